Background: an optimization exercise with open tools, aiming at small area, a short achievable clock period and few clock cycles. Do not read the settings as production practice.
RTL that was checked went through simulation tests only; none was proved equivalent to the original.
Runs are listed by start time; runs that overlapped did not see each other's results, and the first one shown may already differ from the original design.
The series may have gaps, and a smaller design here may also do less where the tests do not look.
No functional check of the RTL was part of run 1.
Power figures rest on the tool's default switching activity, not on a simulated workload.

===== flow/run.sh =====
#!/bin/bash
# synth_recipe.tcl (not shown) runs the flow's synth.tcl, then flattens the netlist and writes it again
# the make line also repeats each setting of config.mk as NAME=value (left out here)
make -C /OpenROAD-flow-scripts/flow DESIGN_CONFIG=/design/flow/config.mk WORK_HOME=/design/flow/orfs CLKGATE_MAP_FILE= SYNTH_SCRIPT=/design/flow/synth_recipe.tcl finish

===== flow/config.mk =====
export PLATFORM = sky130hd
export DESIGN_NAME = cpu
export DESIGN_NICKNAME = cpu
export VERILOG_FILES = /design/flow/design.v
export SDC_FILE = /design/flow/constraint.sdc
export NUM_CORES = 4
export LEC_CHECK = 0
export CAP_MARGIN = 20
export CORE_MARGIN = 2
export CORE_UTILIZATION = 40
export PLACE_DENSITY = 0.6
export SLEW_MARGIN = 20

===== flow/constraint.sdc =====
create_clock -name core_clock -period 11.0 [get_ports {clk}]
set_input_delay 2.2000 -clock core_clock [delete_from_list [all_inputs] [get_ports {clk}]]
set_output_delay 2.2000 -clock core_clock [all_outputs]
set_load 0.01 [all_outputs]

===== flow/design.v =====
module alu(
    input [6:0] funct7,
    input [2:0] funct3,
    input [11:0] imm,
    input [31:0] rv1,
    input [31:0] rv2,
    input [6:0] opcode,
    input [4:0] shamt,
    output reg [31:0] valout
);
    wire [31:0] imm_ext = {{20{imm[11]}}, imm};  
    always @(*) begin
        valout = 32'd0;
        case (opcode)
            7'b0010011:  
                begin
                    case (funct3)
                        3'b000: valout = imm_ext + rv1;  
                        3'b010: valout = ($signed(rv1) < $signed(imm_ext)) ? 32'd1 : 32'd0;  
                        3'b011: valout = (rv1 < imm_ext) ? 32'd1 : 32'd0;  
                        3'b100: valout = rv1 ^ imm_ext;  
                        3'b110: valout = rv1 | imm_ext;  
                        3'b111: valout = rv1 & imm_ext;  
                        3'b001: valout = rv1 << shamt;  
                        3'b101:
                            begin
                                case (funct7)
                                    7'b0000000: valout = rv1 >> shamt;  
                                    7'b0100000: valout = $signed(rv1) >>> shamt;  
                                    default: valout = 32'd0;
                                endcase 
                            end
                    endcase
                end
            7'b0110011:  
                begin
                    case (funct3)
                        3'b000:
                            case (funct7)
                                7'b0000000: valout = rv1 + rv2;  
                                7'b0100000: valout = rv1 - rv2;  
                                default: valout = 32'd0;
                            endcase
                        3'b001: valout = rv1 << rv2[4:0];  
                        3'b010: valout = ($signed(rv1) < $signed(rv2)) ? 32'd1 : 32'd0;  
                        3'b011: valout = rv1 < rv2 ? 32'd1 : 32'd0;  
                        3'b100: valout = rv1 ^ rv2;  
                        3'b101:
                            case (funct7)
                                7'b0000000: valout = rv1 >> rv2[4:0];  
                                7'b0100000: valout = $signed(rv1) >>> rv2[4:0];  
                                default: valout = 32'd0;
                            endcase
                        3'b110: valout = rv1 | rv2;  
                        3'b111: valout = rv1 & rv2;  
                    endcase
                end
            default: valout = 32'd0;
        endcase
    end
endmodule
module register_file(
    input clk,
    input reset,
    input [4:0] reg1_address,
    input [4:0] reg2_address,
    input write_enable,
    input [4:0] write_address,
    input [31:0] write_data,
    output [31:0] reg1_data,
    output [31:0] reg2_data
);
    reg[31:0] registers[31:0];
    assign reg1_data = registers[reg1_address];
    assign reg2_data = registers[reg2_address];
    integer i;
    always @(posedge clk ) begin
        if (reset) begin
            for (i = 0; i < 32 ; i++) begin
                registers[i] <= 32'd0;
            end
        end
        else begin
            if(write_enable && write_address != 5'd0) begin
                registers[write_address] <= write_data;
            end
        end
    end
endmodule
module cpu (
    input clk, 
    input reset,
    output reg [31:0] iaddr,
    input [31:0] idata,
    output reg [31:0] daddr,
    input [31:0] drdata,
    output reg [31:0] dwdata,
    output reg [3:0] dwe
);
    reg [31:0] iaddr_new;
    reg [31:0] reg_write;
    reg jump;    
    reg rf_we;
    wire[6:0] opcode;
    wire[4:0] rd;
    wire[2:0] funct3;
    wire[4:0] rs1;
    wire[4:0] rs2;
    wire[6:0] funct7;
    wire[11:0] imm;
    wire[11:0] offset_load;
    wire[11:0] offset_store;
    assign opcode = idata[6:0];
    assign rd = idata[11:7];
    assign funct3 = idata[14:12];
    assign rs1 = idata[19:15];
    assign rs2 = idata[24:20];
    assign funct7 = idata[31:25];
    assign imm = idata[31:20];
    assign offset_load = idata[31:20];
    assign offset_store = {idata[31:25], idata[11:7]};
    wire [31:0] rv1;
    wire [31:0] rv2;
    wire [31:0] alu_out;
    register_file RF(.clk(clk), .reset(reset), .reg1_address(rs1), .reg2_address(rs2), .write_enable(rf_we), .write_address(rd), .write_data(reg_write), .reg1_data(rv1), .reg2_data(rv2));
    alu A(.funct7(funct7), .funct3(funct3), .imm(imm), .rv1(rv1), .rv2(rv2), .opcode(opcode), .shamt(rs2), .valout(alu_out));
    always @(*) begin
        dwe = 4'b0000;
        jump = 1'b0;
        rf_we = 1'b1;
        reg_write = 32'd0;
        iaddr_new = 32'd0;
        daddr = 32'd0;
        dwdata = 32'd0;
        case (opcode)
            7'b1100011:  
                begin
                    rf_we = 0;
                    case(funct3)
                        3'b000 : begin  
                            if(rv1 == rv2) begin
                                jump = 1'b1;
                                iaddr_new = iaddr + {{20{idata[31]}}, idata[7], idata[30:25], idata[11:8], 1'b0 };    
                            end
                        end
                        3'b001 : begin  
                            if(rv1 != rv2) begin
                                jump = 1'b1;
                                iaddr_new = iaddr + {{20{idata[31]}}, idata[7], idata[30:25], idata[11:8], 1'b0 };    
                            end
                        end
                        3'b100 : begin  
                            if($signed(rv1) < $signed(rv2)) begin
                                jump = 1'b1;
                                iaddr_new = iaddr + {{20{idata[31]}}, idata[7], idata[30:25], idata[11:8], 1'b0 };    
                            end
                        end
                        3'b101 : begin  
                            if($signed(rv1) >= $signed(rv2)) begin
                                jump = 1'b1;
                                iaddr_new = iaddr + {{20{idata[31]}}, idata[7], idata[30:25], idata[11:8], 1'b0 };    
                            end
                        end
                        3'b110 : begin  
                            if(rv1 < rv2) begin
                                jump = 1'b1;
                                iaddr_new = iaddr + {{20{idata[31]}}, idata[7], idata[30:25], idata[11:8], 1'b0 };    
                            end
                        end
                        3'b111 : begin  
                            if(rv1 >= rv2) begin
                                jump = 1'b1;
                                iaddr_new = iaddr + {{20{idata[31]}}, idata[7], idata[30:25], idata[11:8], 1'b0 };    
                            end
                        end
                    endcase
                end            
            7'b1101111:  
                begin
                    reg_write = iaddr + 3'b100;
                    jump = 1'b1;
                    iaddr_new = iaddr + {{12{idata[31]}}, idata[19:12], idata[20], idata[30:21], 1'b0};
                end
            7'b1100111:  
                begin
                    reg_write = iaddr + 3'b100;
                    jump = 1'b1;
                    iaddr_new = (rv1 + { {20{imm[11]}},imm}) & (~32'b1);
                end
            7'b0110111: reg_write = {idata[31:12], {12'd0}};  
            7'b0010111: reg_write = {idata[31:12], {12'd0}} + iaddr;  
            7'b0010011: reg_write = alu_out;
            7'b0110011: reg_write = alu_out;
            7'b0000011:  
                begin
                    daddr = {{20{offset_load[11]}}, offset_load} + rv1;
                    case (funct3)
                        3'b000:  
                            begin
                                if     (daddr%4 == 0) reg_write = {{24{drdata[ 7]}}, drdata[ 7: 0]};
                                else if(daddr%4 == 1) reg_write = {{24{drdata[15]}}, drdata[15: 8]};
                                else if(daddr%4 == 2) reg_write = {{24{drdata[23]}}, drdata[23:16]};
                                else if(daddr%4 == 3) reg_write = {{24{drdata[31]}}, drdata[31:24]};
                            end
                        3'b001:  
                            begin
                                if     (daddr%4 == 0) reg_write = {{16{drdata[15]}}, drdata[15: 0]};
                                else if(daddr%4 == 2) reg_write = {{16{drdata[31]}}, drdata[31:16]};
                            end
                        3'b010:  
                            begin
                                reg_write = drdata;
                            end
                        3'b100:  
                            begin
                                if     (daddr%4 == 0) reg_write = {{24{1'b0}}, drdata[ 7: 0]};
                                else if(daddr%4 == 1) reg_write = {{24{1'b0}}, drdata[15: 8]};
                                else if(daddr%4 == 2) reg_write = {{24{1'b0}}, drdata[23:16]};
                                else if(daddr%4 == 3) reg_write = {{24{1'b0}}, drdata[31:24]};
                            end
                        3'b101:  
                            begin
                                if     (daddr%4 == 0) reg_write = {{16{1'b0}}, drdata[15: 0]};
                                else if(daddr%4 == 2) reg_write = {{16{1'b0}}, drdata[31:16]};
                            end
                    endcase
                end
            7'b0100011:  
                begin
                    rf_we = 0;
                    daddr = {{20{offset_store[11]}}, offset_store} + rv1;
                    case (funct3)
                        3'b000:  
                            begin
                                if     (daddr%4 == 0) begin
                                    dwe = 4'b0001;
                                    dwdata = {{24{1'b0}}, rv2[7:0]};
                                end
                                else if(daddr%4 == 1) begin
                                    dwe = 4'b0010;
                                    dwdata = {{16{1'b0}}, rv2[7:0], {8{1'b0}}};
                                end
                                else if(daddr%4 == 2) begin
                                    dwe = 4'b0100;
                                    dwdata = {{ 8{1'b0}}, rv2[7:0], {16{1'b0}}};
                                end
                                else if(daddr%4 == 3) begin
                                    dwe = 4'b1000;
                                    dwdata = {rv2[7:0], {24{1'b0}}};
                                end
                            end
                        3'b001:  
                            begin
                                if     (daddr%4 == 0) begin
                                    dwe = 4'b0011;
                                    dwdata = {{16{1'b0}}, rv2[15:0]};
                                end
                                else if(daddr%4 == 2) begin
                                    dwe = 4'b1100;
                                    dwdata = {rv2[15:0], {16{1'b0}}};
                                end
                            end
                        3'b010:  
                            begin
                                dwe = 4'b1111;
                                dwdata = rv2;
                            end
                    endcase
                end
        endcase
    end
    always @(posedge clk) begin
        if (reset) begin
            iaddr <= 0;
        end else begin 
            if(jump == 0) iaddr <= iaddr + 4;
            else begin  
                iaddr <= iaddr_new;
            end 
        end
    end
endmodule

==> results of run 1 <==
[Yosys cell counts (19+ instances only)]
master,instances,area [sq um]
sky130_fd_sc_hd__a22o_1,20,175
sky130_fd_sc_hd__o21bai_1,37,278
sky130_fd_sc_hd__buf_6,37,417
sky130_fd_sc_hd__buf_2,155,776
sky130_fd_sc_hd__nor3_1,92,460
sky130_fd_sc_hd__nand4_1,47,294
sky130_fd_sc_hd__ha_1,259,3240
sky130_fd_sc_hd__o21a_1,35,263
sky130_fd_sc_hd__mux2i_1,634,6350
sky130_fd_sc_hd__nor2_1,1282,4810
sky130_fd_sc_hd__a211oi_1,61,458
sky130_fd_sc_hd__nand2b_1,38,238
sky130_fd_sc_hd__xor2_1,46,403
sky130_fd_sc_hd__a21o_1,56,420
sky130_fd_sc_hd__edfxtp_1,1024,30700
sky130_fd_sc_hd__mux2_2,33,372
sky130_fd_sc_hd__buf_4,32,240
sky130_fd_sc_hd__nor2b_1,64,400
sky130_fd_sc_hd__buf_1,63,236
sky130_fd_sc_hd__o31ai_1,32,240
sky130_fd_sc_hd__o21ai_0,321,1610
sky130_fd_sc_hd__o211ai_1,67,503
sky130_fd_sc_hd__and3_1,37,231
sky130_fd_sc_hd__mux4_2,397,8940
sky130_fd_sc_hd__dfxtp_1,31,621
sky130_fd_sc_hd__and2_1,23,144
sky130_fd_sc_hd__nand3_1,144,721
sky130_fd_sc_hd__o221ai_1,51,447
sky130_fd_sc_hd__or3_1,23,144
sky130_fd_sc_hd__nor2_2,30,188
sky130_fd_sc_hd__a22oi_1,182,1370
sky130_fd_sc_hd__a221o_1,19,190
sky130_fd_sc_hd__a221oi_1,70,613
sky130_fd_sc_hd__inv_1,133,499
sky130_fd_sc_hd__nor4_1,42,263
sky130_fd_sc_hd__nand2_1,479,1800
sky130_fd_sc_hd__clkbuf_1,441,1660
sky130_fd_sc_hd__a31oi_1,48,300
sky130_fd_sc_hd__xnor2_1,107,937
sky130_fd_sc_hd__o22ai_1,186,1160
sky130_fd_sc_hd__a21oi_1,534,2670
[layer usage]
metal	up-vias	global-route usage (%)	share of wire, %
li1	29900	-	-
met1	38000	54.2	36
met2	6392	64.0	42
met3	1644	13.0	13
met4	32	33.2	9.5
met5	-	0	0.045
[critical path, cell delays in order]
cell and delay (ps):
sky130_fd_sc_hd__buf_8 340, sky130_fd_sc_hd__buf_4 470, sky130_fd_sc_hd__buf_4 340, sky130_fd_sc_hd__mux2i_1 270
sky130_fd_sc_hd__o22ai_1 100, sky130_fd_sc_hd__nor4_1 380, sky130_fd_sc_hd__and3_1 900, sky130_fd_sc_hd__clkinv_1 270
sky130_fd_sc_hd__ha_1 320, sky130_fd_sc_hd__a21oi_1 300, sky130_fd_sc_hd__o21ai_0 270, sky130_fd_sc_hd__a21o_1 230
sky130_fd_sc_hd__a221oi_1 420, sky130_fd_sc_hd__o21ai_0 170, sky130_fd_sc_hd__a21o_1 230, sky130_fd_sc_hd__nor2_1 110
sky130_fd_sc_hd__a21oi_1 50, sky130_fd_sc_hd__a21oi_1 190, sky130_fd_sc_hd__clkdlybuf4s50_1 560
[cells by family (layout without fill, tap and decap cells)]
family,Yosys count,in the layout
other cells,1,60
fa+ha+maj,266,266
simple gates,2390,2390
compound gates,1974,1974
xor+xnor,153,153
mux,1082,1082
buf+inv,884,994
flops,1055,1055
[power breakdown]
part / total [W] / switching, W / internal (W)
clock: 0.00378 / 0.00169 / 0.00209
sequential: 0.00464 / 0.0000909 / 0.00455
combinational: 0.00422 / 0.00297 / 0.00126
[final timing paths]
kind	slack, ps	depth (start not counted)	startpoint	end
hold / removal	720	1	iaddr[2]	iaddr[2]
setup reg to reg	3480	20	RF.registers[22][1]	RF.registers[25][9]
hold reg to reg	720	1	iaddr[2]	iaddr[2]
setup / recovery	480	19	idata[16]	daddr[28]
[flip-flops by register name, summed over array words and instances, names as in the netlist]
signal and count:
iaddr 31, RF.registers 1024
[layout make-up]
| type | count | area (sq um) | area share (%) |
|---|---|---|---|
| Tap cell | 2640 | 3300 | 3.69 |
| Antenna cell | 27 | 67.6 | 0.0755 |
| Sequential cell | 1055 | 31400 | 35.1 |
| Clock inverter | 54 | 623 | 0.697 |
| Timing Repair Buffer | 642 | 5500 | 6.14 |
| Inverter | 152 | 576 | 0.643 |
| Multi-Input combinational cell | 5898 | 45100 | 50.4 |
| Clock buffer | 146 | 2930 | 3.28 |
[stage by stage]
stage | cell area, sq um | instances | total power, W
3_5_place_dp | 85800 | 10400 | 0.00871
5_1_grt | 89400 | 10600 | 0.0128
6_report | 89400 | 10600 | 0.0126
2_1_floorplan | 79800 | 7837 | 0.00682
3_3_place_gp | 85700 | 10400 | 0.00872
4_1_cts | 89300 | 10600 | 0.0124
==> run summary, run 1 <==
- The final max-slew violation count is 0.
- The number of antenna violations at the first check in global routing is 37.
- The average cell area after synthesis is just over 10 sq um.
- Synthesis produced a netlist whose cell count is around 7800.
- The tool flagged a number of max-cap violations equal to 0.
- The analysis attributes to cell leakage a power of roughly 32 nW.
- The element type at the critical path end is an output pin.
- The post-synthesis cell type count is approximately 110.
- In this run, the number of DRC markers left after iteration 0 of detailed routing was around 12000.
- Input and output buffers added on the ports amount to 164.
- The fraction of synthesized area in multiplexers is 20.2%.
- The number of setup buffers added after CTS is 0.
- The commonest non-fill, non-tap cell in the layout is sky130_fd_sc_hd__nor2_1.
- STA puts the critical path data arrival time at ~8300 ps.
- The number of hold violations in the final report came to 0.
- The power density over the cells is 141 nW/um^2.
- The number of warning messages in the yosys log is 3.
- The final setup TNS is 0 ps.
- Of all nets on the critical path, the largest fanout is 41.
- Subtracting the final worst setup slack from the clock period gives about 11000 ps.
- After clock tree synthesis, the clock-pin slew on the worst setup and hold paths is roughly 60 ps.
- The total setup violations reported at the end of the flow is 0.
- For this configuration, the core starts out at a cell density of 40.3%.
- The largest net degree at the start of global routing is around 110.
- The netlist area before placement is 79700 sq um.
- The share of the synthesized area in compound gates (AO/OA/AOI/OAI) is ~16%.
- Setup repair after global routing left no endpoint under its margin.
- In this run the remaining antenna-violating nets after routing total 0.
- The count of nets after finishing is between 8000 and 9000.
- IR analysis of the VDD net gives a maximum drop of 182 uV.
- The category of the most critical setup path is in2out.
- The post-layout worst setup margin is 478 ps.
- For the worst-skew pair, the clock arrives at the later sink with an insertion delay of approximately 800 ps.
- The floorplan has ~160 rows.
- Buffers inserted during clock tree synthesis total 112.
- The number of hold buffers added after CTS was 0.
- The H-tree depth reported by CTS is 3.
- The final worst-path cycle share is between 90 and 100%.
- The sequential-to-total area share from yosys stat is between 30% and 40%.
- The post-cts sizing count is 0.
- The floorplan step defined a die boundary enclosing around 200000 sq um.
- The flow ran to the end and the layout has no timing, DRC or antenna violations.
- In the layout the commonest cells are sky130_fd_sc_hd__nor2_1 (1275), sky130_fd_sc_hd__edfxtp_1 (1024), sky130_fd_sc_hd__mux2i_1 (628).
- The detailed-routing iteration count for the pre-antenna-repair pass is 8.
- The number of global-route vias before repair is about 71000.
- The floorplan die width is between 400 and 500 um.
- The combinational family with the most area after synthesis is multiplexers.
- The maximum clock frequency is around 95 MHz.
- After synthesis, the share of flip-flops with an asynchronous set or reset is 0%.
- The filler cells instantiated in the layout total between 15000 and 20000.
- The tree is rooted in a sky130_fd_sc_hd__clkbuf_16.
- The startpoint type of the worst setup path is an input port.
- Detailed placement ended at an HPWL of 320 mm.
- Of the total synthesized cell area, the portion taken by full adders, half adders and majority gates is roughly 4.2%.
- The routability-driven placement congestion ratio is around 1.1.
- The final hold slack is approximately 720 ps.
- Using the TritonRoute via totals, the vias-per-cell ratio works out to ~7.
- Data on the critical path is required at its endpoint by 8800 ps.
- The relative slew slack is a little over an eighth.
- At the end of the flow the core is filled with cells to a little under half.
- Pin placement for this block handled ~170 I/O pins.
- The clock tree from TritonCTS is yes.
- In the routed design, unresolved DRC markers number 0.
- Counting flops with a built-in enable in the synthesized netlist gives 1024.
- The total core area is between 150000 and 200000 sq um.
- Counting flops and latches in the post-synthesis netlist gives 1055.
- The height of the die is approximately 450 um.
- The clock passes through at most 3 buffers.
- The post-synthesis share of cell area spent on xor and xnor gates is 1.68%.
- The total wirelength of the detailed-routed design is around 460 mm.
- For this design, the sink count on the clock tree is roughly 1100.
- Summed over all layers, the global routing overflow is 0.
- The via count is approximately 76000.
- The area growth from synthesis to layout is 12.2%.
- The post-route clock skew is around 100 ps.
- At the pin with the least slew margin, the transition time is approximately 1300 ps.
- Cells with a size suffix above 1 make up 16.3% of the layout.
- The post-synthesis share of cell area spent on and, or, nand and nor gates is 13.1%.
- The most used flip-flop cell after synthesis is sky130_fd_sc_hd__edfxtp_1.
- Global routing used between 40% and 50% of the available tracks across all layers.
- The setup slack at placement is approximately 830 ps.
- The wire length of the first global-routing pass is between 600 and 700 mm.
- The routed length per instance is between 40 and 50 um.
- The type of the worst min-delay path is reg2reg.
==> run 2, diff against run 1 <==
==> flow/design.v (replaced) <==
module alu(
    input [31:0] a,
    input [31:0] b,
    input        sub,       
    input        sra,       
    input        sel_add,
    input        sel_slt,
    input        sel_sltu,
    input        sel_xor,
    input        sel_or,
    input        sel_and,
    input        sel_sll,
    input        sel_srl,
    output [31:0] sum,
    output        eq,
    output        lt,
    output        ltu,
    output [31:0] result
);
    wire [32:0] s = {1'b0, a} + {1'b0, sub ? ~b : b} + {32'd0, sub};
    assign sum = s[31:0];
    assign eq  = (a == b);
    assign ltu = ~s[32];
    assign lt  = (a[31] ^ b[31]) ? a[31] : ltu;
    wire [31:0] shl = a << b[4:0];
    wire [31:0] shr = $signed({sra & a[31], a}) >>> b[4:0];
    assign result = ({32{sel_add}}  & sum)
                  | ({32{sel_slt}}  & {31'd0, lt})
                  | ({32{sel_sltu}} & {31'd0, ltu})
                  | ({32{sel_xor}}  & (a ^ b))
                  | ({32{sel_or}}   & (a | b))
                  | ({32{sel_and}}  & (a & b))
                  | ({32{sel_sll}}  & shl)
                  | ({32{sel_srl}}  & shr);
endmodule
module register_file(
    input clk,
    input reset,
    input [4:0] reg1_address,
    input [4:0] reg2_address,
    input write_enable,
    input [4:0] write_address,
    input [31:0] write_data,
    output [31:0] reg1_data,
    output [31:0] reg2_data
);
    reg [31:0] registers [1:31];
    reg [31:1] valid;
    wire [31:0] valid0 = {valid, 1'b0};
    wire [31:0] r1 = registers[reg1_address];
    wire [31:0] r2 = registers[reg2_address];
    wire byp1 = write_enable && (write_address == reg1_address);
    wire byp2 = write_enable && (write_address == reg2_address);
    assign reg1_data = byp1 ? write_data : (valid0[reg1_address] ? r1 : 32'd0);
    assign reg2_data = byp2 ? write_data : (valid0[reg2_address] ? r2 : 32'd0);
    always @(posedge clk) begin
        if (reset)
            valid <= 31'd0;
        else if (write_enable)
            valid[write_address] <= 1'b1;
    end
    integer i;
    always @(posedge clk) begin
        for (i = 1; i < 32; i = i + 1)
            if (write_enable && write_address == i[4:0])
                registers[i] <= write_data;
    end
endmodule
module cpu (
    input clk,
    input reset,
    output reg [31:0] iaddr,
    input [31:0] idata,
    output reg [31:0] daddr,
    input [31:0] drdata,
    output reg [31:0] dwdata,
    output reg [3:0] dwe
);
    reg [31:0] ex_a, ex_b, ex_c;
    reg        ex_valid;
    reg        ex_we;          
    reg [4:0]  ex_rd;
    reg        ex_load, ex_store, ex_branch, ex_jalr, ex_link;
    reg [2:0]  ex_f3;
    reg        ex_sub, ex_sra;
    reg        ex_sel_add, ex_sel_slt, ex_sel_sltu, ex_sel_xor, ex_sel_or,
               ex_sel_and, ex_sel_sll, ex_sel_srl;
    reg        ex_fa, ex_fb, ex_fc;
    reg        mem_we;
    reg [4:0]  mem_rd;
    reg        mem_load;
    reg [2:0]  mem_f3;
    wire [1:0] ma = daddr[1:0];
    wire [7:0] ld_byte = ma[1] ? (ma[0] ? drdata[31:24] : drdata[23:16])
                               : (ma[0] ? drdata[15:8]  : drdata[7:0]);
    wire [15:0] ld_half = ma[1] ? drdata[31:16] : drdata[15:0];
    wire ld_sign = ~mem_f3[2] & (mem_f3[0] ? ld_half[15] : ld_byte[7]);
    wire [31:0] ld_val = mem_f3[1] ? drdata :
                         mem_f3[0] ? {{16{ld_sign}}, ld_half} :
                                     {{24{ld_sign}}, ld_byte};
    wire [31:0] wb_val = mem_load ? ld_val : daddr;
    wire [31:0] ir = idata;
    wire [6:0] opcode = ir[6:0];
    wire [4:0] rd     = ir[11:7];
    wire [2:0] funct3 = ir[14:12];
    wire [4:0] rs1    = ir[19:15];
    wire [4:0] rs2    = ir[24:20];
    wire       f7b5   = ir[30];
    wire op_lui    = (opcode == 7'b0110111);
    wire op_auipc  = (opcode == 7'b0010111);
    wire op_jal    = (opcode == 7'b1101111);
    wire op_jalr   = (opcode == 7'b1100111);
    wire op_branch = (opcode == 7'b1100011);
    wire op_load   = (opcode == 7'b0000011);
    wire op_store  = (opcode == 7'b0100011);
    wire op_imm    = (opcode == 7'b0010011);
    wire op_reg    = (opcode == 7'b0110011);
    wire [31:0] imm_i = {{20{ir[31]}}, ir[31:20]};
    wire [31:0] imm_s = {{20{ir[31]}}, ir[31:25], ir[11:7]};
    wire [31:0] imm_b = {{19{ir[31]}}, ir[31], ir[7], ir[30:25], ir[11:8], 1'b0};
    wire [31:0] imm_u = {ir[31:12], 12'd0};
    wire [31:0] imm_j = {{11{ir[31]}}, ir[31], ir[19:12], ir[20], ir[30:21], 1'b0};
    wire [31:0] rv1, rv2;
    register_file RF(.clk(clk), .reset(reset),
                     .reg1_address(rs1), .reg2_address(rs2),
                     .write_enable(mem_we), .write_address(mem_rd), .write_data(wb_val),
                     .reg1_data(rv1), .reg2_data(rv2));
    wire [31:0] fd_target = iaddr + (ir[3] ? imm_j : imm_b);
    wire [31:0] pc_plus4 = iaddr + 32'd4;
    wire uses_rs1 = ~(op_lui | op_auipc | op_jal);
    wire uses_rs2 = op_reg | op_store | op_branch;
    wire writes_rd = (op_lui | op_auipc | op_jal | op_jalr | op_load | op_imm | op_reg)
                     & (rd != 5'd0);
    wire load_use = ex_we & ex_load &
                    ((uses_rs1 & (rs1 == ex_rd)) | (uses_rs2 & (rs2 == ex_rd)));
    wire a_is_rs = ~(op_lui | op_auipc);
    wire b_is_rs = op_reg | op_branch;
    wire [31:0] fa = ex_fa ? daddr : ex_a;
    wire [31:0] fb = ex_fb ? daddr : ex_b;
    wire [31:0] fc = ex_fc ? daddr : ex_c;
    wire [31:0] sum, alu_res;
    wire eq, lt, ltu;
    alu A(.a(fa), .b(fb), .sub(ex_sub), .sra(ex_sra),
          .sel_add(ex_sel_add), .sel_slt(ex_sel_slt), .sel_sltu(ex_sel_sltu),
          .sel_xor(ex_sel_xor), .sel_or(ex_sel_or), .sel_and(ex_sel_and),
          .sel_sll(ex_sel_sll), .sel_srl(ex_sel_srl),
          .sum(sum), .eq(eq), .lt(lt), .ltu(ltu), .result(alu_res));
    wire cond = (ex_f3[2] ? (ex_f3[1] ? ltu : lt) : eq) ^ ex_f3[0];
    wire ex_redirect = ex_valid & (ex_jalr | (ex_branch & cond));
    wire [31:0] ex_target = ex_jalr ? {sum[31:1], 1'b0} : ex_c;
    wire [31:0] ex_res = ex_link ? ex_c : alu_res;
    wire [3:0] st_mask = ex_f3[1] ? 4'b1111 :
                         ex_f3[0] ? (sum[1] ? 4'b1100 : 4'b0011) :
                         (4'b0001 << sum[1:0]);
    wire [31:0] st_data = ex_f3[1] ? fc :
                          ex_f3[0] ? {2{fc[15:0]}} : {4{fc[7:0]}};
    always @(posedge clk) begin
        if (reset)
            iaddr <= 32'd0;
        else if (ex_redirect)
            iaddr <= ex_target;
        else if (load_use)
            iaddr <= iaddr;
        else if (op_jal)
            iaddr <= fd_target;
        else
            iaddr <= pc_plus4;
    end
    wire issue = ~reset & ~ex_redirect & ~load_use;
    always @(posedge clk) begin
        ex_valid <= issue;
        ex_we    <= issue & writes_rd;
        ex_rd    <= rd;
        ex_load  <= op_load;
        ex_store <= op_store;
        ex_branch <= op_branch;
        ex_jalr  <= op_jalr;
        ex_link  <= op_jal | op_jalr;
        ex_f3    <= funct3;
        ex_sub   <= op_branch | (op_reg & f7b5 & (funct3 == 3'b000)) |
                    ((op_reg | op_imm) & (funct3 == 3'b010 || funct3 == 3'b011));
        ex_sra   <= f7b5;
        ex_sel_add  <= op_lui | op_auipc | op_load | op_store |
                       ((op_reg | op_imm) & (funct3 == 3'b000));
        ex_sel_slt  <= (op_reg | op_imm) & (funct3 == 3'b010);
        ex_sel_sltu <= (op_reg | op_imm) & (funct3 == 3'b011);
        ex_sel_xor  <= (op_reg | op_imm) & (funct3 == 3'b100);
        ex_sel_or   <= (op_reg | op_imm) & (funct3 == 3'b110);
        ex_sel_and  <= (op_reg | op_imm) & (funct3 == 3'b111);
        ex_sel_sll  <= (op_reg | op_imm) & (funct3 == 3'b001);
        ex_sel_srl  <= (op_reg | op_imm) & (funct3 == 3'b101);
        ex_a <= op_auipc ? iaddr : op_lui ? 32'd0 : rv1;
        ex_b <= b_is_rs ? rv2 : op_store ? imm_s : (op_lui | op_auipc) ? imm_u : imm_i;
        ex_c <= op_store ? rv2 : op_branch ? fd_target : pc_plus4;
        ex_fa <= a_is_rs & ex_we & (ex_rd == rs1);
        ex_fb <= b_is_rs & ex_we & (ex_rd == rs2);
        ex_fc <= op_store & ex_we & (ex_rd == rs2);
    end
    always @(posedge clk) begin
        daddr    <= ex_res;
        dwdata   <= st_data;
        dwe      <= (~reset & ex_valid & ex_store) ? st_mask : 4'b0000;
        mem_we   <= ~reset & ex_we;
        mem_rd   <= ex_rd;
        mem_load <= ex_load;
        mem_f3   <= ex_f3;
    end
endmodule
==> run 2 against run 1 <==
  * Clock power increased by 25%
  * Non-clock buffer count down 262
  * Register-to-register slack better by 1700 ps
  * Maximum frequency grew 50%
  * Still clean on timing, DRC and antenna
  * Clock skew shrank 26 ps
==> run summary, run 2 <==
- The flow ran to the end and the layout has no timing, DRC or antenna violations.
- The post-synthesis register bit count is 1257 (+19%).
- The largest net degree at the start of global routing is 68 (-39%).
- The minimum period implied by the final worst setup slack is 7000 ps (-3530 ps).
- The final worst-path cycle share is 63.6% (-32 points).
- Leaving out fill and tap cells, the most frequent cell in the layout is sky130_fd_sc_hd__edfxtp_1.
- The total global routing track utilization came to 40.2% (-3.5 points).
- The H-tree depth reported by CTS is 4 (+1).
- The fraction of final layout cells sized beyond drive strength 1 was 11.2% (-5.1 points).
- The sequential-to-total area share from yosys stat came to 54.9% (+16 points).
- Counting instances in the post-synthesis netlist gives the leading cell types as sky130_fd_sc_hd__edfxtp_1 (992), sky130_fd_sc_hd__a22oi_1 (617), sky130_fd_sc_hd__nor2_1 (459), sky130_fd_sc_hd__a21oi_1 (433), sky130_fd_sc_hd__nand2_1 (290).
- The startpoint type of the worst setup path is an input port.
- The type of the worst min-delay path is reg2reg.
- The cell accounting for the most synthesized area is sky130_fd_sc_hd__edfxtp_1.
- The data arrival time of the critical path is 7670 ps (-650 ps).
- The final max-slew violation count came to 0 (unchanged).
- The post-route clock skew is 73.6 ps (-26.4 ps).
- The initial core utilization is 40.3% (-0.042 points).
- The setup slack at placement came to 3990 ps (+3170 ps).
- The count of antenna-violating nets left after detailed routing is 0 (unchanged).
- The number of buffers inserted to repair setup after CTS is 0 (unchanged).
- The number of antenna violations at the first check in global routing is 28 (-24%).
- The number of max-cap violations was 0 (unchanged).
- In the layout the commonest cells are sky130_fd_sc_hd__edfxtp_1 (992), sky130_fd_sc_hd__a22oi_1 (617), sky130_fd_sc_hd__a21oi_1 (404).
- The top-level port count is 166 (unchanged).
- The clock root buffer master is sky130_fd_sc_hd__clkbuf_16.
- The via count was 59900 (-21%).
- The required time of the critical path is 11670 ps (+2870 ps).
- The CTS clock-pin slew for the worst setup and hold paths is 60 ps (about the same).
- The highest ir drop seen on vdd was 166 uV (-8.8%).
- The total setup violations reported at the end of the flow is 0 (unchanged).
- The maximum clock frequency is 143 MHz (+50%).
- The total chip power is 0.0108 W (-14%).
- The count of nets after finishing is 5970 (-27%).
- The cell class contributing the biggest share of worst-path delay is simple AND/OR/NAND/NOR gates.
- The maximum buffer depth of the clock tree is 3 (unchanged).
- The post-synthesis cell type count is 100 (-7.4%).
- The pin slew with the least headroom to its limit is 1400 ps (+107 ps).
- The number of flip-flops under the largest register name is 992 (-3.1%).
- The total stage count of the critical path is 11 (-8).
- The post-cts sizing count is 0 (unchanged).
- Walking the worst path, the cells encountered are clkdlybuf4s50_1 -> nand3b_1 -> nor2_4 -> buf_4 -> a22oi_1 -> and3_1 -> nand4_1 -> nor3_1 -> nor4_1 -> a21oi_1 -> o21ai_0.
- The share of Yosys cell area claimed by the top area cell type is 46.6% (+8.0 points).
- The cell count after synthesis is 5687 (-27%).
- The placed instance area is 68800 sq um (-20%).
- The via density per instance came to 7.53 (+5.3%).
- The peak per-stage delay on the critical path came to 1140 ps (+240 ps).
- The relative slew slack is 5.89% (-7.4 points).
- The insertion delay of the later-clocked pin in the worst-skew pair is 840 ps (+40 ps).
- From synthesis to final layout, the design area changed by 14.8%.
- The fraction of synthesis flops using an asynchronous set or reset pin was 0% (unchanged).
- Setup repair after global routing left no endpoint under its margin.
- The final core utilization is 46.3% (+1.0 points).
- The routability-driven placement congestion ratio was 1.05 (-4.8%).
- The number of clock sinks is 1257 (+19%).
- The critical path is of the in2reg type.
- The final instance area is 73400 sq um (-18%).
- The total core area is 159000 sq um (-20%).
- TritonCTS built the clock tree.
- The number of global-route vias before repair is 54800 (-23%).
- The starting DRC count in detailed routing is 13600 (+13%).
- The number of buffer and inverter stages on the critical path is 2 (-3).
- The number of buffers created by CTS came to 134 (+20%).
- The estimated wirelength of the detail-placed design is 214 mm (-33%).
- The post-layout worst setup margin was 4000 ps (+3530 ps).
- The total wirelength of the detailed-routed design is 340 mm (-26%).
- The wire length of the first global-routing pass came to 456 mm (-26%).
- The register with the most flip-flops in the final layout is RF.registers.
- The final setup TNS was 0 ps (unchanged).
- The routed length per instance is 42.7 um (-0.83%).
- By instance count, the leading cell after synthesis is sky130_fd_sc_hd__edfxtp_1.
- The netlist area before placement is 63900 sq um (-20%).
- The total DRC errors in the routed layout is 0 (unchanged).
- The peak fanout along the critical path is 19 (-54%).
- The count of flip-flops with a built-in enable after synthesis is 992 (-3.1%).
- The static leakage was 23.4 nW (-27%).
- In the synthesized netlist the dominant register cell turns out to be sky130_fd_sc_hd__edfxtp_1.
- The number of warning messages in the yosys log was 35 (+32).
- The die area is 163000 sq um (-20%).
- The worst reg2reg path depth came to 14 (-30%).
- The number of hold violations in the final report is 0 (unchanged).
- The largest individual stage delay along the critical path comes from the cell sky130_fd_sc_hd__clkdlybuf4s50_1.
- The overall overflow remaining after global route was 0 (unchanged).
- The element type at the critical path end is a flop.
- The average cell area after synthesis came to 11.2 sq um (+10%).
- The height of the die is 404 um (-10%).
- The floorplan die width is 404 um (-10%).
- The number of input and output port buffers inserted is 165 (+0.61%).
- The site row count is 146 (-10%).
- The instance count along the most critical hold path is 0 (-1).
- The number of hold buffers added after cts is 0 (unchanged).
- In the post-synthesis netlist, the biggest area contributors are sky130_fd_sc_hd__edfxtp_1 (47%), sky130_fd_sc_hd__dfxtp_1 (8.3%), sky130_fd_sc_hd__a22oi_1 (7.2%), sky130_fd_sc_hd__a21oi_1 (3.4%), sky130_fd_sc_hd__mux2i_1 (2.9%).
- The detailed-routing iteration count for the pre-antenna-repair pass was 17 (+9).
- The power density over the cells is 147 nW/um^2 (+4.3%).
[run 2: path summary, 6_finish.rpt]
| check | end | from | slack, ps |
|---|---|---|---|
| min reg2reg | mem_rd[3] | ex_rd[3] | 410 |
| max | ex_c[17] | idata[22] | 4000 |
| max reg2reg | iaddr[17] | ex_fb | 5210 |
| min | mem_rd[3] | ex_rd[3] | 410 |
[run 2: layout make-up]
cell class | instances | area (sq um)
fill | 14300 | 85200
sequential | 1257 | 35100
multi-input combinational | 3864 | 27400
clock buffer | 176 | 3640
timing repair buffer | 380 | 3270
tap | 2072 | 2590
clock inverter | 71 | 915
inverter | 126 | 473
antenna | 14 | 35.0
[run 2: logic make-up after synthesis]
group	count (synthesis)	share of synthesized area, %
DFF	1257	54.9
and+or+nand+nor	1405	10.8
AOI/OAI and AO/OA	1929	21.3
adders and majority gates	141	2.78
xor gates and xnor gates	138	1.89
muxes	251	4.60
buffers and inverters	566	3.69
[run 2: metrics by stage]
step	std cells	hold WS, ps
2_1_floorplan	5687	329
3_3_place_gp	7699	388
3_5_place_dp	7699	390
4_1_cts	7946	408
5_1_grt	7947	417
6_report	7960	409
[run 2: where the power goes]
part,leakage [nW],switching (W),internal (W)
Clock,2.19,0.00210,0.00263
Sequential,10.0,0.0000538,0.00512
Combinational,11.1,0.000625,0.000297
[run 2: routing by layer]
layer	wire length, um	up-vias	global-route usage (%)
met2	132000	6604	54.7
met5	406	-	0.922
li1	-	22700	-
met1	119000	28700	51.0
met4	31300	31	27.3
met3	57800	1856	17.7
Testbench counts for the RTL of run 2, summed over its fixed seeds: cycles 69,023.
==> run 3, diff against run 2 <==
--- a/flow/design.v
+++ b/flow/design.v
@@ -1 +1,48 @@
+module prefix_add #(parameter W = 32) (
+    input  [W-1:0] a,
+    input  [W-1:0] b,
+    input          cin,
+    output [W-1:0] s,
+    output         cout
+);
+    localparam L = (W + 1 <= 2) ? 1 : (W + 1 <= 4) ? 2 : (W + 1 <= 8) ? 3 :
+                   (W + 1 <= 16) ? 4 : (W + 1 <= 32) ? 5 : 6;
+    wire [W:0] g [0:L];
+    wire [W:0] p [0:L];
+    wire [W-1:0] hp = a ^ b;
+    assign g[0] = {a & b, cin};
+    assign p[0] = {hp, 1'b0};
+    genvar k, i;
+    generate
+        for (k = 0; k < L; k = k + 1) begin : lvl
+            for (i = 0; i <= W; i = i + 1) begin : bitk
+                if (i >= (1 << k)) begin : comb
+                    assign g[k+1][i] = g[k][i] | (p[k][i] & g[k][i - (1 << k)]);
+                    assign p[k+1][i] = p[k][i] & p[k][i - (1 << k)];
+                end else begin : pass
+                    assign g[k+1][i] = g[k][i];
+                    assign p[k+1][i] = p[k][i];
+                end
+            end
+        end
+    endgenerate
+    assign s = hp ^ g[L][W-1:0];
+    assign cout = g[L][W];
+endmodule
+module pc_rel #(parameter N = 13) (
+    input  [31:0] pc,
+    input  [N-1:0] imm,
+    output [31:0] t
+);
+    wire [N-1:0] lo;
+    wire c;
+    prefix_add #(.W(N)) add_lo(.a(pc[N-1:0]), .b(imm), .cin(1'b0), .s(lo), .cout(c));
+    wire [31-N:0] hi = pc[31:N];
+    wire [31-N:0] hi_inc, hi_dec;
+    wire ci, cd;
+    prefix_add #(.W(32-N)) inc(.a(hi), .b({(32-N){1'b0}}), .cin(1'b1), .s(hi_inc), .cout(ci));
+    prefix_add #(.W(32-N)) dec(.a(hi), .b({(32-N){1'b1}}), .cin(1'b0), .s(hi_dec), .cout(cd));
+    wire sg = imm[N-1];
+    assign t = {(c & ~sg) ? hi_inc : (~c & sg) ? hi_dec : hi, lo};
+endmodule
 module alu(
@@ -19,6 +66,6 @@
 );
-    wire [32:0] s = {1'b0, a} + {1'b0, sub ? ~b : b} + {32'd0, sub};
-    assign sum = s[31:0];
+    wire co;
+    prefix_add #(.W(32)) add(.a(a), .b(sub ? ~b : b), .cin(sub), .s(sum), .cout(co));
     assign eq  = (a == b);
-    assign ltu = ~s[32];
+    assign ltu = ~co;
     assign lt  = (a[31] ^ b[31]) ? a[31] : ltu;
@@ -43,4 +90,4 @@
     input [31:0] write_data,
-    output [31:0] reg1_data,
-    output [31:0] reg2_data
+    output reg [31:0] reg1_data,
+    output reg [31:0] reg2_data
 );
@@ -48,16 +95,19 @@
     reg [31:1] valid;
-    wire [31:0] valid0 = {valid, 1'b0};
-    wire [31:0] r1 = registers[reg1_address];
-    wire [31:0] r2 = registers[reg2_address];
-    wire byp1 = write_enable && (write_address == reg1_address);
-    wire byp2 = write_enable && (write_address == reg2_address);
-    assign reg1_data = byp1 ? write_data : (valid0[reg1_address] ? r1 : 32'd0);
-    assign reg2_data = byp2 ? write_data : (valid0[reg2_address] ? r2 : 32'd0);
-    always @(posedge clk) begin
-        if (reset)
-            valid <= 31'd0;
-        else if (write_enable)
-            valid[write_address] <= 1'b1;
-    end
     integer i;
+    always @(*) begin
+        reg1_data = 32'd0;
+        reg2_data = 32'd0;
+        for (i = 1; i < 32; i = i + 1) begin
+            reg1_data = reg1_data | ({32{valid[i] && reg1_address == i[4:0]}} & registers[i]);
+            reg2_data = reg2_data | ({32{valid[i] && reg2_address == i[4:0]}} & registers[i]);
+        end
+    end
+    always @(posedge clk) begin
+        for (i = 1; i < 32; i = i + 1) begin
+            if (reset)
+                valid[i] <= 1'b0;
+            else if (write_enable && write_address == i[4:0])
+                valid[i] <= 1'b1;
+        end
+    end
     always @(posedge clk) begin
@@ -71,3 +121,3 @@
     input reset,
-    output reg [31:0] iaddr,
+    output [31:0] iaddr,
     input [31:0] idata,
@@ -78,7 +128,9 @@
 );
+    reg [31:2] pc;
     reg [31:0] ex_a, ex_b, ex_c;
-    reg        ex_valid;
-    reg        ex_we;          
+    reg        ex_issued;      
+    reg        ex_killed;      
+    reg        ex_wr;          
     reg [4:0]  ex_rd;
-    reg        ex_load, ex_store, ex_branch, ex_jalr, ex_link;
+    reg        ex_load, ex_store, ex_branch, ex_jal, ex_jalr, ex_link;
     reg [2:0]  ex_f3;
@@ -90,13 +142,19 @@
     reg [4:0]  mem_rd;
-    reg        mem_load;
-    reg [2:0]  mem_f3;
-    wire [1:0] ma = daddr[1:0];
-    wire [7:0] ld_byte = ma[1] ? (ma[0] ? drdata[31:24] : drdata[23:16])
-                               : (ma[0] ? drdata[15:8]  : drdata[7:0]);
-    wire [15:0] ld_half = ma[1] ? drdata[31:16] : drdata[15:0];
-    wire ld_sign = ~mem_f3[2] & (mem_f3[0] ? ld_half[15] : ld_byte[7]);
-    wire [31:0] ld_val = mem_f3[1] ? drdata :
-                         mem_f3[0] ? {{16{ld_sign}}, ld_half} :
-                                     {{24{ld_sign}}, ld_byte};
-    wire [31:0] wb_val = mem_load ? ld_val : daddr;
+    wire ex_valid = ex_issued & ~ex_killed;
+    wire ex_we    = ex_wr & ~ex_killed;
+    reg m_n;                          
+    reg m_b0, m_b1, m_b2, m_b3;       
+    reg m_h1, m_h3, m_hs;             
+    reg m_w, m_ws;                    
+    reg m_s0, m_s1, m_s2, m_s3;       
+    wire ld_sign = (m_s0 & drdata[7]) | (m_s1 & drdata[15]) |
+                   (m_s2 & drdata[23]) | (m_s3 & drdata[31]);
+    wire [31:0] wb_val;
+    assign wb_val[7:0] = ({8{m_b0}} & drdata[7:0]) | ({8{m_b1}} & drdata[15:8]) |
+                         ({8{m_b2}} & drdata[23:16]) | ({8{m_b3}} & drdata[31:24]) |
+                         ({8{m_n}} & daddr[7:0]);
+    assign wb_val[15:8] = ({8{m_h1}} & drdata[15:8]) | ({8{m_h3}} & drdata[31:24]) |
+                          ({8{m_hs & ld_sign}}) | ({8{m_n}} & daddr[15:8]);
+    assign wb_val[31:16] = ({16{m_w}} & drdata[31:16]) | ({16{m_ws & ld_sign}}) |
+                           ({16{m_n}} & daddr[31:16]);
     wire [31:0] ir = idata;
@@ -122,3 +180,3 @@
     wire [31:0] imm_j = {{11{ir[31]}}, ir[31], ir[19:12], ir[20], ir[30:21], 1'b0};
-    wire [31:0] rv1, rv2;
+    wire [31:0] rf1, rf2;
     register_file RF(.clk(clk), .reset(reset),
@@ -126,5 +184,11 @@
                      .write_enable(mem_we), .write_address(mem_rd), .write_data(wb_val),
-                     .reg1_data(rv1), .reg2_data(rv2));
-    wire [31:0] fd_target = iaddr + (ir[3] ? imm_j : imm_b);
-    wire [31:0] pc_plus4 = iaddr + 32'd4;
+                     .reg1_data(rf1), .reg2_data(rf2));
+    wire byp1 = mem_we & (mem_rd == rs1);
+    wire byp2 = mem_we & (mem_rd == rs2);
+    wire [31:0] fd_target;
+    pc_rel #(.N(21)) t_pc(.pc(iaddr), .imm(ir[3] ? imm_j[20:0] : imm_b[20:0]), .t(fd_target));
+    wire [29:0] pc4_hi;
+    wire pc4_c;
+    prefix_add #(.W(30)) inc4(.a(pc), .b(30'd0), .cin(1'b1), .s(pc4_hi), .cout(pc4_c));
+    wire [31:0] pc_plus4 = {pc4_hi, 2'b00};
     wire uses_rs1 = ~(op_lui | op_auipc | op_jal);
@@ -135,4 +199,20 @@
                     ((uses_rs1 & (rs1 == ex_rd)) | (uses_rs2 & (rs2 == ex_rd)));
-    wire a_is_rs = ~(op_lui | op_auipc);
+    wire a_is_rs = ~(op_lui | op_auipc | op_jal);
     wire b_is_rs = op_reg | op_branch;
+    wire c_is_br = op_branch | op_jal;
+    wire a_rf  = a_is_rs & ~byp1;
+    wire a_byp = a_is_rs & byp1;
+    wire a_pc  = op_auipc | op_jal;
+    wire b_rf  = b_is_rs & ~byp2;
+    wire b_byp = b_is_rs & byp2;
+    wire c_rf  = op_store & ~byp2;
+    wire c_byp = op_store & byp2;
+    wire c_br  = c_is_br;
+    wire c_pc4 = ~op_store & ~c_is_br;
+    wire [31:0] b_imm = op_store ? imm_s : (op_lui | op_auipc) ? imm_u :
+                        op_jal ? 32'd4 : imm_i;
+    wire [31:0] fd_a = ({32{a_rf}} & rf1) | ({32{a_byp}} & wb_val) | ({32{a_pc}} & iaddr);
+    wire [31:0] fd_b = ({32{b_rf}} & rf2) | ({32{b_byp}} & wb_val) | ({32{~b_is_rs}} & b_imm);
+    wire [31:0] fd_c = ({32{c_rf}} & rf2) | ({32{c_byp}} & wb_val) |
+                       ({32{c_br}} & fd_target) | ({32{c_pc4}} & pc_plus4);
     wire [31:0] fa = ex_fa ? daddr : ex_a;
@@ -148,5 +228,13 @@
     wire cond = (ex_f3[2] ? (ex_f3[1] ? ltu : lt) : eq) ^ ex_f3[0];
-    wire ex_redirect = ex_valid & (ex_jalr | (ex_branch & cond));
+    wire ex_redirect = ex_valid & (ex_jal | ex_jalr | (ex_branch & cond));
     wire [31:0] ex_target = ex_jalr ? {sum[31:1], 1'b0} : ex_c;
     wire [31:0] ex_res = ex_link ? ex_c : alu_res;
+    wire ld   = ex_load;
+    wire ld_b = (ex_f3[1:0] == 2'b00);
+    wire ld_h = (ex_f3[1:0] == 2'b01);
+    wire ld_w = ex_f3[1];
+    wire la0 = (sum[1:0] == 2'd0);
+    wire la1 = (sum[1:0] == 2'd1);
+    wire la2 = (sum[1:0] == 2'd2);
+    wire la3 = (sum[1:0] == 2'd3);
     wire [3:0] st_mask = ex_f3[1] ? 4'b1111 :
@@ -156,18 +244,18 @@
                           ex_f3[0] ? {2{fc[15:0]}} : {4{fc[7:0]}};
+    assign iaddr = {pc, 2'b00};
     always @(posedge clk) begin
         if (reset)
-            iaddr <= 32'd0;
+            pc <= 30'd0;
         else if (ex_redirect)
-            iaddr <= ex_target;
+            pc <= ex_target[31:2];
         else if (load_use)
-            iaddr <= iaddr;
-        else if (op_jal)
-            iaddr <= fd_target;
+            pc <= pc;
         else
-            iaddr <= pc_plus4;
-    end
-    wire issue = ~reset & ~ex_redirect & ~load_use;
-    always @(posedge clk) begin
-        ex_valid <= issue;
-        ex_we    <= issue & writes_rd;
+            pc <= pc_plus4[31:2];
+    end
+    wire issue = ~reset & ~load_use;
+    always @(posedge clk) begin
+        ex_issued <= issue;
+        ex_killed <= ex_redirect;
+        ex_wr    <= issue & writes_rd;
         ex_rd    <= rd;
@@ -176,4 +264,5 @@
         ex_branch <= op_branch;
+        ex_jal   <= op_jal;
         ex_jalr  <= op_jalr;
-        ex_link  <= op_jal | op_jalr;
+        ex_link  <= op_jalr;
         ex_f3    <= funct3;
@@ -182,3 +271,3 @@
         ex_sra   <= f7b5;
-        ex_sel_add  <= op_lui | op_auipc | op_load | op_store |
+        ex_sel_add  <= op_lui | op_auipc | op_jal | op_load | op_store |
                        ((op_reg | op_imm) & (funct3 == 3'b000));
@@ -191,5 +280,5 @@
         ex_sel_srl  <= (op_reg | op_imm) & (funct3 == 3'b101);
-        ex_a <= op_auipc ? iaddr : op_lui ? 32'd0 : rv1;
-        ex_b <= b_is_rs ? rv2 : op_store ? imm_s : (op_lui | op_auipc) ? imm_u : imm_i;
-        ex_c <= op_store ? rv2 : op_branch ? fd_target : pc_plus4;
+        ex_a <= fd_a;
+        ex_b <= fd_b;
+        ex_c <= fd_c;
         ex_fa <= a_is_rs & ex_we & (ex_rd == rs1);
@@ -204,5 +293,17 @@
         mem_rd   <= ex_rd;
-        mem_load <= ex_load;
-        mem_f3   <= ex_f3;
-    end
-endmodule
+        m_n  <= ~ld;
+        m_b0 <= ld & (ld_w | (ld_h & la0) | (ld_b & la0));
+        m_b1 <= ld & ld_b & la1;
+        m_b2 <= ld & (ld_h | ld_b) & la2;
+        m_b3 <= ld & ld_b & la3;
+        m_h1 <= ld & (ld_w | (ld_h & la0));
+        m_h3 <= ld & ld_h & la2;
+        m_hs <= ld & ld_b & ~ex_f3[2];
+        m_w  <= ld & ld_w;
+        m_ws <= ld & (ld_b | ld_h) & ~ex_f3[2];
+        m_s0 <= ld_b & la0;
+        m_s1 <= (ld_b & la1) | (ld_h & la0);
+        m_s2 <= ld_b & la2;
+        m_s3 <= (ld_b & la3) | (ld_h & la2);
+    end
+endmodule
==> flow/flow/run.sh (new file) <==
#!/bin/bash
# The standard layout (standard.sh), with two extra ORFS settings from
# flow/extra.mk: repair_timing aims for extra setup slack (SETUP_SLACK_MARGIN),
# and ports are buffered with a regular buffer instead of a delay cell.
# The clock period, SDC and every other setting are the standard flow's.
set -euo pipefail
cat flow/extra.mk >> config.mk
bash standard.sh finish > standard_flow.log 2>&1
==> flow/flow/extra.mk (new file) <==
export SETUP_SLACK_MARGIN = 7
export BUFFER_PORTS_ARGS = -buffer_cell sky130_fd_sc_hd__buf_4
==> flow/standard.sh (new file) <==
#!/bin/bash
# synth_recipe.tcl (not shown) runs the flow's synth.tcl, then flattens the netlist and writes it again
# the make line also repeats each setting of config.mk as NAME=value (left out here)
make -C /OpenROAD-flow-scripts/flow DESIGN_CONFIG=/design/flow/config.mk WORK_HOME=/design/flow/orfs CLKGATE_MAP_FILE= SYNTH_SCRIPT=/design/flow/synth_recipe.tcl "${@:-finish}"
--- a/flow/config.mk
+++ b/flow/config.mk
@@ -12 +12,3 @@
 export SLEW_MARGIN = 20
+export SETUP_SLACK_MARGIN = 7
+export BUFFER_PORTS_ARGS = -buffer_cell sky130_fd_sc_hd__buf_4
removed: flow/run.sh
==> run 3 against run 2 <==
  * Combinational power shrank 38%
  * Design area grew 2.7%
  * Area after synthesis shrank 3.5%
  * Power shrank 3.1%
  * Die area shrank 3.5%
  * Worst hold slack lost 3.9 ps
  * Largest cell class unchanged
  * Via count shrank 3.5%
  * Sequential power is essentially flat
  * Register-to-register slack gained 1800 ps
  * Flip-flop and latch count grew 9
  * Sequential share of layout area shrank 1.0 points
==> run summary, run 3 <==
- The flow ran to the end and the layout has no timing, DRC or antenna violations.
- The number of clock sinks is 1266 (+0.72%).
- The met3 wire length is 56.1 mm (-3.1%).
- The number of antenna violations at the first check in global routing came to 18 (-36%).
- The number of flip-flops under the largest register name is 992 (unchanged).
- The number of global-route vias before repair is 53000 (-3.3%).
- The static leakage is 25.2 nW (+8.1%).
- The uppermost layer routed is met5.
- In the layout the commonest cells are sky130_fd_sc_hd__edfxtp_1 (992), sky130_fd_sc_hd__buf_4 (423), sky130_fd_sc_hd__a22oi_1 (394).
- The highest-delay cell along the critical path is sky130_fd_sc_hd__a2111o_1.
- The met1 routed wirelength after detailed routing was 107 mm (-9.8%).
- The synthesized design spends more area on one cell type than any other, namely sky130_fd_sc_hd__edfxtp_1.
- The floorplan die width is 397 um (-1.8%).
- The final setup TNS is 0 ps (unchanged).
- The maximum clock frequency is 233 MHz (+63%).
- The H-tree depth reported by CTS came to 4 (unchanged).
- The peak per-stage delay on the critical path is 440 ps (-700 ps).
- The average cell area after synthesis is 11.8 sq um (+4.7%).
- The final-layout fill cell count is 13400 (-6.4%).
- The total setup violations reported at the end of the flow is 0 (unchanged).
- The post-layout worst setup margin came to 6700 ps (+2700 ps).
- The fraction of synthesis flops using an asynchronous set or reset pin is 0% (unchanged).
- The sequential-to-total area share from yosys stat is 57.2% (+2.3 points).
- The minimum period implied by the final worst setup slack is 4300 ps (-2700 ps).
- The insertion delay of the later-clocked pin in the worst-skew pair is 870 ps (+30 ps).
- The share of Yosys cell area claimed by the top area cell type is 48.3% (+1.7 points).
- The total DRC errors in the routed layout came to 0 (unchanged).
- The count of flip-flops with a built-in enable after synthesis was 992 (unchanged).
- The final worst-path cycle share is 39.1% (-25 points).
- The clock root buffer master is sky130_fd_sc_hd__clkbuf_16.
- The commonest cells after synthesis are sky130_fd_sc_hd__edfxtp_1 (992), sky130_fd_sc_hd__a22oi_1 (406), sky130_fd_sc_hd__clkbuf_1 (366), sky130_fd_sc_hd__nor2_1 (347), sky130_fd_sc_hd__a221oi_1 (289).
- The required time of the critical path was 11690 ps (+20 ps).
- The power density over the cells is 139 nW/um^2 (-5.6%).
- The peak fanout along the critical path is 5 (-14).
- The post-route clock skew is 73.9 ps (+0.269 ps).
- The total met2 wirelength after detailed routing was 134 mm (+1.7%).
- The setup slack at placement is 4910 ps (+916 ps).
- The number of max-cap violations is 0 (unchanged).
- The largest register by flop count is RF.registers.
- Compared with the post-synthesis result, the final layout area differs by 22.3%.
- The largest net degree at the start of global routing is 66 (-2.9%).
- The top-level port count is 166 (unchanged).
- Setup repair after global routing could not meet its margin everywhere.
- The worst setup path is captured at a flop.
- The highest ir drop seen on vdd is 203 uV (+22%).
- The post-synthesis register bit count came to 1266 (+0.72%).
- The number of hold violations in the final report is 0 (unchanged).
- The startpoint of the most critical register-to-register path is ex_fb.
- The commonest non-fill, non-tap cell in the layout is sky130_fd_sc_hd__edfxtp_1.
- The most critical setup path has its startpoint at idata[3].
- The data arrival time of the critical path is 4990 ps (-2680 ps).
- The number of hold buffers added after cts is 0 (unchanged).
- The overall overflow remaining after global route came to 0 (unchanged).
- The worst hold path begins at ex_rd[0].
- The routed length per instance came to 43.7 um (+2.4%).
- The number of input and output port buffers inserted came to 163 (-1.2%).
- The startpoint type of the worst setup path is an input port.
- The cell count after synthesis is 5239 (-7.9%).
- The cell that appears most often on the critical path is sky130_fd_sc_hd__a21o_1.
- The total global routing track utilization was 40.8% (+0.52 points).
- After synthesis, the cell types taking the most area are sky130_fd_sc_hd__edfxtp_1 (48%), sky130_fd_sc_hd__dfxtp_1 (8.9%), sky130_fd_sc_hd__a22oi_1 (4.9%), sky130_fd_sc_hd__a221oi_1 (4.1%), sky130_fd_sc_hd__a22o_1 (3.9%).
- The site row count is 144 (-1.4%).
- The most used flip-flop cell after synthesis is sky130_fd_sc_hd__edfxtp_1.
- The total core area is 154000 sq um (-3.2%).
- The estimated wirelength of the detail-placed design is 199 mm (-6.9%).
- The height of the die is 397 um (-1.8%).
- The signal on the critical path passes through buf_16 -> mux2_4 -> ha_4 -> a21o_1 -> a21o_1 -> a2111o_1 -> nor4bb_4 -> o211ai_1 -> buf_4 -> nand3_4 -> o32ai_4 -> o221ai_2 -> a22o_1.
- The netlist area before placement came to 61600 sq um (-3.5%).
- The number of warning messages in the yosys log is 7 (-80%).
- The routability-driven placement congestion ratio was 1.04 (-1.3%).
- The detailed-routing iteration count for the pre-antenna-repair pass came to 14 (-3).
- The count of nets after finishing is 5682 (-4.8%).
- The initial core utilization was 40.2% (-0.14 points).
- The relative slew slack is 16.0% (+10 points).
- The CTS clock-pin slew for the worst setup and hold paths was 60 ps (about the same).
- The total wirelength of the detailed-routed design is 335 mm (-1.5%).
- The worst setup path is of the in2reg kind.
- The path class of the tightest hold or removal check is reg2reg.
- The final max-slew violation count is 0 (unchanged).
- The post-synthesis cell type count is 82 (-18%).
- The maximum buffer depth of the clock tree is 3 (unchanged).
- The number of buffers created by CTS is 137 (+2.2%).
- The most repeated cell in the gate-level netlist after synthesis is sky130_fd_sc_hd__edfxtp_1.
- The via density per instance was 7.55 (+0.23%).
- The total area of multi-input combinational cells is 27100 sq um (-0.83%).
- The pin slew with the least headroom to its limit is 1260 ps (-142 ps).
- The combined flip-flop and latch cell area is 35300 sq um (+0.59%).
- The count of antenna-violating nets left after detailed routing was 0 (unchanged).
- The via count is 57800 (-3.5%).
- The wire length of the first global-routing pass is 442 mm (-3.2%).
- The fraction of final layout cells sized beyond drive strength 1 is 22.3% (+11 points).
- The die area was 157000 sq um (-3.5%).
- The starting DRC count in detailed routing came to 12500 (-8.1%).
- The reg-to-reg setup timing slack was 6990 ps (+1780 ps).
- The clock tree from TritonCTS is yes.
==> run 3: worst paths after layout <==
kind                to  cells past startpoint
max           ex_c[24]                     13
min          mem_rd[0]                      0
max reg2reg     pc[28]                     16
min reg2reg  mem_rd[0]                      0
==> run 3: kinds of logic (layout without fill, tap and decap cells) <==
| group | Yosys count | in the layout | share of synthesized area, % |
|---|---|---|---|
| AOI/OAI and AO/OA | 1731 | 1731 | 21.5 |
| DFF | 1266 | 1266 | 57.2 |
| and+or+nand+nor | 1190 | 1195 | 9.39 |
| buffers and inverters | 552 | 910 | 3.40 |
| muxes | 236 | 237 | 3.96 |
| xor gates and xnor gates | 143 | 143 | 2.03 |
| adders and majority gates | 120 | 120 | 2.45 |
| other | 1 | 17 | 0.00608 |
==> run 3: metal layers <==
metal  GRT usage [%]  vias to the layer above
met2            56.9                     6399
li1                -                    21600
met5            2.59                        -
met4            33.8                       16
met3            18.3                     2123
met1            47.5                    27700
==> run 3: report_power, final <==
part           internal (W)  total [W]  switching, W
clock network       0.00259    0.00472       0.00213
registers           0.00515    0.00520     0.0000527
logic              0.000206   0.000570      0.000364
==> run 3: critical path, delay by kind of cell <==
family / cells / cell delay [ps]
buffers and inverters: 2 / 300
multiplexers: 1 / 330
AND/OR/NAND/NOR: 2 / 280
AO/OA/AOI/OAI: 7 / 1660
adder cells (fa/ha/maj): 1 / 210
==> run 3: per-stage QoR <==
| step | hold WS, ps | cells | cell area, sq um | utilization, % | power [W] |
|---|---|---|---|---|---|
| floorplan | 375 | 5240 | 62700 | - | 0.00554 |
| global placement | 387 | 7188 | 66000 | 43.0 | 0.00577 |
| finish | 405 | 7663 | 75400 | 49.1 | 0.0105 |
| global route | 415 | 7649 | 75300 | 49.1 | 0.0107 |
| detailed placement | 387 | 7188 | 66000 | 43.0 | 0.00577 |
| CTS | 400 | 7533 | 73100 | 47.6 | 0.0104 |
==> run 3: what timing repair did <==
item,4_1_cts,5_1_grt
gates resized for setup,313,251
pin swaps,71,173
gates cloned,13,10
endpoints found under the setup margin,171,140
buffers inserted,85,102
==> run 3: layout make-up <==
class	instances	area share, %
inverter	112	0.564
multi-input combinational	3428	36.0
timing repair buffer	551	7.14
sequential	1266	46.8
clock buffer	170	4.82
tap	2044	3.39
clock inverter	77	1.21
antenna	15	0.0498
Testbench counts for the RTL of run 3, summed over its fixed seeds: cycles 70,592.
==> run 4, diff against run 3 <==
--- a/flow/design.v
+++ b/flow/design.v
@@ -71,4 +71,11 @@
     assign lt  = (a[31] ^ b[31]) ? a[31] : ltu;
-    wire [31:0] shl = a << b[4:0];
-    wire [31:0] shr = $signed({sra & a[31], a}) >>> b[4:0];
+    function [31:0] rev(input [31:0] x);
+        integer k;
+        for (k = 0; k < 32; k = k + 1) rev[k] = x[31 - k];
+    endfunction
+    wire [31:0] sh_in = sel_sll ? rev(a) : a;
+    wire [32:0] sh_x  = {sra & a[31], sh_in};
+    wire [32:0] sh_r  = $signed(sh_x) >>> b[4:0];
+    wire [31:0] shl = rev(sh_r[31:0]);
+    wire [31:0] shr = sh_r[31:0];
     assign result = ({32{sel_add}}  & sum)
@@ -130,2 +137,5 @@
     reg [31:0] ex_a, ex_b, ex_c;
+    reg [12:1] ex_imm;         
+    reg        ex_pred;        
+    reg        ex_auipc;
     reg        ex_issued;      
@@ -187,4 +197,8 @@
     wire byp2 = mem_we & (mem_rd == rs2);
-    wire [31:0] fd_target;
-    pc_rel #(.N(21)) t_pc(.pc(iaddr), .imm(ir[3] ? imm_j[20:0] : imm_b[20:0]), .t(fd_target));
+    wire [5:0] jal_lo = {1'b0, pc[6:2]} + {1'b0, imm_j[6:2]};
+    wire jal_fd = op_jal & (imm_j[20:7] == 14'd0) & ~jal_lo[5];
+    wire [5:0] jr_lo = {1'b0, ex_a[6:2]} + {1'b0, imm_i[6:2]};
+    wire [31:12] auipc_hi = ex_a[31:12] + ex_b[31:12];
+    wire jalr_fd = op_jalr & ex_we & ex_auipc & (ex_rd == rs1) &
+                   (imm_i[11:7] == 5'd0) & ~jr_lo[5];
     wire [29:0] pc4_hi;
@@ -201,3 +215,3 @@
     wire b_is_rs = op_reg | op_branch;
-    wire c_is_br = op_branch | op_jal;
+    wire c_is_br = op_branch;
     wire a_rf  = a_is_rs & ~byp1;
@@ -212,3 +226,3 @@
     wire [31:0] b_imm = op_store ? imm_s : (op_lui | op_auipc) ? imm_u :
-                        op_jal ? 32'd4 : imm_i;
+                        op_jal ? imm_j : imm_i;
     wire [31:0] fd_a = ({32{a_rf}} & rf1) | ({32{a_byp}} & wb_val) | ({32{a_pc}} & iaddr);
@@ -216,3 +230,3 @@
     wire [31:0] fd_c = ({32{c_rf}} & rf2) | ({32{c_byp}} & wb_val) |
-                       ({32{c_br}} & fd_target) | ({32{c_pc4}} & pc_plus4);
+                       ({32{c_br}} & iaddr) | ({32{c_pc4}} & pc_plus4);
     wire [31:0] fa = ex_fa ? daddr : ex_a;
@@ -228,4 +242,6 @@
     wire cond = (ex_f3[2] ? (ex_f3[1] ? ltu : lt) : eq) ^ ex_f3[0];
-    wire ex_redirect = ex_valid & (ex_jal | ex_jalr | (ex_branch & cond));
-    wire [31:0] ex_target = ex_jalr ? {sum[31:1], 1'b0} : ex_c;
+    wire ex_redirect = ex_valid & (((ex_jal | ex_jalr) & ~ex_pred) | (ex_branch & cond));
+    wire [31:0] br_target;
+    pc_rel #(.N(13)) t_br(.pc(ex_c), .imm({ex_imm, 1'b0}), .t(br_target));
+    wire [31:0] ex_target = ex_branch ? br_target : {sum[31:1], 1'b0};
     wire [31:0] ex_res = ex_link ? ex_c : alu_res;
@@ -245,2 +261,13 @@
     assign iaddr = {pc, 2'b00};
+    reg [31:2] fd_next;
+    always @(*) begin
+        if (load_use)
+            fd_next = pc;
+        else if (jal_fd)
+            fd_next = {pc[31:7], jal_lo[4:0]};
+        else if (jalr_fd)
+            fd_next = {auipc_hi, ex_a[11:7], jr_lo[4:0]};
+        else
+            fd_next = pc_plus4[31:2];
+    end
     always @(posedge clk) begin
@@ -248,8 +275,4 @@
             pc <= 30'd0;
-        else if (ex_redirect)
-            pc <= ex_target[31:2];
-        else if (load_use)
-            pc <= pc;
         else
-            pc <= pc_plus4[31:2];
+            pc <= ex_redirect ? ex_target[31:2] : fd_next;
     end
@@ -266,3 +289,3 @@
         ex_jalr  <= op_jalr;
-        ex_link  <= op_jalr;
+        ex_link  <= op_jal | op_jalr;
         ex_f3    <= funct3;
@@ -271,3 +294,3 @@
         ex_sra   <= f7b5;
-        ex_sel_add  <= op_lui | op_auipc | op_jal | op_load | op_store |
+        ex_sel_add  <= op_lui | op_auipc | op_load | op_store |
                        ((op_reg | op_imm) & (funct3 == 3'b000));
@@ -283,2 +306,5 @@
         ex_c <= fd_c;
+        ex_imm <= imm_b[12:1];
+        ex_pred <= jal_fd | jalr_fd;
+        ex_auipc <= op_auipc;
         ex_fa <= a_is_rs & ex_we & (ex_rd == rs1);
--- a/flow/config.mk
+++ b/flow/config.mk
@@ -10,2 +10,3 @@
 export CORE_UTILIZATION = 40
+export CTS_BUF_LIST = sky130_fd_sc_hd__clkbuf_8
 export PLACE_DENSITY = 0.6
==> run 4 against run 3 <==
  * Critical path depth up 4
  * Routed wire length up 0.97%
  * Sequential share of layout area up 1.2 points
  * Worst hold slack better by 77 ps
  * Design area down 2.0%
  * Cell count up 2.0%
  * Combinational power up 0.9%
  * Non-clock buffer count down 144
  * Power down 2.8%
  * Maximum frequency up 3.3%
  * Still clean on timing, DRC and antenna
  * Core utilization down 1.8 points
==> run summary, run 4 <==
- The flow ran to the end and the layout has no timing, DRC or antenna violations.
- The starting DRC count in detailed routing is 11700 (-6.3%).
- The number of input and output port buffers inserted is 163 (unchanged).
- The post-synthesis register bit count was 1275 (+0.71%).
- The post-synthesis cell type count is 100 (+22%).
- The peak fanout along the critical path is 7 (+2).
- The relative slew slack is 19.1% (+3.0 points).
- The sequential-to-total area share from yosys stat is 56.5% (-0.71 points).
- The minimum period implied by the final worst setup slack came to 4160 ps (-136 ps).
- The height of the die is 400 um (+0.88%).
- The number of antenna violations at the first check in global routing came to 26 (+8).
- The data arrival time of the critical path was 4970 ps (-20 ps).
- The maximum buffer depth of the clock tree was 3 (unchanged).
- The fraction of final layout cells sized beyond drive strength 1 came to 21.0% (-1.3 points).
- The highest-delay cell along the critical path is sky130_fd_sc_hd__dfxtp_4.
- The global routing met2 resource utilization is 59.6% (+2.7 points).
- The count of flip-flops with a built-in enable after synthesis is 992 (unchanged).
- Setup repair after global routing could not meet its margin everywhere.
- The number of global-route vias before repair came to 54600 (+3.0%).
- The clock tree from TritonCTS is yes.
- By count the netlist is led by sky130_fd_sc_hd__edfxtp_1 (992), sky130_fd_sc_hd__a22oi_1 (370), sky130_fd_sc_hd__clkbuf_1 (355), sky130_fd_sc_hd__nand2_1 (348), sky130_fd_sc_hd__nor2_1 (346).
- The routed length per instance is 43.3 um (-0.99%).
- The post-route clock skew is 117 ps (+43.0 ps).
- The cell count after synthesis is 5412 (+3.3%).
- The power density over the cells is 138 nW/um^2 (-0.87%).
- In the layout the commonest cells are sky130_fd_sc_hd__edfxtp_1 (992), sky130_fd_sc_hd__a22oi_1 (360), sky130_fd_sc_hd__buf_4 (336).
- The most used routing layer is met2.
- The final setup TNS was 0 ps (unchanged).
- The most repeated cell in the gate-level netlist after synthesis is sky130_fd_sc_hd__edfxtp_1.
- The signal on the critical path passes through buf_12 -> mux2i_4 -> buf_12 -> xnor2_2 -> ha_1 -> a21oi_4 -> nor2_2 -> o31a_1 -> o31a_4 -> o21ai_4 -> o211ai_4 -> a31oi_2 -> xor2_1 -> a31oi_1 -> buf_6 -> a211oi_1 -> a211oi_4.
- The routability-driven placement congestion ratio came to 1.07 (+3.4%).
- The via count came to 58400 (+0.90%).
- The number of hold violations in the final report is 0 (unchanged).
- The worst setup path is captured at a flop.
- The setup slack at placement is 4870 ps (-37.2 ps).
- The cell accounting for the most synthesized area is sky130_fd_sc_hd__edfxtp_1.
- The largest register by flop count is RF.registers.
- The site row count is 145 (+0.69%).
- The detailed-routing iteration count for the pre-antenna-repair pass is 14 (unchanged).
- The number of warning messages in the yosys log was 8 (+1).
- The final max-slew violation count is 0 (unchanged).
- The number of max-cap violations was 0 (unchanged).
- The final-layout fill cell count is 14000 (+4.6%).
- The number of flip-flops under the largest register name was 992 (unchanged).
- Yosys attributes the largest share of cell area to sky130_fd_sc_hd__edfxtp_1 (47%), sky130_fd_sc_hd__dfxtp_1 (9.0%), sky130_fd_sc_hd__a22oi_1 (4.4%), sky130_fd_sc_hd__a221oi_1 (4.1%), sky130_fd_sc_hd__a22o_1 (3.8%).
- In the synthesized netlist the dominant register cell turns out to be sky130_fd_sc_hd__edfxtp_1.
- Among the stages of the critical path, the cell type that occurs most often is sky130_fd_sc_hd__buf_12.
- The total wirelength of the detailed-routed design is 338 mm (+0.97%).
- The largest net degree at the start of global routing is 68 (+3.0%).
- The count of antenna-violating nets left after detailed routing is 0 (unchanged).
- The total global routing track utilization is 41.1% (+0.35 points).
- The via density per instance is 7.47 (-1.0%).
- The total setup violations reported at the end of the flow was 0 (unchanged).
- The estimated wirelength of the detail-placed design is 203 mm (+2.1%).
- The insertion delay of the later-clocked pin in the worst-skew pair is 1050 ps (+180 ps).
- The wire length of the first global-routing pass is 452 mm (+2.4%).
- The fraction of synthesis flops using an asynchronous set or reset pin was 0% (unchanged).
- The netlist area before placement was 62700 sq um (+1.8%).
- The average cell area after synthesis is 11.6 sq um (-1.5%).
- The count of nets after finishing was 5787 (+1.8%).
- The total core area is 156000 sq um (+1.6%).
- The total DRC errors in the routed layout came to 0 (unchanged).
- Compared with the post-synthesis result, the final layout area differs by 17.8%.
- The CTS clock-pin slew for the worst setup and hold paths is 70 ps (about the same).
- The pin slew with the least headroom to its limit is 1210 ps (-50.4 ps).
- The initial core utilization came to 40.2% (+0.054 points).
- The root buffer cell chosen for the clock tree is sky130_fd_sc_hd__clkbuf_8.
- The overall overflow remaining after global route was 0 (unchanged).
- The met1 track demand over resource in global routing is 48.0% (+0.47 points).
- The type of the worst min-delay path is reg2reg.
- The number of hold buffers added after cts is 0 (unchanged).
- The peak per-stage delay on the critical path is 420 ps (-20 ps).
- The highest ir drop seen on vdd is 116 uV (-43%).
- The maximum clock frequency is 240 MHz (+3.3%).
- The top-level port count is 166 (unchanged).
- The H-tree depth reported by CTS was 4 (unchanged).
- The met3 layer usage reported by global route came to 16.9% (-1.4 points).
- The share of Yosys cell area claimed by the top area cell type is 47.5% (-0.84 points).
- STA classifies the critical path startpoint as a flop.
- The number of buffer and inverter stages on the critical path came to 3 (+1).
- The post-layout worst setup margin was 6840 ps (+136 ps).
- The required time of the critical path is 11810 ps (+120 ps).
- The number of clock sinks was 1275 (+0.71%).
- The static leakage is 25.2 nW (-0.33%).
- The die area is 160000 sq um (+1.8%).
- The floorplan die width is 400 um (+0.88%).
- The category of the most critical setup path is reg2reg.
- The cell class contributing the biggest share of worst-path delay is compound AO/OA/AOI/OAI gates.
- The final worst-path cycle share is 37.8% (-1.2 points).
- The number of buffers created by CTS is 204 (+49%).
- Leaving out fill and tap cells, the most frequent cell in the layout is sky130_fd_sc_hd__edfxtp_1.
[run 4: cell count changes after synthesis, moves of 32 or more]
cell                      change
sky130_fd_sc_hd__a22oi_1     -36
sky130_fd_sc_hd__mux2i_1     -63
sky130_fd_sc_hd__nand4_1     +32
sky130_fd_sc_hd__a21oi_1     +55
sky130_fd_sc_hd__o21ai_0     +49
sky130_fd_sc_hd__nand2_1    +114
sky130_fd_sc_hd__nand3_1     -41
[run 4: routing by layer]
layer  up-vias  part of all wire [%]
li1      22000                     -
met1     27900                    32
met2      6334                    41
met3      2112                    16
met4        30                    11
met5         -                  0.18
[run 4: cells by family (layout without fill, tap and decap cells)]
| logic type | count (synthesis) | count (layout) | share of synthesized area (%) |
|---|---|---|---|
| AOI/OAI and AO/OA | 1791 | 1791 | 21.5 |
| xor gates and xnor gates | 135 | 135 | 1.88 |
| adders and majority gates | 143 | 143 | 2.90 |
| buffers and inverters | 582 | 910 | 3.69 |
| DFF | 1275 | 1275 | 56.5 |
| muxes | 178 | 178 | 3.55 |
| other | 1 | 14 | 0.00598 |
| and+or+nand+nor | 1307 | 1310 | 9.91 |
[run 4: final cells by class]
| cell class | instances | area [sq um] | area share, % |
|---|---|---|---|
| Clock inverter | 150 | 1230 | 1.66 |
| Timing Repair Buffer | 407 | 3580 | 4.85 |
| Tap cell | 2058 | 2570 | 3.49 |
| Inverter | 124 | 505 | 0.684 |
| Antenna cell | 12 | 30.0 | 0.0406 |
| Timing Repair inverter | 7 | 95.1 | 0.129 |
| Clock buffer | 222 | 3060 | 4.14 |
| Multi-Input combinational cell | 3559 | 27300 | 36.9 |
| Sequential cell | 1275 | 35500 | 48.1 |
[run 4: worst register-to-register path, stage by stage, from the launching register on]
cell and delay (ps):
sky130_fd_sc_hd__dfxtp_4 420, sky130_fd_sc_hd__buf_12 180, sky130_fd_sc_hd__mux2i_4 260, sky130_fd_sc_hd__buf_12 130, sky130_fd_sc_hd__xnor2_2 60, sky130_fd_sc_hd__ha_1 360, sky130_fd_sc_hd__a21oi_4 180, sky130_fd_sc_hd__nor2_2 50
sky130_fd_sc_hd__o31a_1 300, sky130_fd_sc_hd__o31a_4 370, sky130_fd_sc_hd__o21ai_4 230, sky130_fd_sc_hd__o211ai_4 150, sky130_fd_sc_hd__a31oi_2 220, sky130_fd_sc_hd__xor2_1 220, sky130_fd_sc_hd__a31oi_1 120, sky130_fd_sc_hd__buf_6 200
sky130_fd_sc_hd__a211oi_1 420, sky130_fd_sc_hd__a211oi_4 110
[run 4: timing repair]
item,CTS,global route
cloned,17,0
resized for setup,250,145
buffers inserted,48,27
endpoints found under the setup margin,175,146
pin swaps,33,44
[run 4: through the flow]
stage / power, W / area [sq um] / hold WS, ps / instances / utilization (%)
CTS: 0.0101 / 73000 / 480 / 7773 / 46.8
floorplan: 0.00560 / 64200 / 388 / 5413 / -
finish: 0.0102 / 73900 / 481 / 7814 / 47.4
global route: 0.0104 / 73900 / 484 / 7807 / 47.3
detailed placement: 0.00584 / 66900 / 466 / 7336 / 42.9
global placement: 0.00584 / 66900 / 470 / 7334 / 42.9
[run 4: worst paths after layout]
kind	startpoint	to	slack (ps)	cells after the start
worst max-delay path	ex_fb	pc[22]	6840	17
worst min register to register	ex_imm[4]	mem_rd[4]	480	0
worst min-delay path	ex_imm[4]	mem_rd[4]	480	0
worst max register to register	ex_fb	pc[22]	6840	17
[run 4: power by group]
part,internal (W),leakage [nW],switching [W]
Sequential,0.00519,10.3,0.0000563
Clock,0.00223,2.42,0.00215
Combinational,0.000192,12.5,0.000383
Total,0.00761,25.2,0.00259
Testbench counts for the RTL of run 4, summed over its fixed seeds: cycles 67,781.
==> run 5, diff against run 4 <==
--- a/flow/design.v
+++ b/flow/design.v
@@ -139,3 +139,2 @@
     reg        ex_pred;        
-    reg        ex_auipc;
     reg        ex_issued;      
@@ -199,6 +198,2 @@
     wire jal_fd = op_jal & (imm_j[20:7] == 14'd0) & ~jal_lo[5];
-    wire [5:0] jr_lo = {1'b0, ex_a[6:2]} + {1'b0, imm_i[6:2]};
-    wire [31:12] auipc_hi = ex_a[31:12] + ex_b[31:12];
-    wire jalr_fd = op_jalr & ex_we & ex_auipc & (ex_rd == rs1) &
-                   (imm_i[11:7] == 5'd0) & ~jr_lo[5];
     wire [29:0] pc4_hi;
@@ -242,3 +237,3 @@
     wire cond = (ex_f3[2] ? (ex_f3[1] ? ltu : lt) : eq) ^ ex_f3[0];
-    wire ex_redirect = ex_valid & (((ex_jal | ex_jalr) & ~ex_pred) | (ex_branch & cond));
+    wire ex_redirect = ex_valid & ((ex_jal & ~ex_pred) | ex_jalr | (ex_branch & cond));
     wire [31:0] br_target;
@@ -261,13 +256,2 @@
     assign iaddr = {pc, 2'b00};
-    reg [31:2] fd_next;
-    always @(*) begin
-        if (load_use)
-            fd_next = pc;
-        else if (jal_fd)
-            fd_next = {pc[31:7], jal_lo[4:0]};
-        else if (jalr_fd)
-            fd_next = {auipc_hi, ex_a[11:7], jr_lo[4:0]};
-        else
-            fd_next = pc_plus4[31:2];
-    end
     always @(posedge clk) begin
@@ -275,4 +259,10 @@
             pc <= 30'd0;
+        else if (ex_redirect)
+            pc <= ex_target[31:2];
+        else if (load_use)
+            pc <= pc;
+        else if (jal_fd)
+            pc <= {pc[31:7], jal_lo[4:0]};
         else
-            pc <= ex_redirect ? ex_target[31:2] : fd_next;
+            pc <= pc_plus4[31:2];
     end
@@ -307,4 +297,3 @@
         ex_imm <= imm_b[12:1];
-        ex_pred <= jal_fd | jalr_fd;
-        ex_auipc <= op_auipc;
+        ex_pred <= jal_fd;
         ex_fa <= a_is_rs & ex_we & (ex_rd == rs1);
==> run 5 against run 4 <==
  * Flip-flop and latch count shrank 1
  * Clock skew decreased by 48 ps
  * Non-clock buffer count increased by 59
  * Routed wire length is 0.30% lower
  * Area after synthesis fell by 2.6%
  * Critical endpoint is now ex_a[18]
  * Highest routed layer unchanged
==> run summary, run 5 <==
- The run finished with no timing, DRC or antenna violations.
- The largest register by flop count is RF.registers.
- The post-synthesis register bit count is 1274 (-0.078%).
- The wire length of the first global-routing pass was 447 mm (-1.3%).
- The post-route clock skew is 68.8 ps (-48.1 ps).
- The final max-slew violation count was 0 (unchanged).
- The relative slew slack is 12.5% (-6.5 points).
- The estimated wirelength of the detail-placed design is 203 mm (-0.27%).
- The final worst-path cycle share came to 40.2% (+2.3 points).
- Setup repair after global routing could not meet its margin everywhere.
- The maximum buffer depth of the clock tree is 3 (unchanged).
- The count of flip-flops with a built-in enable after synthesis was 992 (unchanged).
- The H-tree depth reported by CTS is 4 (unchanged).
- The final-layout fill cell count is 13500 (-3.6%).
- The total global routing track utilization was 41.6% (+0.48 points).
- The post-synthesis share of cell area spent on xor and xnor gates is 1.89% (+0.0064 points).
- The post-synthesis cell type count came to 79 (-21%).
- By area the synthesized netlist is led by sky130_fd_sc_hd__edfxtp_1 (49%), sky130_fd_sc_hd__dfxtp_1 (9.2%), sky130_fd_sc_hd__a22oi_1 (5.8%), sky130_fd_sc_hd__a221oi_1 (4.0%), sky130_fd_sc_hd__a22o_1 (3.6%).
- The share of the synthesized area in compound gates (AO/OA/AOI/OAI) is 21.1% (-0.46 points).
- The top-level port count was 166 (unchanged).
- The fraction of synthesized area in multiplexers came to 3.56% (+0.0051 points).
- The startpoint type of the worst setup path is an input port.
- The initial core utilization is 40.2% (about the same).
- The minimum period implied by the final worst setup slack is 4420 ps (+257 ps).
- The fraction of final layout cells sized beyond drive strength 1 was 22.8% (+1.8 points).
- The die area came to 156000 sq um (-2.5%).
- The placed instance area is 65300 sq um (-2.4%).
- The detailed-routing iteration count for the pre-antenna-repair pass is 17 (+3).
- The final setup TNS is 0 ps (unchanged).
- The static leakage is 24.7 nW (-1.7%).
- The most repeated cell in the gate-level netlist after synthesis is sky130_fd_sc_hd__edfxtp_1.
- The peak fanout along the critical path came to 18 (+11).
- The maximum clock frequency is 226 MHz (-5.8%).
- The data arrival time of the critical path is 5260 ps (+290 ps).
- The via density per instance is 7.47 (about the same).
- The power density over the cells is 138 nW/um^2 (about the same).
- The share of Yosys cell area claimed by the top area cell type is 48.7% (+1.2 points).
- The tightest min-delay check is of the reg2reg type.
- The via count is 57200 (-1.9%).
- The starting DRC count in detailed routing is 12800 (+8.6%).
- The tree is rooted in a sky130_fd_sc_hd__clkbuf_8.
- The most used flip-flop cell after synthesis is sky130_fd_sc_hd__edfxtp_1.
- The count of antenna-violating nets left after detailed routing is 0 (unchanged).
- The insertion delay of the later-clocked pin in the worst-skew pair is 1010 ps (-40 ps).
- The CTS clock-pin slew for the worst setup and hold paths is 60 ps (about the same).
- The largest net degree at the start of global routing is 61 (-10%).
- The highest ir drop seen on vdd is 119 uV (+2.9%).
- The overall overflow remaining after global route is 0 (unchanged).
- The number of buffers created by CTS is 209 (+2.5%).
- The routability-driven placement congestion ratio is 1.05 (-1.6%).
- The total core area is 152000 sq um (-2.6%).
- The cell that appears most often on the critical path is sky130_fd_sc_hd__buf_4.
- By count the netlist is led by sky130_fd_sc_hd__edfxtp_1 (992), sky130_fd_sc_hd__a22oi_1 (469), sky130_fd_sc_hd__clkbuf_1 (388), sky130_fd_sc_hd__nor2_1 (323), sky130_fd_sc_hd__nand2_1 (288).
- The number of global-route vias before repair was 53200 (-2.5%).
- The final instance area came to 73000 sq um (-1.2%).
- The number of hold violations in the final report is 0 (unchanged).
- The post-synthesis share of cell area spent on and, or, nand and nor gates came to 9.57% (-0.34 points).
- The height of the die is 395 um (-1.3%).
- The relative area change from synthesis to final layout is 19.4%.
- The site row count is 143 (-1.4%).
- The peak per-stage delay on the critical path is 880 ps (+460 ps).
- The top cell types in the final layout, fill and taps aside, are sky130_fd_sc_hd__edfxtp_1 (992), sky130_fd_sc_hd__a22oi_1 (461), sky130_fd_sc_hd__buf_4 (386).
- The highest-delay cell along the critical path is sky130_fd_sc_hd__and3_2.
- The kind of cell with the highest combined delay along the critical path is simple AND/OR/NAND/NOR gates.
- The final hold slack is 472 ps (-9.60 ps).
- The total setup violations reported at the end of the flow is 0 (unchanged).
- The sequential-to-total area share from yosys stat was 58.0% (+1.4 points).
- The clock tree from TritonCTS is yes.
- The total wirelength of the detailed-routed design is 337 mm (-0.30%).
- The critical path is of the in2reg type.
- The number of clock sinks was 1274 (-0.078%).
- The number of antenna violations at the first check in global routing came to 24 (-7.7%).
- The fraction of synthesis flops using an asynchronous set or reset pin is 0% (unchanged).
- The combined flip-flop and latch cell area is 35500 sq um (about the same).
- The total DRC errors in the routed layout came to 0 (unchanged).
- The cell count after synthesis is 5197 (-4.0%).
- The number of max-cap violations was 0 (unchanged).
- The routed length per instance is 44.0 um (+1.7%).
- The number of flip-flops under the largest register name was 992 (unchanged).
- The area share of fa/ha/maj cells after synthesis came to 2.42% (-0.48 points).
- The total area of multi-input combinational cells is 26100 sq um (-4.3%).
- The non-filler instance count after layout is 7657 (-2.0%).
- The commonest non-fill, non-tap cell in the layout is sky130_fd_sc_hd__edfxtp_1.
- The required time of the critical path is 11840 ps (+30 ps).
- The number of warning messages in the yosys log was 8 (unchanged).
- The number of placed instances, taps included is 7121 (-2.9%).
- After synthesis, the largest family of logic cells by area is compound AO/OA/AOI/OAI gates.
- The netlist area before placement is 61100 sq um (-2.6%).
- The count of nets after finishing came to 5619 (-2.9%).
- The average cell area after synthesis was 11.8 sq um (+1.5%).
- The worst setup path is captured at a flop.
- The pin slew with the least headroom to its limit is 1300 ps (+96.5 ps).
- Summed over all instances, the cell type with the most area after synthesis is sky130_fd_sc_hd__edfxtp_1.
- The number of buffer and inverter stages on the critical path is 2 (-1).
- The number of input and output port buffers inserted was 163 (unchanged).
- Walking the worst path, the cells encountered are buf_4 -> nor2b_1 -> and3_2 -> buf_4 -> a221oi_1 -> nand3_1 -> nor3_2 -> o21ai_0.
- The floorplan die width is 395 um (-1.3%).
run 5: per-layer routing:
layer | global-route usage (%) | part of all wire, % | vias up
li1 | - | - | 21400
met1 | 47.6 | 32 | 27200
met2 | 57.8 | 39 | 6441
met3 | 20.7 | 17 | 2219
met4 | 34.6 | 11 | 30
met5 | 0.616 | 0.086 | -
run 5: logic make-up (layout without fill, tap and decap cells):
logic type,Yosys count,count (layout)
and+or+nand+nor,1229,1230
buffers and inverters,562,978
AOI/OAI and AO/OA,1705,1705
DFF,1274,1274
other,1,13
muxes,177,178
xor gates and xnor gates,132,132
adders and majority gates,117,117
run 5: worst reg2reg max path, stage by stage, from the launching register on:
cell,delay (ps)
sky130_fd_sc_hd__dfxtp_4,370
sky130_fd_sc_hd__buf_12,140
sky130_fd_sc_hd__buf_12,150
sky130_fd_sc_hd__mux2i_4,250
sky130_fd_sc_hd__inv_2,110
sky130_fd_sc_hd__ha_1,340
sky130_fd_sc_hd__a21o_1,170
sky130_fd_sc_hd__nand4_1,290
sky130_fd_sc_hd__a211oi_4,370
sky130_fd_sc_hd__nor3_4,90
sky130_fd_sc_hd__nor3_2,250
sky130_fd_sc_hd__o2111ai_2,220
sky130_fd_sc_hd__a311oi_4,340
sky130_fd_sc_hd__buf_6,170
sky130_fd_sc_hd__buf_6,100
sky130_fd_sc_hd__mux2i_4,80
sky130_fd_sc_hd__buf_12,200
sky130_fd_sc_hd__a221o_1,320
sky130_fd_sc_hd__o211a_1,130
run 5: through the flow:
step	total power [W]	worst slack, ps	utilization [%]
6_report	0.0101	6580	48.0
5_1_grt	0.0103	6690	48.0
4_1_cts	0.00999	6970	47.1
3_5_place_dp	0.00580	5160	43.0
3_3_place_gp	0.00580	5020	43.0
2_1_floorplan	0.00557	6780	-
run 5: layout make-up:
| class | instances | area share [%] |
|---|---|---|
| Antenna cell | 11 | 0.0377 |
| Clock buffer | 226 | 4.26 |
| Clock inverter | 165 | 1.51 |
| Inverter | 119 | 0.651 |
| Multi-Input combinational cell | 3364 | 35.8 |
| Sequential cell | 1274 | 48.7 |
| Tap cell | 2030 | 3.48 |
| Timing Repair Buffer | 466 | 5.59 |
| Timing Repair inverter | 2 | 0.0240 |
run 5: worst paths after layout:
check                                from         to  slack [ps]  depth (start not counted)
worst min register to register   ex_rd[3]  mem_rd[3]         470                          0
worst max register to register      ex_fa      pc[4]        6780                         18
worst max-delay path            idata[17]   ex_a[18]        6580                          8
worst min-delay path             ex_rd[3]  mem_rd[3]         470                          0
run 5: power by group:
part           leakage (nW)  switching (W)  total (W)  internal, W
registers              10.3      0.0000640    0.00525      0.00518
logic                  12.0       0.000360   0.000554     0.000194
clock network          2.42        0.00211    0.00427      0.00216
run 5: what timing repair did:
item / in CTS / in global routing
cloned: 10 / 3
setup buffers: 65 / 51
setup endpoints to repair: 185 / 136
pin swaps: 37 / 56
hold buffers: 0 / 0
gates resized for setup: 282 / 208
Testbench counts for the RTL of run 5, summed over its fixed seeds: cycles 69,118.

[what the ideal ports hide]
Ports are ideal in the flow. The routed layouts listed here were re-timed in OpenROAD. Step 1 sets driving cells, clkbuf_16 on the clock port and buf_2 on the other inputs (assumed; they add their load-dependent delay and slew). Step 2 adds t to the input delays and takes it off the output delays; t is the mean of the earliest and latest rising clock arrival at the registers after step 1. Input paths then give back, and output paths get back, about the clock's delay inside the block. a / b / c = no drivers / after step 1 / after step 2; a / b = the first two.
run | shift t [ns] | slack for setup (ns) | worst setup path at the end | slew at the worst register clock pin (ns)
run 1 | 0.841 | 0.478 / 0.398 / 0.398 | input to output | 0.07 / 0.07
run 2 | 0.879 | 4.004 / 4.061 / 3.182 | input to register | 0.07 / 0.07
run 3 | 0.913 | 6.704 / 6.588 / 5.675 | input to register | 0.07 / 0.07
run 4 | 1.071 | 6.840 / 6.840 / 5.837 | input to register | 0.08 / 0.08
run 5 | 1.055 | 6.583 / 6.633 / 5.577 | input to register | 0.07 / 0.07
After both steps setup and hold are still met in every run listed. The setup slack of run 3, which loses most, moves by -0.116 ns with the drivers and by -1.029 ns with both steps.
